Background: an optimization exercise with open tools, aiming at a short achievable clock period and few clock cycles. Do not read the settings as production practice.
Function was checked by simulation only, so behaviour that the tests miss may differ from the original.
Runs are listed by start time; runs that overlapped did not see each other's results, and the first one shown may already differ from the original design.
Not every run is shown, and edits may drop behaviour that the tests do not exercise.
Power figures rest on the tool's default switching activity, not on a simulated workload.

**flow/config.mk**
```make
export PLATFORM = sky130hd
export DESIGN_NAME = rv_core
export DESIGN_NICKNAME = rv_core
export VERILOG_FILES = /design/flow/design.v
export SDC_FILE = /design/flow/constraint.sdc
export NUM_CORES = 4
export LEC_CHECK = 0
export CAP_MARGIN = 20
export CORE_MARGIN = 2
export CORE_UTILIZATION = 45
export PLACE_DENSITY = 0.6
export SLEW_MARGIN = 20
```
**flow/constraint.sdc**
```tcl
create_clock -name core_clock -period 8.0 [get_ports {i_core_clk}]
set_input_delay 1.6000 -clock core_clock [delete_from_list [all_inputs] [get_ports {i_core_clk}]]
set_output_delay 1.6000 -clock core_clock [all_outputs]
set_load 0.01 [all_outputs]
```
**flow/design.v**
```verilog
module rv_dff #(
    parameter   BW_DATA     = 32,
    parameter   INIT_VAL    = 0
)(  
    input                       i_dff_clk,
    input                       i_dff_rstn,
    input                       i_dff_en,
    input       [BW_DATA-1:0]   i_dff_d,
    output reg  [BW_DATA-1:0]   o_dff_q
);
    always @(posedge i_dff_clk) begin
        if (!i_dff_rstn) begin
            o_dff_q <= INIT_VAL;
        end else if (i_dff_en) begin
            o_dff_q <= i_dff_d;
        end
    end
endmodule
module rv_adder #(  
    parameter   BW_DATA = 32
)(  
    input   [BW_DATA-1:0]   i_adder_data1,
    input   [BW_DATA-1:0]   i_adder_data2,
    output  [BW_DATA-1:0]   o_adder_data
);
    assign o_adder_data = i_adder_data1 + i_adder_data2;
endmodule
module rv_alu ( 
    input       [32-1:0]     i_alu_a,
    input       [32-1:0]     i_alu_b,
    input       [3:0]           i_alu_ctrl,
    output reg  [32-1:0]     o_alu_res
);
    always @(*) begin
        case (i_alu_ctrl)
            4'd4   : o_alu_res = i_alu_a & i_alu_b;
            4'd3    : o_alu_res = i_alu_a | i_alu_b;
            4'd0   : o_alu_res = i_alu_a + i_alu_b;
            4'd1   : o_alu_res = i_alu_a - i_alu_b;
            4'd2   : o_alu_res = i_alu_a ^ i_alu_b;
            4'd9  : o_alu_res = i_alu_a < i_alu_b ? 32'd1 : 32'd0;
            4'd5   : o_alu_res = i_alu_a << i_alu_b[4:0];
            4'd7   : o_alu_res = $signed(i_alu_a) >>> $signed(i_alu_b[4:0]);
            4'd6   : o_alu_res = i_alu_a >>> (i_alu_b[4:0]);
            4'd8   : o_alu_res = $signed(i_alu_a) < $signed(i_alu_b) ? 32'd1 : 32'd0;
            default             : o_alu_res = 32'bx;
        endcase
    end
endmodule
module rv_immext (  
    input       [31:7]      i_immext_instr_31to7,
    input       [2:0]       i_immext_ctrl,
    output reg  [32-1:0] o_immext_ext_imm
);
    always @(*) begin 
        case (i_immext_ctrl)
            3'd4  : o_immext_ext_imm = {{20{i_immext_instr_31to7[31]}}, i_immext_instr_31to7[31:20]};
            3'd1  : o_immext_ext_imm = {{20{i_immext_instr_31to7[31]}}, i_immext_instr_31to7[31:25], i_immext_instr_31to7[11:7]};
            3'd2  : o_immext_ext_imm = {{20{i_immext_instr_31to7[31]}}, i_immext_instr_31to7[7], i_immext_instr_31to7[30:25], i_immext_instr_31to7[11:8], 1'b0};
            3'd3  : o_immext_ext_imm = {{12{i_immext_instr_31to7[31]}}, i_immext_instr_31to7[19:12], i_immext_instr_31to7[20], i_immext_instr_31to7[30:21], 1'b0};
            default         : o_immext_ext_imm = {i_immext_instr_31to7[31:12], 12'b0};   
        endcase
    end
endmodule
module rv_regfile ( 
    input                   i_rf_clk,
    input                   i_rf_rstn,
    input   [4:0]           i_rf_ra1,
    input   [4:0]           i_rf_ra2,
    input   [32-1:0]     i_rf_wd,
    input   [4:0]           i_rf_wa,
    input                   i_rf_we,
    output  [32-1:0]     o_rf_rd1,
    output  [32-1:0]     o_rf_rd2
);
    reg [32-1:0] reg_arr [0:31];
    integer i;
    always @(posedge i_rf_clk) begin
        if (!i_rf_rstn) begin
            for (i=0; i<32; i=i+1) begin
                reg_arr[i] <= 32'd0;
            end
        end else if (i_rf_we) begin
            if (i_rf_wa != 5'd0) begin
                reg_arr[i_rf_wa] <= i_rf_wd;
            end
        end
    end
    assign o_rf_rd1 = reg_arr[i_rf_ra1];
    assign o_rf_rd2 = reg_arr[i_rf_ra2];
endmodule
module rv_if_stage (    
    input                       i_if_clk,
    input                       i_if_rstn,
    input                       i_if_flush,      
    input                       i_if_stall,      
    input       [32-1:0]     i_if_imem_rd,
    output      [32-1:0]     o_if_imem_ra,
    input       [32-1:0]     i_if_target_addr,
    output reg  [32-1:0]     o_if_id_pc,
    output reg  [31:0]          o_if_id_instr
);
    wire    [31:0]          instr_if;
    wire    [32-1:0]     pc_if;
    wire    [32-1:0]     pc_next;
    wire    [32-1:0]     pc_plus_4_if;
    assign  o_if_imem_ra    = pc_if;
    assign  instr_if        = i_if_imem_rd;
    assign  pc_next         = i_if_flush ? i_if_target_addr : pc_plus_4_if;
    rv_dff #(
        .BW_DATA                (32                      ),
        .INIT_VAL               (0                   )
    ) u_pc(
        .i_dff_clk              (i_if_clk                   ),
        .i_dff_rstn             (i_if_rstn                  ),
        .i_dff_en               (!i_if_stall                ),
        .i_dff_d                (pc_next                    ),
        .o_dff_q                (pc_if                      )
    );
    rv_adder #(
        .BW_DATA                (32                      )
    ) u_rv_adder_pc_plus_4_id(
        .i_adder_data1          (pc_if                      ),
        .i_adder_data2          (32'd4                      ),
        .o_adder_data           (pc_plus_4_if               )
    );
    always @(posedge i_if_clk) begin
        if (!i_if_rstn) begin
            o_if_id_instr   <= 'd0;
            o_if_id_pc      <= 'd0;
        end else begin
            if (i_if_flush) begin
                o_if_id_instr   <= 'd0;
                o_if_id_pc      <= 'd0;
            end else if (!i_if_stall) begin
                o_if_id_instr   <= instr_if;
                o_if_id_pc      <= pc_if;
            end
        end
    end
endmodule
module rv_ctrl(
    input       [6:0]   i_ctrl_opcode,
    input       [2:0]   i_ctrl_func3,
    input               i_ctrl_func7_5,
    output reg  [2:0]   o_ctrl_immext_ctrl,
    output              o_ctrl_is_branch,
    output              o_ctrl_is_jump,
    output              o_ctrl_is_load,
    output reg  [3:0]   o_ctrl_alu_ctrl,
    output              o_ctrl_alu_a_sel,
    output              o_ctrl_alu_b_sel,
    output              o_ctrl_dmem_we,
    output reg  [2:0]   o_ctrl_dmem_bytectrl,
    output              o_ctrl_rf_we,
    output reg  [1:0]   o_ctrl_rf_wd_pre_sel
);
    reg     illegal_instr;
    always @(*) begin
        case (i_ctrl_opcode)
            7'b0100011,
            7'b1100011,
            7'b0110111,
            7'b0010111,
            7'b1101111,
            7'b0000011,
            7'b1100111,
            7'b0110011,
            7'b0010011,
            7'b1110011     : illegal_instr = 1'b0;
            default             : illegal_instr = 1'b1;
        endcase
    end
    assign o_ctrl_is_branch = (i_ctrl_opcode == 7'b1100011);
    assign o_ctrl_is_jump   = (i_ctrl_opcode == 7'b1101111) || (i_ctrl_opcode == 7'b1100111);
    assign o_ctrl_is_load   = (i_ctrl_opcode == 7'b0000011);
    assign o_ctrl_alu_a_sel = (i_ctrl_opcode == 7'b0010111) || (i_ctrl_opcode == 7'b1101111) || (i_ctrl_opcode == 7'b1100011);    
    assign o_ctrl_alu_b_sel = (i_ctrl_opcode == 7'b0110011);                                                                                  
    assign o_ctrl_dmem_we   = !illegal_instr ? (i_ctrl_opcode[6:4] == 3'b010)   : 1'b0;      
    assign o_ctrl_rf_we     = !illegal_instr ? (i_ctrl_opcode[5:2] != 4'b1000)  : 1'b0;      
    always @(*) begin
        case (i_ctrl_opcode)
            7'b1100111,
            7'b1101111       : o_ctrl_rf_wd_pre_sel = 2'd2;       
            7'b0110111   : o_ctrl_rf_wd_pre_sel = 2'd1;         
            default             : o_ctrl_rf_wd_pre_sel = 2'd0;         
        endcase
    end
    always @(*) begin
        case (i_ctrl_opcode)
            7'b0110111,
            7'b0010111 : o_ctrl_immext_ctrl = 3'd0;   
            7'b0100011       : o_ctrl_immext_ctrl = 3'd1;   
            7'b1100011       : o_ctrl_immext_ctrl = 3'd2;   
            7'b1101111       : o_ctrl_immext_ctrl = 3'd3;   
            default             : o_ctrl_immext_ctrl = 3'd4;   
        endcase
    end
    always @(*) begin
        case (i_ctrl_func3)
            3'h0    : o_ctrl_dmem_bytectrl = 3'd1;
            3'h1    : o_ctrl_dmem_bytectrl = 3'd3;
            3'h2    : o_ctrl_dmem_bytectrl = 3'd0;
            3'h4    : o_ctrl_dmem_bytectrl = 3'd2;
            default : o_ctrl_dmem_bytectrl = 3'd4;
        endcase
    end
    always @(*) begin
        case (i_ctrl_opcode)
            7'b0110011,
            7'b0010011 : begin
                case (i_ctrl_func3)
                     3'h0       : o_ctrl_alu_ctrl = i_ctrl_opcode[5]&&i_ctrl_func7_5 ? 4'd1 : 4'd0;
                     3'h1       : o_ctrl_alu_ctrl = 4'd5;
                     3'h2       : o_ctrl_alu_ctrl = 4'd8;
                     3'h3       : o_ctrl_alu_ctrl = 4'd9;
                     3'h4       : o_ctrl_alu_ctrl = 4'd2;
                     3'h5       : o_ctrl_alu_ctrl = i_ctrl_func7_5 ? 4'd7 : 4'd6;
                     3'h6       : o_ctrl_alu_ctrl = 4'd3;
                     3'h7       : o_ctrl_alu_ctrl = 4'd4;
                endcase
            end
            default : o_ctrl_alu_ctrl = 4'd0;
        endcase
    end
    reg [8*128-1:0] DEBUG_INSTR_ID;
    always @(*) begin
        case (i_ctrl_opcode)
            7'b0110011   : begin
                case (i_ctrl_func3)
                    3'h0    : DEBUG_INSTR_ID = i_ctrl_func7_5 ? "SUB" : "ADD";
                    3'h4    : DEBUG_INSTR_ID = i_ctrl_func7_5 ? "UNDEFINED" : "XOR";
                    3'h6    : DEBUG_INSTR_ID = i_ctrl_func7_5 ? "UNDEFINED" : "OR";
                    3'h7    : DEBUG_INSTR_ID = i_ctrl_func7_5 ? "UNDEFINED" : "AND";
                    3'h1    : DEBUG_INSTR_ID = i_ctrl_func7_5 ? "UNDEFINED" : "SLL";
                    3'h5    : DEBUG_INSTR_ID = i_ctrl_func7_5 ? "SRA" : "SRL";
                    3'h2    : DEBUG_INSTR_ID = i_ctrl_func7_5 ? "UNDEFINED" : "SLT";
                    3'h3    : DEBUG_INSTR_ID = i_ctrl_func7_5 ? "UNDEFINED" : "SLTU";
                endcase
            end
            7'b0010011 : begin
                case (i_ctrl_func3)
                    3'h0    : DEBUG_INSTR_ID = "ADDI";
                    3'h4    : DEBUG_INSTR_ID = "XORI";
                    3'h6    : DEBUG_INSTR_ID = "ORI";
                    3'h7    : DEBUG_INSTR_ID = "ANDI";
                    3'h1    : DEBUG_INSTR_ID = i_ctrl_func7_5 ? "UNDEFINED" : "SLLI";
                    3'h5    : DEBUG_INSTR_ID = i_ctrl_func7_5 ? "SRAI" : "SRLI";
                    3'h2    : DEBUG_INSTR_ID = i_ctrl_func7_5 ? "UNDEFINED" : "SLTI";
                    default : DEBUG_INSTR_ID = i_ctrl_func7_5 ? "UNDEFINED" : "SLTIU";
                endcase
            end
            7'b0000011 : begin
                case (i_ctrl_func3)
                    3'h0    : DEBUG_INSTR_ID = "LB";
                    3'h1    : DEBUG_INSTR_ID = "LH";
                    3'h2    : DEBUG_INSTR_ID = "LW";
                    3'h4    : DEBUG_INSTR_ID = "LBU";
                    3'h5    : DEBUG_INSTR_ID = "LHU";
                    default : DEBUG_INSTR_ID = "UNDEFINED";
                endcase
            end
            7'b1100111 : DEBUG_INSTR_ID = i_ctrl_func3==3'h0 ? "JALR" : "UNDEFINED";
            7'b0100011 : begin
                case (i_ctrl_func3)
                    3'h0    : DEBUG_INSTR_ID = "SB";
                    3'h1    : DEBUG_INSTR_ID = "SH";
                    3'h2    : DEBUG_INSTR_ID = "SW";
                    default : DEBUG_INSTR_ID = "UNDEFINED";
                endcase
            end
            7'b1100011 : begin
                case (i_ctrl_func3)
                    3'h0    : DEBUG_INSTR_ID = "BEQ";
                    3'h1    : DEBUG_INSTR_ID = "BNE";
                    3'h4    : DEBUG_INSTR_ID = "BLT";
                    3'h5    : DEBUG_INSTR_ID = "BGE";
                    3'h6    : DEBUG_INSTR_ID = "BLTU";
                    3'h7    : DEBUG_INSTR_ID = "BGEU";
                    default : DEBUG_INSTR_ID = "UNDEFINED";
                endcase
            end
            7'b1101111       : DEBUG_INSTR_ID = "JAL";
            7'b0110111   : DEBUG_INSTR_ID = "LUI";
            7'b0010111 : DEBUG_INSTR_ID = "AUIPC";
            7'b1110011     : DEBUG_INSTR_ID = i_ctrl_func3==3'h0 ? "E" : "UNDEFINED";
            default             : DEBUG_INSTR_ID = "UNDEFINED";
        endcase
    end
endmodule 
module rv_id_stage (    
    input                       i_id_clk,
    input                       i_id_rstn,
    input                       i_id_flush,      
    input                       i_id_stall,      
    input       [32-1:0]     i_id_pc,
    input       [31:0]          i_id_instr,
    input       [32-1:0]     i_id_rf_rd1,
    input       [32-1:0]     i_id_rf_rd2,
    output      [4:0]           o_id_rf_ra1,
    output      [4:0]           o_id_rf_ra2,
    output reg  [32-1:0]     o_id_ex_pc,
    output reg  [2:0]           o_id_ex_func3,
    output reg  [32-1:0]     o_id_ex_ext_imm,
    output reg                  o_id_ex_is_branch,
    output reg                  o_id_ex_is_jump,
    output reg                  o_id_ex_is_load,
    output reg  [3:0]           o_id_ex_alu_ctrl,
    output reg                  o_id_ex_alu_a_sel,
    output reg                  o_id_ex_alu_b_sel,
    output reg                  o_id_ex_dmem_we,
    output reg  [2:0]           o_id_ex_dmem_bytectrl,
    output reg                  o_id_ex_rf_we,
    output reg  [4:0]           o_id_ex_rf_wa,
    output reg  [32-1:0]     o_id_ex_rf_rd1,
    output reg  [32-1:0]     o_id_ex_rf_rd2,
    output reg  [1:0]           o_id_ex_rf_wd_pre_sel,
    input       [32-1:0]     i_id_rf_rd_fwd_wb,
    input                       i_id_rf_rd1_sel,
    input                       i_id_rf_rd2_sel,
    input       [32-1:0]     i_id_ex_rf_rd1_hold,     
    input       [32-1:0]     i_id_ex_rf_rd2_hold,
    output reg  [4:0]           o_id_ex_rf_ra1,          
    output reg  [4:0]           o_id_ex_rf_ra2           
);
    wire                is_branch_id;
    wire                is_jump_id;
    wire                is_load_id;
    wire [2:0]          immext_ctrl;
    wire [32-1:0]    ext_imm_id;
    wire [3:0]          alu_ctrl_id;
    wire                alu_a_sel_id;
    wire                alu_b_sel_id;
    wire                dmem_we_id;
    wire [2:0]          dmem_bytectrl_id;
    wire                rf_we_id;
    wire [4:0]          rf_wa_id;
    wire [1:0]          rf_wd_pre_sel_id;
    wire [32-1:0]    rf_rd_muxed_id [1:2];
    assign rf_wa_id             = i_id_instr[11:7];
    assign o_id_rf_ra1          = i_id_instr[19:15];
    assign o_id_rf_ra2          = i_id_instr[24:20];
    assign rf_rd_muxed_id[1]    = i_id_rf_rd1_sel ? i_id_rf_rd_fwd_wb : i_id_rf_rd1;
    assign rf_rd_muxed_id[2]    = i_id_rf_rd2_sel ? i_id_rf_rd_fwd_wb : i_id_rf_rd2;
    rv_ctrl 
    u_rv_ctrl(
        .i_ctrl_opcode              (i_id_instr[6:0]                        ),
        .i_ctrl_func3               (i_id_instr[14:12]                      ),
        .i_ctrl_func7_5             (i_id_instr[30]                         ),
        .o_ctrl_immext_ctrl         (immext_ctrl                            ),
        .o_ctrl_is_branch           (is_branch_id                           ),
        .o_ctrl_is_jump             (is_jump_id                             ),
        .o_ctrl_is_load             (is_load_id                             ),
        .o_ctrl_alu_ctrl            (alu_ctrl_id                            ),
        .o_ctrl_alu_a_sel           (alu_a_sel_id                           ),
        .o_ctrl_alu_b_sel           (alu_b_sel_id                           ),
        .o_ctrl_dmem_we             (dmem_we_id                             ),
        .o_ctrl_dmem_bytectrl       (dmem_bytectrl_id                       ),
        .o_ctrl_rf_we               (rf_we_id                               ),
        .o_ctrl_rf_wd_pre_sel       (rf_wd_pre_sel_id                       )
    );
    rv_immext 
    u_rv_immext(
        .i_immext_instr_31to7       (i_id_instr[31:7]                       ),
        .i_immext_ctrl              (immext_ctrl                            ),
        .o_immext_ext_imm           (ext_imm_id                             )
    );
    always @(posedge i_id_clk) begin
        if (!i_id_rstn) begin
            o_id_ex_pc              <= 'd0; 
            o_id_ex_func3           <= 'd0;
            o_id_ex_ext_imm         <= 'd0;
            o_id_ex_is_branch       <= 'd0;
            o_id_ex_is_jump         <= 'd0;
            o_id_ex_is_load         <= 'd0;
            o_id_ex_alu_ctrl        <= 'd0;
            o_id_ex_alu_a_sel       <= 'd0;
            o_id_ex_alu_b_sel       <= 'd0;
            o_id_ex_dmem_we         <= 'd0;
            o_id_ex_dmem_bytectrl   <= 'd0;
            o_id_ex_rf_we           <= 'd0;
            o_id_ex_rf_wa           <= 'd0;
            o_id_ex_rf_rd1          <= 'd0;
            o_id_ex_rf_rd2          <= 'd0;
            o_id_ex_rf_wd_pre_sel   <= 'd0;
            o_id_ex_rf_ra1          <= 'd0;
            o_id_ex_rf_ra2          <= 'd0;
        end else begin
            if (i_id_flush) begin
                o_id_ex_pc              <= 'd0;
                o_id_ex_func3           <= 'd0;
                o_id_ex_ext_imm         <= 'd0;
                o_id_ex_is_branch       <= 'd0;
                o_id_ex_is_jump         <= 'd0;
                o_id_ex_is_load         <= 'd0;
                o_id_ex_alu_ctrl        <= 'd0;
                o_id_ex_alu_a_sel       <= 'd0;
                o_id_ex_alu_b_sel       <= 'd0;
                o_id_ex_dmem_we         <= 'd0;
                o_id_ex_dmem_bytectrl   <= 'd0;
                o_id_ex_rf_we           <= 'd0;
                o_id_ex_rf_wa           <= 'd0;
                o_id_ex_rf_rd1          <= 'd0;
                o_id_ex_rf_rd2          <= 'd0;
                o_id_ex_rf_wd_pre_sel   <= 'd0;
                o_id_ex_rf_ra1          <= 'd0;
                o_id_ex_rf_ra2          <= 'd0;
            end else if (i_id_stall) begin
                o_id_ex_rf_rd1          <= i_id_ex_rf_rd1_hold;
                o_id_ex_rf_rd2          <= i_id_ex_rf_rd2_hold;
            end else begin
                o_id_ex_pc              <= i_id_pc;
                o_id_ex_func3           <= i_id_instr[14:12];
                o_id_ex_ext_imm         <= ext_imm_id;
                o_id_ex_is_branch       <= is_branch_id;
                o_id_ex_is_jump         <= is_jump_id;
                o_id_ex_is_load         <= is_load_id;
                o_id_ex_alu_ctrl        <= alu_ctrl_id;
                o_id_ex_alu_a_sel       <= alu_a_sel_id;
                o_id_ex_alu_b_sel       <= alu_b_sel_id;
                o_id_ex_dmem_we         <= dmem_we_id;
                o_id_ex_dmem_bytectrl   <= dmem_bytectrl_id;
                o_id_ex_rf_wa           <= rf_wa_id;
                o_id_ex_rf_we           <= rf_we_id;
                o_id_ex_rf_rd1          <= rf_rd_muxed_id[1];
                o_id_ex_rf_rd2          <= rf_rd_muxed_id[2];
                o_id_ex_rf_wd_pre_sel   <= rf_wd_pre_sel_id;
                o_id_ex_rf_ra1          <= o_id_rf_ra1;
                o_id_ex_rf_ra2          <= o_id_rf_ra2;
            end
        end
    end
endmodule
module rv_branch_comp ( 
    input   [32-1:0]     i_brcomp_a,
    input   [32-1:0]     i_brcomp_b,
    input   [2:0]           i_brcomp_func3_ex,
    input                   i_brcomp_is_branch_ex,
    input                   i_brcomp_is_jump_ex,
    output                  o_brcomp_flush_ifid 
);
    reg     take_branch;
    wire    brcomp_eq   = i_brcomp_a == i_brcomp_b;
    wire    brcomp_lt   = $signed(i_brcomp_a) < $signed(i_brcomp_b);
    wire    brcomp_ltu  = i_brcomp_a < i_brcomp_b;
    assign  o_brcomp_flush_ifid = take_branch&&i_brcomp_is_branch_ex || i_brcomp_is_jump_ex;
    always @(*) begin
        case (i_brcomp_func3_ex)
            3'h0  : take_branch = brcomp_eq;
            3'h1  : take_branch = !brcomp_eq;
            3'h4  : take_branch = brcomp_lt;
            3'h5  : take_branch = !brcomp_lt;
            3'h6 : take_branch = brcomp_ltu;
            default     : take_branch = !brcomp_ltu;  
        endcase
    end
endmodule
module rv_ex_stage (    
    input                       i_ex_clk,
    input                       i_ex_rstn,
    input                       i_ex_stall,      
    output                      o_ex_flush_ifid,
    input       [32-1:0]     i_ex_pc,
    input       [2:0]           i_ex_func3,
    input       [32-1:0]     i_ex_ext_imm,
    input                       i_ex_is_branch,
    input                       i_ex_is_jump,
    input                       i_ex_is_load,
    input       [3:0]           i_ex_alu_ctrl,
    input                       i_ex_alu_a_sel,
    input                       i_ex_alu_b_sel,
    input                       i_ex_dmem_we,
    input       [2:0]           i_ex_dmem_bytectrl,
    input       [32-1:0]     i_ex_rf_rd1,
    input       [32-1:0]     i_ex_rf_rd2,
    input       [4:0]           i_ex_rf_wa,
    input                       i_ex_rf_we,
    input       [1:0]           i_ex_rf_wd_pre_sel,
    output reg  [32-1:0]     o_ex_if_target_addr,
    output reg                  o_ex_mem_is_load,
    output reg  [32-1:0]     o_ex_mem_alu_res,
    output reg  [32-1:0]     o_ex_mem_ext_imm,
    output reg  [32-1:0]     o_ex_mem_pc_plus_4,
    output reg                  o_ex_mem_dmem_we,
    output reg  [32-1:0]     o_ex_mem_dmem_wd,
    output reg  [2:0]           o_ex_mem_dmem_bytectrl,
    output reg                  o_ex_mem_rf_we,
    output reg  [4:0]           o_ex_mem_rf_wa,
    output reg  [1:0]           o_ex_mem_rf_wd_pre_sel,
    input       [32-1:0]     i_ex_rf_rd_fwd_mem,
    input       [32-1:0]     i_ex_rf_rd_fwd_wb,
    input       [1:0]           i_ex_rf_rd1_sel,
    input       [1:0]           i_ex_rf_rd2_sel,
    output      [32-1:0]     o_ex_rf_rd1_fwd,         
    output      [32-1:0]     o_ex_rf_rd2_fwd          
);
    wire    [32-1:0]     pc_plus_4_ex;
    wire                    flush_ifid_ex;
    assign o_ex_flush_ifid      = flush_ifid_ex && !i_ex_stall;
    reg     [32-1:0]     rf_rd_muxed_ex [1:2];
    reg     [32-1:0]     alu_a;
    reg     [32-1:0]     alu_b;
    wire    [32-1:0]     alu_res_ex;
    assign o_ex_if_target_addr  = alu_res_ex;
    always @(*) begin
        case (i_ex_rf_rd1_sel)
            2'b01   : rf_rd_muxed_ex[1] = i_ex_rf_rd_fwd_mem;
            2'b10   : rf_rd_muxed_ex[1] = i_ex_rf_rd_fwd_wb;
            default : rf_rd_muxed_ex[1] = i_ex_rf_rd1;
        endcase
    end
    always @(*) begin
        case (i_ex_rf_rd2_sel)
            2'b01   : rf_rd_muxed_ex[2] = i_ex_rf_rd_fwd_mem;
            2'b10   : rf_rd_muxed_ex[2] = i_ex_rf_rd_fwd_wb;
            default : rf_rd_muxed_ex[2] = i_ex_rf_rd2;
        endcase
    end
    assign o_ex_rf_rd1_fwd = rf_rd_muxed_ex[1];
    assign o_ex_rf_rd2_fwd = rf_rd_muxed_ex[2];
    assign alu_a = i_ex_alu_a_sel ? i_ex_pc             : rf_rd_muxed_ex[1];
    assign alu_b = i_ex_alu_b_sel ? rf_rd_muxed_ex[2]   : i_ex_ext_imm;
    rv_alu 
    u_rv_alu(
        .i_alu_a                (alu_a                  ),
        .i_alu_b                (alu_b                  ),
        .i_alu_ctrl             (i_ex_alu_ctrl          ),
        .o_alu_res              (alu_res_ex             )
    );
    rv_branch_comp
    u_rv_branch_comp(
        .i_brcomp_a             (rf_rd_muxed_ex[1]      ),
        .i_brcomp_b             (rf_rd_muxed_ex[2]      ),
        .i_brcomp_func3_ex      (i_ex_func3             ),
        .i_brcomp_is_branch_ex  (i_ex_is_branch         ),
        .i_brcomp_is_jump_ex    (i_ex_is_jump           ),
        .o_brcomp_flush_ifid    (flush_ifid_ex          )
    );
    rv_adder #(
        .BW_DATA                (32                  )
    ) u_rv_adder_pc_plus_4_ex(
        .i_adder_data1          (i_ex_pc                ),
        .i_adder_data2          (32'd4                  ),
        .o_adder_data           (pc_plus_4_ex           )
    );
    always @(posedge i_ex_clk) begin
        if (!i_ex_rstn) begin
            o_ex_mem_dmem_we        <= 'd0;
            o_ex_mem_rf_we          <= 'd0;
            o_ex_mem_is_load        <= 'd0;
            o_ex_mem_alu_res        <= 'd0;
            o_ex_mem_pc_plus_4      <= 'd0;
            o_ex_mem_ext_imm        <= 'd0;
            o_ex_mem_dmem_wd        <= 'd0;
            o_ex_mem_dmem_bytectrl  <= 'd0;
            o_ex_mem_rf_wa          <= 'd0;
            o_ex_mem_rf_wd_pre_sel  <= 'd0;
        end else begin
            o_ex_mem_dmem_we        <= i_ex_dmem_we && !i_ex_stall;
            o_ex_mem_rf_we          <= i_ex_rf_we   && !i_ex_stall;
            o_ex_mem_is_load        <= i_ex_is_load && !i_ex_stall;
            o_ex_mem_alu_res        <= alu_res_ex;
            o_ex_mem_pc_plus_4      <= pc_plus_4_ex;
            o_ex_mem_ext_imm        <= i_ex_ext_imm;
            o_ex_mem_dmem_wd        <= rf_rd_muxed_ex[2];
            o_ex_mem_dmem_bytectrl  <= i_ex_dmem_bytectrl;
            o_ex_mem_rf_wa          <= i_ex_rf_wa;
            o_ex_mem_rf_wd_pre_sel  <= i_ex_rf_wd_pre_sel;
        end
    end
endmodule
module rv_mem_stage (   
    input                       i_mem_clk,
    input                       i_mem_rstn,
    input                       i_mem_is_load,
    input       [32-1:0]     i_mem_alu_res,
    input       [32-1:0]     i_mem_ext_imm,
    input       [32-1:0]     i_mem_pc_plus_4,
    input                       i_mem_dmem_we,
    input       [32-1:0]     i_mem_dmem_wd,
    input       [2:0]           i_mem_dmem_bytectrl,
    input                       i_mem_rf_we,
    input       [4:0]           i_mem_rf_wa,
    input       [1:0]           i_mem_rf_wd_pre_sel,
    output reg                  o_mem_wb_is_load,
    output reg  [32-1:0]     o_mem_wb_dmem_rd,
    output reg                  o_mem_wb_rf_we,
    output reg  [4:0]           o_mem_wb_rf_wa,
    output reg  [32-1:0]     o_mem_wb_rf_wd_pre,
    input       [32-1:0]     i_mem_dmem_rd,
    output      [32-1:0]     o_mem_dmem_a,
    output                      o_mem_dmem_we,
    output      [32-1:0]     o_mem_dmem_wd,
    output      [2:0]           o_mem_dmem_bytectrl,
    output reg  [32-1:0]     o_mem_rf_rd_fwd          
);
    assign o_mem_dmem_a         = i_mem_alu_res;
    assign o_mem_dmem_we        = i_mem_dmem_we;
    assign o_mem_dmem_wd        = i_mem_dmem_wd;
    assign o_mem_dmem_bytectrl  = i_mem_dmem_bytectrl;
    always @(*) begin
        case (i_mem_rf_wd_pre_sel)
            2'd1      : o_mem_rf_rd_fwd = i_mem_ext_imm;
            2'd2    : o_mem_rf_rd_fwd = i_mem_pc_plus_4;
            default                 : o_mem_rf_rd_fwd = i_mem_alu_res;
        endcase
    end
    always @(posedge i_mem_clk) begin
        if (!i_mem_rstn) begin
            o_mem_wb_rf_we      <= 'd0;
            o_mem_wb_is_load    <= 'd0;
            o_mem_wb_dmem_rd    <= 'd0;
            o_mem_wb_rf_wa      <= 'd0;
            o_mem_wb_rf_wd_pre  <= 'd0;
        end else begin
            o_mem_wb_rf_we      <= i_mem_rf_we;
            o_mem_wb_is_load    <= i_mem_is_load;
            o_mem_wb_dmem_rd    <= i_mem_dmem_rd;
            o_mem_wb_rf_wa      <= i_mem_rf_wa;
            o_mem_wb_rf_wd_pre  <= o_mem_rf_rd_fwd;
        end
    end
endmodule
module rv_wb_stage (    
    input                   i_wb_is_load,
    input   [32-1:0]     i_wb_dmem_rd,
    input                   i_wb_rf_we,
    input   [4:0]           i_wb_rf_wa,
    input   [32-1:0]     i_wb_rf_wd_pre,
    output                  o_wb_rf_we,
    output  [4:0]           o_wb_rf_wa,
    output  [32-1:0]     o_wb_rf_wd,
    output  [32-1:0]     o_wb_rf_rd_fwd   
);
    assign o_wb_rf_we       = i_wb_rf_we;
    assign o_wb_rf_wa       = i_wb_rf_wa;
    assign o_wb_rf_wd       = i_wb_is_load ? i_wb_dmem_rd : i_wb_rf_wd_pre;
    assign o_wb_rf_rd_fwd   = o_wb_rf_wd;
endmodule
module rv_hazard_unit(
    input               i_haz_is_load_mem,
    input               i_haz_is_load_wb,
    input       [4:0]   i_haz_rf_ra1_id,
    input       [4:0]   i_haz_rf_ra2_id,
    input       [4:0]   i_haz_rf_ra1_ex,
    input       [4:0]   i_haz_rf_ra2_ex,
    input       [4:0]   i_haz_rf_wa_mem,
    input       [4:0]   i_haz_rf_wa_wb,
    input               i_haz_rf_we_mem,
    input               i_haz_rf_we_wb,
    output reg  [1:0]   o_haz_rf_rd1_sel_ex,     
    output reg  [1:0]   o_haz_rf_rd2_sel_ex,     
    output              o_haz_rf_rd1_sel_id,     
    output              o_haz_rf_rd2_sel_id,     
    output              o_haz_stall_ifid         
);
    wire    [1:0]   raw_hazard [1:2];            
    assign o_haz_stall_ifid = i_haz_is_load_mem && (raw_hazard[1][0] || raw_hazard[2][0]);
    assign raw_hazard[1][0] = (i_haz_rf_ra1_ex == i_haz_rf_wa_mem)  &&  i_haz_rf_we_mem && (i_haz_rf_wa_mem != 5'b0);
    assign raw_hazard[1][1] = (i_haz_rf_ra1_ex == i_haz_rf_wa_wb)   &&  i_haz_rf_we_wb  && (i_haz_rf_wa_wb != 5'b0);
    assign raw_hazard[2][0] = (i_haz_rf_ra2_ex == i_haz_rf_wa_mem)  &&  i_haz_rf_we_mem && (i_haz_rf_wa_mem != 5'b0);
    assign raw_hazard[2][1] = (i_haz_rf_ra2_ex == i_haz_rf_wa_wb)   &&  i_haz_rf_we_wb  && (i_haz_rf_wa_wb != 5'b0);
    assign o_haz_rf_rd1_sel_id = (i_haz_rf_ra1_id==i_haz_rf_wa_wb) && i_haz_rf_we_wb && (i_haz_rf_wa_wb != 5'b0);
    assign o_haz_rf_rd2_sel_id = (i_haz_rf_ra2_id==i_haz_rf_wa_wb) && i_haz_rf_we_wb && (i_haz_rf_wa_wb != 5'b0);
    always @(*) begin
        case (raw_hazard[1])
            2'b00 : o_haz_rf_rd1_sel_ex = 2'd0;
            2'b01 : o_haz_rf_rd1_sel_ex = 2'd1;
            2'b10 : o_haz_rf_rd1_sel_ex = 2'd2;
            2'b11 : o_haz_rf_rd1_sel_ex = 2'd1;
        endcase
    end
    always @(*) begin
        case (raw_hazard[2])
            2'b00 : o_haz_rf_rd2_sel_ex = 2'd0;
            2'b01 : o_haz_rf_rd2_sel_ex = 2'd1;
            2'b10 : o_haz_rf_rd2_sel_ex = 2'd2;
            2'b11 : o_haz_rf_rd2_sel_ex = 2'd1;
        endcase
    end
endmodule
module rv_core (
    input                   i_core_clk,
    input                   i_core_rstn,
    input   [31:0]          i_core_imem_rd,
    output  [32-1:0]     o_core_imem_ra,
    input   [32-1:0]     i_core_dmem_rd,
    output  [32-1:0]     o_core_dmem_a,
    output  [32-1:0]     o_core_dmem_wd,
    output                  o_core_dmem_we,
    output  [2:0]           o_core_dmem_bytectrl
);
    wire                    flush_ifid;
    wire                    stall_ifid;
    wire    [32-1:0]     target_addr;
    wire    [32-1:0]     rf_rd_fwd_mem;
    wire    [32-1:0]     rf_rd_fwd_wb;
    wire                    rf_rd1_sel_id;
    wire                    rf_rd2_sel_id;
    wire    [1:0]           rf_rd1_sel_ex;
    wire    [1:0]           rf_rd2_sel_ex;
    wire                    rf_we_core;
    wire    [4:0]           rf_wa_core;
    wire    [32-1:0]     rf_wd_core;
    wire    [4:0]           rf_ra1_core;
    wire    [4:0]           rf_ra2_core;
    wire    [32-1:0]     rf_rd1_core;
    wire    [32-1:0]     rf_rd2_core;
    wire    [32-1:0]     pc_id;
    wire    [31:0]          instr_id;
    wire    [32-1:0]     pc_ex;
    wire    [2:0]           func3_ex;
    wire    [32-1:0]     ext_imm_ex;
    wire                    is_branch_ex;
    wire                    is_jump_ex;
    wire                    is_load_ex;
    wire    [3:0]           alu_ctrl_ex;
    wire                    alu_a_sel_ex;
    wire                    alu_b_sel_ex;
    wire                    dmem_we_ex;
    wire    [32-1:0]     dmem_wd_ex;
    wire    [2:0]           dmem_bytectrl_ex;
    wire                    rf_we_ex;
    wire    [4:0]           rf_wa_ex;
    wire    [32-1:0]     rf_rd1_ex;
    wire    [32-1:0]     rf_rd2_ex;
    wire    [1:0]           rf_wd_pre_sel_ex;
    wire    [32-1:0]     rf_rd1_fwd_ex;
    wire    [32-1:0]     rf_rd2_fwd_ex;
    wire    [4:0]           rf_ra1_ex;
    wire    [4:0]           rf_ra2_ex;
    wire                    is_load_mem;
    wire    [32-1:0]     alu_res_mem;
    wire    [32-1:0]     pc_plus_4_mem;
    wire    [32-1:0]     ext_imm_mem;
    wire                    dmem_we_mem;
    wire    [32-1:0]     dmem_wd_mem;
    wire    [2:0]           dmem_bytectrl_mem;
    wire    [1:0]           rf_wd_pre_sel_mem;
    wire                    rf_we_mem;
    wire    [4:0]           rf_wa_mem;
    wire                    is_load_wb;
    wire    [32-1:0]     dmem_rd_wb;
    wire                    rf_we_wb;
    wire    [4:0]           rf_wa_wb;
    wire    [32-1:0]     rf_wd_pre_wb;
    rv_regfile
    u_rv_regfle(
        .i_rf_clk               (i_core_clk             ),
        .i_rf_rstn              (i_core_rstn            ),
        .i_rf_ra1               (rf_ra1_core            ),
        .i_rf_ra2               (rf_ra2_core            ),
        .i_rf_wd                (rf_wd_core             ),
        .i_rf_wa                (rf_wa_core             ),
        .i_rf_we                (rf_we_core             ),
        .o_rf_rd1               (rf_rd1_core            ),
        .o_rf_rd2               (rf_rd2_core            )
    );
    rv_if_stage 
    u_rv_if_stage(
        .i_if_clk               (i_core_clk             ),
        .i_if_rstn              (i_core_rstn            ),
        .i_if_flush             (flush_ifid             ),   
        .i_if_stall             (stall_ifid             ),   
        .i_if_imem_rd           (i_core_imem_rd         ),
        .o_if_imem_ra           (o_core_imem_ra         ),
        .i_if_target_addr       (target_addr            ),
        .o_if_id_pc             (pc_id                  ),
        .o_if_id_instr          (instr_id               )
    );
    rv_id_stage 
    u_rv_id_stage(
        .i_id_clk               (i_core_clk             ),
        .i_id_rstn              (i_core_rstn            ),
        .i_id_flush             (flush_ifid             ),   
        .i_id_stall             (stall_ifid             ),   
        .i_id_rf_rd1            (rf_rd1_core            ),
        .i_id_rf_rd2            (rf_rd2_core            ),
        .o_id_rf_ra1            (rf_ra1_core            ),
        .o_id_rf_ra2            (rf_ra2_core            ),
        .i_id_pc                (pc_id                  ),
        .i_id_instr             (instr_id               ),
        .o_id_ex_pc             (pc_ex                  ),
        .o_id_ex_func3          (func3_ex               ),
        .o_id_ex_ext_imm        (ext_imm_ex             ),
        .o_id_ex_is_branch      (is_branch_ex           ),
        .o_id_ex_is_jump        (is_jump_ex             ),
        .o_id_ex_is_load        (is_load_ex             ),
        .o_id_ex_alu_ctrl       (alu_ctrl_ex            ),
        .o_id_ex_alu_a_sel      (alu_a_sel_ex           ),
        .o_id_ex_alu_b_sel      (alu_b_sel_ex           ),
        .o_id_ex_dmem_we        (dmem_we_ex             ),
        .o_id_ex_dmem_bytectrl  (dmem_bytectrl_ex       ),
        .o_id_ex_rf_we          (rf_we_ex               ),
        .o_id_ex_rf_wa          (rf_wa_ex               ),
        .o_id_ex_rf_rd1         (rf_rd1_ex              ),
        .o_id_ex_rf_rd2         (rf_rd2_ex              ),
        .o_id_ex_rf_wd_pre_sel  (rf_wd_pre_sel_ex       ),
        .i_id_rf_rd_fwd_wb      (rf_rd_fwd_wb           ),   
        .i_id_rf_rd1_sel        (rf_rd1_sel_id          ),   
        .i_id_rf_rd2_sel        (rf_rd2_sel_id          ),   
        .i_id_ex_rf_rd1_hold    (rf_rd1_fwd_ex          ),   
        .i_id_ex_rf_rd2_hold    (rf_rd2_fwd_ex          ),   
        .o_id_ex_rf_ra1         (rf_ra1_ex              ),   
        .o_id_ex_rf_ra2         (rf_ra2_ex              )    
    );
    rv_ex_stage 
    u_rv_ex_stage(
        .i_ex_clk               (i_core_clk             ),
        .i_ex_rstn              (i_core_rstn            ),
        .i_ex_stall             (stall_ifid             ),   
        .o_ex_flush_ifid        (flush_ifid             ),
        .i_ex_pc                (pc_ex                  ),
        .i_ex_func3             (func3_ex               ),
        .i_ex_ext_imm           (ext_imm_ex             ),
        .i_ex_is_branch         (is_branch_ex           ),
        .i_ex_is_jump           (is_jump_ex             ),
        .i_ex_is_load           (is_load_ex             ),
        .i_ex_alu_ctrl          (alu_ctrl_ex            ),
        .i_ex_alu_a_sel         (alu_a_sel_ex           ),
        .i_ex_alu_b_sel         (alu_b_sel_ex           ),
        .i_ex_dmem_we           (dmem_we_ex             ),
        .i_ex_dmem_bytectrl     (dmem_bytectrl_ex       ),
        .i_ex_rf_we             (rf_we_ex               ),
        .i_ex_rf_wa             (rf_wa_ex               ),
        .i_ex_rf_rd1            (rf_rd1_ex              ),
        .i_ex_rf_rd2            (rf_rd2_ex              ),
        .i_ex_rf_wd_pre_sel     (rf_wd_pre_sel_ex       ),
        .o_ex_if_target_addr    (target_addr            ),
        .o_ex_mem_is_load       (is_load_mem            ),
        .o_ex_mem_alu_res       (alu_res_mem            ),
        .o_ex_mem_ext_imm       (ext_imm_mem            ),
        .o_ex_mem_pc_plus_4     (pc_plus_4_mem          ),
        .o_ex_mem_dmem_we       (dmem_we_mem            ),
        .o_ex_mem_dmem_wd       (dmem_wd_mem            ),
        .o_ex_mem_dmem_bytectrl (dmem_bytectrl_mem      ),
        .o_ex_mem_rf_wa         (rf_wa_mem              ),
        .o_ex_mem_rf_we         (rf_we_mem              ),
        .o_ex_mem_rf_wd_pre_sel (rf_wd_pre_sel_mem      ),
        .i_ex_rf_rd_fwd_mem     (rf_rd_fwd_mem          ),   
        .i_ex_rf_rd_fwd_wb      (rf_rd_fwd_wb           ),   
        .i_ex_rf_rd1_sel        (rf_rd1_sel_ex          ),   
        .i_ex_rf_rd2_sel        (rf_rd2_sel_ex          ),   
        .o_ex_rf_rd1_fwd        (rf_rd1_fwd_ex          ),   
        .o_ex_rf_rd2_fwd        (rf_rd2_fwd_ex          )    
    );
    rv_mem_stage 
    u_rv_mem_stage(
        .i_mem_clk              (i_core_clk             ),
        .i_mem_rstn             (i_core_rstn            ),
        .i_mem_dmem_rd          (i_core_dmem_rd         ),
        .o_mem_dmem_a           (o_core_dmem_a          ),
        .o_mem_dmem_we          (o_core_dmem_we         ),
        .o_mem_dmem_wd          (o_core_dmem_wd         ),
        .o_mem_dmem_bytectrl    (o_core_dmem_bytectrl   ),
        .i_mem_is_load          (is_load_mem            ),
        .i_mem_alu_res          (alu_res_mem            ),
        .i_mem_pc_plus_4        (pc_plus_4_mem          ),
        .i_mem_ext_imm          (ext_imm_mem            ),
        .i_mem_dmem_we          (dmem_we_mem            ),
        .i_mem_dmem_wd          (dmem_wd_mem            ),
        .i_mem_dmem_bytectrl    (dmem_bytectrl_mem      ),
        .i_mem_rf_we            (rf_we_mem              ),
        .i_mem_rf_wa            (rf_wa_mem              ),
        .i_mem_rf_wd_pre_sel    (rf_wd_pre_sel_mem      ),
        .o_mem_wb_is_load       (is_load_wb             ),
        .o_mem_wb_dmem_rd       (dmem_rd_wb             ),
        .o_mem_wb_rf_we         (rf_we_wb               ),
        .o_mem_wb_rf_wa         (rf_wa_wb               ),
        .o_mem_wb_rf_wd_pre     (rf_wd_pre_wb           ),
        .o_mem_rf_rd_fwd        (rf_rd_fwd_mem          )    
    );
    rv_wb_stage 
    u_rv_wb_stage(
        .o_wb_rf_wa             (rf_wa_core             ),
        .o_wb_rf_we             (rf_we_core             ),
        .o_wb_rf_wd             (rf_wd_core             ),
        .i_wb_is_load           (is_load_wb             ),
        .i_wb_dmem_rd           (dmem_rd_wb             ),
        .i_wb_rf_wa             (rf_wa_wb               ),
        .i_wb_rf_we             (rf_we_wb               ),
        .i_wb_rf_wd_pre         (rf_wd_pre_wb           ),
        .o_wb_rf_rd_fwd         (rf_rd_fwd_wb           )    
    );
    rv_hazard_unit 
    u_rv_hazard_unit(
        .i_haz_is_load_mem      (is_load_mem            ),
        .i_haz_is_load_wb       (is_load_wb             ),
        .i_haz_rf_ra1_id        (rf_ra1_core            ),
        .i_haz_rf_ra2_id        (rf_ra2_core            ),
        .i_haz_rf_ra1_ex        (rf_ra1_ex              ),
        .i_haz_rf_ra2_ex        (rf_ra2_ex              ),
        .i_haz_rf_we_mem        (rf_we_mem              ),
        .i_haz_rf_wa_mem        (rf_wa_mem              ),
        .i_haz_rf_we_wb         (rf_we_wb               ),
        .i_haz_rf_wa_wb         (rf_wa_wb               ),
        .o_haz_rf_rd1_sel_ex    (rf_rd1_sel_ex          ),   
        .o_haz_rf_rd2_sel_ex    (rf_rd2_sel_ex          ),   
        .o_haz_rf_rd1_sel_id    (rf_rd1_sel_id          ),   
        .o_haz_rf_rd2_sel_id    (rf_rd2_sel_id          ),   
        .o_haz_stall_ifid       (stall_ifid             )    
    );
endmodule
```
**flow/run.sh**
```bash
#!/bin/bash
# synth_recipe.tcl (not shown) runs the flow's synth.tcl, then flattens the netlist and writes it again
# the make line also repeats each setting of config.mk as NAME=value (left out here)
make -C /OpenROAD-flow-scripts/flow DESIGN_CONFIG=/design/flow/config.mk WORK_HOME=/design/flow/orfs CLKGATE_MAP_FILE= SYNTH_SCRIPT=/design/flow/synth_recipe.tcl finish
```
==> results of run 1 <==
==> cell usage in the layout, fill, tap and decap left out, drive strengths merged, types with 120 or more instances in the layout <==
cell type | synthesis | layout
dfxtp | 480 | 480
and2 | 126 | 126
buf | 147 | 254
clkdlybuf4s50 | 0 | 164
o21ai | 261 | 261
nor2 | 1537 | 1537
mux4 | 640 | 640
mux2i | 181 | 181
a21oi | 462 | 462
ha | 141 | 141
nand2 | 524 | 524
clkbuf | 515 | 209
edfxtp | 1024 | 1024
inv | 112 | 120
==> stage by stage <==
step / total power [mW] / setup WS [ns] / area, um2
finish: 19.33 / 0.5194 / 92250
global route: 19.79 / 0.1297 / 92240
CTS: 19.29 / 0.8095 / 92180
detailed placement: 11.89 / 0.8630 / 86970
global placement: 11.87 / 0.8101 / 86950
floorplan: 10.64 / 2.255 / 82090
==> worst reg2reg max path, cell delays in order, from the launching register on <==
cell	delay [ns]
dfxtp_1	0.57
nor2_1	0.23
a211o_1	0.42
nor2_4	0.85
nor2_1	0.14
a211oi_1	0.29
a21oi_1	0.15
a21oi_1	0.74
inv_1	0.17
ha_1	0.27
or4_1	0.54
o211ai_1	0.37
o211ai_1	0.27
a311oi_1	0.53
o21bai_1	0.18
a2111oi_0	0.62
nor2_1	0.13
xor2_1	0.17
nor2_1	0.06
o32ai_1	0.52
a21oi_1	0.12
==> where the power goes <==
part / switching (mW) / internal (mW)
logic: 1.85 / 1.14
registers: 0.246 / 8.58
clock network: 3.30 / 4.21
total: 5.40 / 13.9
==> per-layer routing <==
metal / wire length [um] / GRT usage [%] / vias up / share of wire [%]
met5: 78 / 0 / - / 0.024
li1: - / - / 26540 / -
met2: 148300 / 52.99 / 4489 / 45
met3: 36430 / 6.697 / 763 / 11
met4: 17730 / 16.96 / 12 / 5.4
met1: 125900 / 48.02 / 32760 / 38
==> final timing paths <==
check	start	endpoint	slack (ns)	cells past startpoint
hold / removal	u_rv_id_stage.o_id_ex_rf_wa[3]	u_rv_id_stage.o_id_ex_rf_wa[3]	0.45	2
setup reg to reg	u_rv_mem_stage.o_mem_wb_rf_wa[0]	u_rv_if_stage.u_pc.o_dff_q[28]	0.52	20
hold reg to reg	u_rv_id_stage.o_id_ex_rf_wa[3]	u_rv_id_stage.o_id_ex_rf_wa[3]	0.45	2
setup / recovery	u_rv_mem_stage.o_mem_wb_rf_wa[0]	u_rv_if_stage.u_pc.o_dff_q[28]	0.52	20
==> cell families (layout without fill, tap and decap cells) <==
family / after synthesis / count (layout) / synth area share, %
mux: 901 / 901 / 21.00
buf+inv: 775 / 827 / 3.710
other cells: 1 / 38 / 0.004575
fa+ha+maj: 143 / 143 / 2.201
xor+xnor: 84 / 84 / 0.8975
flops: 1504 / 1504 / 49.23
compound gates: 1211 / 1211 / 9.620
simple gates: 2598 / 2598 / 13.33
==> layout make-up <==
type	count	area, um2	area share (%)
repair buffers	419	3827	4.149
diodes	6	15.01	0.01627
well taps	2370	2965	3.214
flip-flops and latches	1504	40400	43.79
inverters	113	429.2	0.4652
multi-input cells	4969	39410	42.72
clock inverters	87	832.0	0.9019
clock buffers	208	4380	4.748
==> impl_metrics.csv, run 1 <==
group,metric,value,unit
floorplanning,die-width,430.8,um
status,run_status,"finished clean",
cts,post_cts_hold_buffer_count,0,
timing,worst_relative_slew_slack,19.92,%
timing,tightestPinTransition,1.178,ns
timing,max_clock_freq,133.7,MHz
cts,numCtsBuffers,164,
grt,globalRouteOverflowTotal,0,
grt,maximum_number_of_pins_on_one_net_before_global_route_repair,109,
synth,synth_top_flop_cell,"edfxtp_1",
setup_path,cp.required,8.67,ns
floorplanning,io_pins,166,
setup_path,path_buf_inv,1,
layout,drive_gt1_share,19.64,%
worst_hold_path,worstHoldPathType,"register to register",
cts,cts_buffer_depth,3,
synth,cell_area_synth,81970,um2
setup_path,cp_max_fo,45,
layout,largest_register,"u_rv_regfle.reg_arr",
drt,drt-wirelength-per-cell,33.95,um
layout,layout.cells.non_filler,9676,
synth,synthMostInstantiatedCell,"nor2_1",
grt,grt_pass1_vias,61580,
layout,largest_register_ff_count,1024,
setup_path,cp-end-kind,"register",
floorplanning,start_util,45.31,%
drt,drtIter0Drc,10190,
synth,syn_avg_cell_area,11.36,um2
cts,post-cts-setup-buffer-count,0,
timing,setup_viol,0,
timing,hold_viol,0,
drt,routed_wl,328.5,mm
setup_path,critical_path.startpoint_type,"register",
timing,setup_repair_after_global_routing_missed_its_margin,"false",
cts,worst_skew_pair.late_latency,0.84,ns
grt,initial_antenna_violation_count,13,
drt,detail_route.first_pass.iterations,6,
place,io_buffers,165,
floorplanning,die_h,430.8,um
drt,dr_total_vias,64560,
grt,globalRouteTotalUtil,34.84,%
synth,synth_enable_flop_cells,1024,
cts,cts.sink_count,1504,
pwr,ir_worst_vdd,0.1739,mV
setup_path,crit_path_top_delay_cell,"nor2_4",
synth,yosys.area.top_type_share,37.51,%
timing,finalHoldWorstSlack,0.4490,ns
drt,drtAntennaViolNets,0,
floorplanning,row_count,156,
setup_path,timing.setup.critical_path_class,"register to register",
pwr,power.density_cell_area,209.6,nW/um2
synth,netlist_instances,7217,
layout,final.fill_count,15790,
setup_path,critical-path-top-cell-by-count,"nor2_1",
setup_path,cp_top_family,"compound AO/OA/AOI/OAI gates",
job,cap_viol_max_count,0,
timing,finClkSkew,0.06528,ns
timing,finalMaxSlewViolations,0,
cts,tritoncts,"done",
layout,fin_util,50.99,%
timing,period_minus_slack,7.481,ns
layout,areaGrowthSynthToFinish,12.54,%
place,gp_congestion,1.034,
drt,post-route-drc-count,0,
drt,detail_route.vias_per_cell,6.672,
synth,ys_warn_count,19,
cts,clk_pin_slew,0.06,ns
timing,setup-tns-final,0,ns
pwr,leakage,31.57,nW
place,placed_cells_incl_taps,9373,
synth,post_synth_main_area_contributors,"edfxtp_1 (38%), mux4_2 (18%), dfxtp_1 (12%)",
setup_path,cp_cell_sequence,"nor2_1 > a211o_1 > nor2_4 > nor2_1 > a211oi_1 > a21oi_1 > a21oi_1 > inv_1 > ha_1 > or4_1 > o211ai_1 > o211ai_1 > a311oi_1 > o21bai_1 > a2111oi_0 > nor2_1 > xor2_1 > nor2_1 > o32ai_1 > a21oi_1",
synth,flip_flop_and_latch_count_after_synthesis,1504,
cts,cts.root.buffer_cell,"clkbuf_16",
layout,layout.nets,7380,
cts,cts.htree.levels,4,
timing,final.period_utilization,93.51,%
synth,seq_area_frac_synth,49.23,%
synth,yosysTopAreaCell,"edfxtp_1",
cts,post_cts_gate_resize_count,0,
synth,async_flop_share,0,%
setup_path,delay_of_the_slowest_cell_on_the_worst_path,0.84,ns
floorplanning,core_area,180900,um2
place,hpwl,216.4,mm
grt,grt_pass1_wl,461.3,mm
synth,synth_cell_types,103,
synth,synth_commonest_cells,"nor2_1 (1536), edfxtp_1 (1024), mux4_2 (640)",
floorplanning,die-area,185600,um2
setup_path,worst-endpoint-arrival,8.15,ns
Testbench counts, summed over its fixed seeds: cycles 56,341.
==> inputs of run 2 (changes only) <==
==> flow/design.v (replaced) <==
module rv_adder #(
    parameter   W = 32
)(
    input   [W-1:0] a,
    input   [W-1:0] b,
    input           ci,
    output  [W-1:0] s
);
    localparam L = 5;            
    wire [W-1:0] g [0:L];
    wire [W-1:0] p [0:L];
    wire [W-1:0] x = a ^ b;
    assign g[0] = (a & b) | {{(W-1){1'b0}}, x[0] & ci};
    assign p[0] = x;
    genvar l, i;
    generate
        for (l = 0; l < L; l = l + 1) begin : g_lvl
            for (i = 0; i < W; i = i + 1) begin : g_bit
                if (i >= (1 << l)) begin : g_op
                    assign g[l+1][i] = g[l][i] | (p[l][i] & g[l][i-(1<<l)]);
                    assign p[l+1][i] = p[l][i] & p[l][i-(1<<l)];
                end else begin : g_pass
                    assign g[l+1][i] = g[l][i];
                    assign p[l+1][i] = p[l][i];
                end
            end
        end
    endgenerate
    assign s = x ^ {g[L][W-2:0], ci};
endmodule
module rv_branch_comp (
    input   [31:0]  a,
    input   [31:0]  b,
    output          eq,
    output          lt,
    output          ltu
);
    wire [30:0] g0 = a[30:0] & ~b[30:0];
    wire [30:0] p0 = ~(a[30:0] ^ b[30:0]);
    wire [31:0] gl0 = {1'b0, g0[30:1], g0[0] | p0[0]};
    wire [31:0] pl0 = {1'b1, p0};
    wire [15:0] gl1, pl1;
    wire [7:0]  gl2, pl2;
    wire [3:0]  gl3, pl3;
    wire [1:0]  gl4, pl4;
    genvar i;
    generate
        for (i = 0; i < 16; i = i + 1) begin : g_l1
            assign gl1[i] = gl0[2*i+1] | (pl0[2*i+1] & gl0[2*i]);
            assign pl1[i] = pl0[2*i+1] & pl0[2*i];
        end
        for (i = 0; i < 8; i = i + 1) begin : g_l2
            assign gl2[i] = gl1[2*i+1] | (pl1[2*i+1] & gl1[2*i]);
            assign pl2[i] = pl1[2*i+1] & pl1[2*i];
        end
        for (i = 0; i < 4; i = i + 1) begin : g_l3
            assign gl3[i] = gl2[2*i+1] | (pl2[2*i+1] & gl2[2*i]);
            assign pl3[i] = pl2[2*i+1] & pl2[2*i];
        end
        for (i = 0; i < 2; i = i + 1) begin : g_l4
            assign gl4[i] = gl3[2*i+1] | (pl3[2*i+1] & gl3[2*i]);
            assign pl4[i] = pl3[2*i+1] & pl3[2*i];
        end
    endgenerate
    wire ge30 = gl4[1] | (pl4[1] & gl4[0]);
    wire p31  = ~(a[31] ^ b[31]);
    wire geu  = (a[31] & ~b[31]) | (p31 & ge30);
    wire ges  = (~a[31] & b[31]) | (p31 & ge30);
    assign ltu = ~geu;
    assign lt  = ~ges;
    assign eq  = &(~(a ^ b));
endmodule
module rv_core (
    input               i_core_clk,
    input               i_core_rstn,
    input       [31:0]  i_core_imem_rd,
    output      [31:0]  o_core_imem_ra,
    input       [31:0]  i_core_dmem_rd,
    output      [31:0]  o_core_dmem_a,
    output      [31:0]  o_core_dmem_wd,
    output              o_core_dmem_we,
    output      [2:0]   o_core_dmem_bytectrl
);
    wire clk  = i_core_clk;
    wire rstn = i_core_rstn;
    reg  [31:0] pc_f;
    reg         valid_d;
    reg  [31:0] ins_d;
    reg  [31:0] pc_d;
    reg  [31:0] off_d;       
    reg  [31:0] imm_d;       
    reg  [31:1] s1_d, s2_d;  
    reg         d_lui, d_auipc, d_jal, d_jalr, d_br, d_load, d_store, d_opimm, d_op;
    reg  [2:0]  bc_d;
    reg         wen_e, ld_e, st_e, jmp_e, br_e;
    reg  [4:0]  rd_e;
    reg  [2:0]  bc_e;
    reg  [31:0] rv1_e, rv2_e, imm_e, pre_e, tgt_e;
    reg         a_m_e, a_w_e, a_r_e;
    reg         b_i_e, b_m_e, b_w_e, b_r_e;
    reg         s_m_e, s_w_e, s_r_e;
    reg  [8:0]  c_eq_e, c_ne_e, c_lt_e, c_ge_e, c_ltu_e, c_geu_e;
    reg         op_add_e, op_sub_e, op_slt_e, op_sltu_e, op_xor_e, op_or_e, op_and_e;
    reg         op_sll_e, op_srl_e, op_sra_e, op_pre_e;
    reg         wen_m, ld_m, st_m;
    reg  [4:0]  rd_m;
    reg  [2:0]  bc_m;
    reg  [31:0] res_m, wd_m;
    reg         wen_w;
    reg  [4:0]  rd_w;
    reg  [31:0] res_w;
    reg  [31:0] rf [1:31];
    assign o_core_imem_ra = pc_f;
    wire [31:0] ins_f = i_core_imem_rd;
    wire [4:0]  opf   = ins_f[6:2];
    wire f_lui   = (opf == 5'b01101);
    wire f_auipc = (opf == 5'b00101);
    wire f_jal   = (opf == 5'b11011);
    wire f_jalr  = (opf == 5'b11001);
    wire f_br    = (opf == 5'b11000);
    wire f_load  = (opf == 5'b00000);
    wire f_store = (opf == 5'b01000);
    wire f_opimm = (opf == 5'b00100);
    wire f_op    = (opf == 5'b01100);
    wire [31:0] immI_f = {{20{ins_f[31]}}, ins_f[31:20]};
    wire [31:0] immS_f = {{20{ins_f[31]}}, ins_f[31:25], ins_f[11:7]};
    wire [31:0] immB_f = {{20{ins_f[31]}}, ins_f[7], ins_f[30:25], ins_f[11:8], 1'b0};
    wire [31:0] immJ_f = {{12{ins_f[31]}}, ins_f[19:12], ins_f[20], ins_f[30:21], 1'b0};
    wire [31:0] immU_f = {ins_f[31:12], 12'b0};
    wire [31:0] off_f  = !ins_f[6] ? immU_f : ins_f[3] ? immJ_f : immB_f;
    wire [31:0] imm_f  = f_store ? immS_f : immI_f;
    reg  [2:0]  bc_f;
    always @(*) begin
        case (ins_f[14:12])
            3'd0:    bc_f = 3'd1;    
            3'd1:    bc_f = 3'd3;    
            3'd2:    bc_f = 3'd0;    
            3'd4:    bc_f = 3'd2;    
            default: bc_f = 3'd4;    
        endcase
    end
    wire [31:1] s1_f, s2_f;
    genvar gi;
    generate
        for (gi = 1; gi < 32; gi = gi + 1) begin : g_sel
            assign s1_f[gi] = (ins_f[19:15] == gi);
            assign s2_f[gi] = (ins_f[24:20] == gi);
        end
    endgenerate
    wire [4:0]  rs1_d = ins_d[19:15];
    wire [4:0]  rs2_d = ins_d[24:20];
    wire [4:0]  rd_d  = ins_d[11:7];
    wire [2:0]  f3_d  = ins_d[14:12];
    wire        f7_d  = ins_d[30];
    wire [31:0] tgt_d;
    rv_adder u_tgt (.a(pc_d), .b(off_d), .ci(1'b0), .s(tgt_d));
    wire [31:0] pcp4_d = pc_d + 32'd4;
    reg  [31:0] rr1_d, rr2_d;
    integer k;
    always @(*) begin
        rr1_d = 32'd0;
        rr2_d = 32'd0;
        for (k = 1; k < 32; k = k + 1) begin
            rr1_d = rr1_d | ({32{s1_d[k]}} & rf[k]);
            rr2_d = rr2_d | ({32{s2_d[k]}} & rf[k]);
        end
    end
    wire byp1_d = wen_w && (rd_w == rs1_d);
    wire byp2_d = wen_w && (rd_w == rs2_d);
    wire [31:0] rv1_d = byp1_d ? res_w : rr1_d;
    wire [31:0] rv2_d = byp2_d ? res_w : rr2_d;
    wire stall = valid_d && ld_e && wen_e && (rs1_d == rd_e || rs2_d == rd_e);
    wire redirect;           
    wire off4_d     = (off_d == 32'd4);
    wire redirect_d = valid_d && d_jal && !off4_d && !stall;
    wire wr_d = d_lui || d_auipc || d_jal || d_jalr || d_load || d_opimm || d_op;
    wire a_m_d = wen_e && (rd_e == rs1_d);
    wire a_w_d = wen_m && (rd_m == rs1_d) && !a_m_d;
    wire a_r_d = !a_m_d && !a_w_d;
    wire b_m_d = wen_e && (rd_e == rs2_d);
    wire b_w_d = wen_m && (rd_m == rs2_d) && !b_m_d;
    wire b_r_d = !b_m_d && !b_w_d;
    wire b_i_d = !(d_op || d_br);
    wire [2:0] as_d = {a_w_d, a_m_d, a_r_d};
    wire [2:0] bs_d = {b_w_d, b_m_d, b_r_d};
    wire [8:0] pair_d;
    generate
        for (gi = 0; gi < 9; gi = gi + 1) begin : g_pair
            assign pair_d[gi] = d_br && as_d[gi / 3] && bs_d[gi % 3];
        end
    endgenerate
    wire alu_d = d_op || d_opimm;
    wire sub_d = d_op && f7_d;
    wire [31:0] pre_d = d_lui ? off_d : d_auipc ? tgt_d : pcp4_d;
    wire go_e = valid_d && !stall && !redirect;
    wire [31:0] opa = ({32{a_m_e}} & res_m) | ({32{a_w_e}} & res_w) | ({32{a_r_e}} & rv1_e);
    wire [31:0] opb = ({32{b_i_e}} & imm_e) | ({32{b_m_e}} & res_m) | ({32{b_w_e}} & res_w) | ({32{b_r_e}} & rv2_e);
    wire [31:0] ops = ({32{s_m_e}} & res_m) | ({32{s_w_e}} & res_w) | ({32{s_r_e}} & rv2_e);
    wire [31:0] sum, dif;
    rv_adder u_add (.a(opa), .b(opb),  .ci(1'b0), .s(sum));
    rv_adder u_sub (.a(opa), .b(~opb), .ci(1'b1), .s(dif));
    wire        eq_ab, lt, ltu;
    rv_branch_comp u_cmp (.a(opa), .b(opb), .eq(eq_ab), .lt(lt), .ltu(ltu));
    wire [31:0] shl  = opa << opb[4:0];
    wire [31:0] shr  = opa >> opb[4:0];
    wire [31:0] sar  = $signed(opa) >>> opb[4:0];
    wire [31:0] res_e = ({32{op_add_e}} & sum)
                      | ({32{op_sub_e}} & dif)
                      | ({32{op_slt_e}} & {31'd0, lt})
                      | ({32{op_sltu_e}} & {31'd0, ltu})
                      | ({32{op_xor_e}} & (opa ^ opb))
                      | ({32{op_or_e}}  & (opa | opb))
                      | ({32{op_and_e}} & (opa & opb))
                      | ({32{op_sll_e}} & shl)
                      | ({32{op_srl_e}} & shr)
                      | ({32{op_sra_e}} & sar)
                      | ({32{op_pre_e}} & pre_e);
    wire [31:0] srcs [0:2];
    assign srcs[0] = rv1_e;
    assign srcs[1] = res_m;
    assign srcs[2] = res_w;
    wire [31:0] srct [0:2];
    assign srct[0] = rv2_e;
    assign srct[1] = res_m;
    assign srct[2] = res_w;
    wire [8:0] p_eq, p_lt, p_ltu;
    generate
        for (gi = 0; gi < 9; gi = gi + 1) begin : g_bc
            if (gi == 4 || gi == 8) begin : g_same
                assign p_eq[gi]  = 1'b1;
                assign p_lt[gi]  = 1'b0;
                assign p_ltu[gi] = 1'b0;
            end else begin : g_cmp
                rv_branch_comp u_c (.a(srcs[gi / 3]), .b(srct[gi % 3]),
                                    .eq(p_eq[gi]), .lt(p_lt[gi]), .ltu(p_ltu[gi]));
            end
        end
    endgenerate
    wire taken = br_e && |((c_eq_e & p_eq) | (c_ne_e & ~p_eq) |
                           (c_lt_e & p_lt) | (c_ge_e & ~p_lt) |
                           (c_ltu_e & p_ltu) | (c_geu_e & ~p_ltu));
    wire [31:0] jt_r, jt_m, jt_w;
    rv_adder u_jr (.a(rv1_e), .b(imm_e), .ci(1'b0), .s(jt_r));
    rv_adder u_jm (.a(res_m), .b(imm_e), .ci(1'b0), .s(jt_m));
    rv_adder u_jw (.a(res_w), .b(imm_e), .ci(1'b0), .s(jt_w));
    wire [31:0] jt = ({32{a_r_e}} & jt_r) | ({32{a_m_e}} & jt_m) | ({32{a_w_e}} & jt_w);
    assign redirect = taken || jmp_e;
    wire [31:0] redir_e = jmp_e ? {jt[31:1], 1'b0} : tgt_e;
    wire [31:0] pc_seq = stall ? pc_f : pc_f + 32'd4;
    always @(posedge clk) begin
        if (!rstn)
            pc_f <= 32'd0;
        else
            pc_f <= redirect ? redir_e : redirect_d ? tgt_d : pc_seq;
    end
    always @(posedge clk) begin
        if (!rstn)
            valid_d <= 1'b0;
        else if (redirect || redirect_d)
            valid_d <= 1'b0;
        else if (!stall)
            valid_d <= 1'b1;
    end
    always @(posedge clk) begin
        if (!stall) begin
            ins_d   <= ins_f;
            pc_d    <= pc_f;
            off_d   <= off_f;
            imm_d   <= imm_f;
            s1_d    <= s1_f;
            s2_d    <= s2_f;
            d_lui   <= f_lui;
            d_auipc <= f_auipc;
            d_jal   <= f_jal;
            d_jalr  <= f_jalr;
            d_br    <= f_br;
            d_load  <= f_load;
            d_store <= f_store;
            d_opimm <= f_opimm;
            d_op    <= f_op;
            bc_d    <= bc_f;
        end
    end
    always @(posedge clk) begin
        if (!rstn) begin
            wen_e  <= 1'b0;
            ld_e   <= 1'b0;
            st_e   <= 1'b0;
            jmp_e  <= 1'b0;
            br_e   <= 1'b0;
        end else begin
            wen_e  <= go_e && wr_d && (rd_d != 5'd0);
            ld_e   <= go_e && d_load;
            st_e   <= go_e && d_store;
            jmp_e  <= go_e && d_jalr;
            br_e   <= go_e && d_br;
        end
    end
    always @(posedge clk) begin
        rd_e      <= rd_d;
        bc_e      <= bc_d;
        rv1_e     <= rv1_d;
        rv2_e     <= rv2_d;
        imm_e     <= imm_d;
        pre_e     <= pre_d;
        tgt_e     <= tgt_d;
        a_m_e     <= a_m_d;
        a_w_e     <= a_w_d;
        a_r_e     <= a_r_d;
        b_i_e     <= b_i_d;
        b_m_e     <= !b_i_d && b_m_d;
        b_w_e     <= !b_i_d && b_w_d;
        b_r_e     <= !b_i_d && b_r_d;
        s_m_e     <= b_m_d;
        s_w_e     <= b_w_d;
        s_r_e     <= b_r_d;
        c_eq_e    <= pair_d & {9{f3_d == 3'd0}};
        c_ne_e    <= pair_d & {9{f3_d == 3'd1}};
        c_lt_e    <= pair_d & {9{f3_d == 3'd4}};
        c_ge_e    <= pair_d & {9{f3_d == 3'd5}};
        c_ltu_e   <= pair_d & {9{f3_d == 3'd6}};
        c_geu_e   <= pair_d & {9{f3_d == 3'd7}};
        op_add_e  <= d_load || d_store || (alu_d && f3_d == 3'd0 && !sub_d);
        op_sub_e  <= alu_d && f3_d == 3'd0 && sub_d;
        op_sll_e  <= alu_d && f3_d == 3'd1;
        op_slt_e  <= alu_d && f3_d == 3'd2;
        op_sltu_e <= alu_d && f3_d == 3'd3;
        op_xor_e  <= alu_d && f3_d == 3'd4;
        op_srl_e  <= alu_d && f3_d == 3'd5 && !f7_d;
        op_sra_e  <= alu_d && f3_d == 3'd5 && f7_d;
        op_or_e   <= alu_d && f3_d == 3'd6;
        op_and_e  <= alu_d && f3_d == 3'd7;
        op_pre_e  <= d_lui || d_auipc || d_jal || d_jalr;
    end
    always @(posedge clk) begin
        if (!rstn) begin
            wen_m <= 1'b0;
            ld_m  <= 1'b0;
            st_m  <= 1'b0;
        end else begin
            wen_m <= wen_e;
            ld_m  <= ld_e;
            st_m  <= st_e;
        end
    end
    always @(posedge clk) begin
        rd_m  <= rd_e;
        bc_m  <= bc_e;
        res_m <= res_e;
        wd_m  <= ops;
    end
    assign o_core_dmem_a        = res_m;
    assign o_core_dmem_wd       = wd_m;
    assign o_core_dmem_we       = st_m;
    assign o_core_dmem_bytectrl = bc_m;
    always @(posedge clk) begin
        if (!rstn)
            wen_w <= 1'b0;
        else
            wen_w <= wen_m;
    end
    always @(posedge clk) begin
        rd_w  <= rd_m;
        res_w <= ld_m ? i_core_dmem_rd : res_m;
    end
    integer i;
    always @(posedge clk) begin
        if (!rstn) begin
            for (i = 1; i < 32; i = i + 1)
                rf[i] <= 32'd0;
        end else if (wen_w) begin
            rf[rd_w] <= res_w;
        end
    end
endmodule
--- a/flow/config.mk
+++ b/flow/config.mk
@@ -5,8 +5,10 @@
 export SDC_FILE = /design/flow/constraint.sdc
 export NUM_CORES = 4
 export LEC_CHECK = 0
+export ABC_CLOCK_PERIOD_IN_PS = 2500
 export CAP_MARGIN = 20
 export CORE_MARGIN = 2
-export CORE_UTILIZATION = 45
-export PLACE_DENSITY = 0.6
+export CORE_UTILIZATION = 50
+export PLACE_DENSITY = 0.62
+export SETUP_SLACK_MARGIN = 5
 export SLEW_MARGIN = 20
==> impl_metrics.csv, run 2 <==
group,metric,value,unit
timing,setup-tns-final,0,ns
floorplanning,die-area,176600,um2
setup_path,critical-path-top-cell-by-count,"a31oi_1",
drt,detail_route.vias_per_cell,7.813,
drt,drtIter0Drc,18440,
synth,synth_enable_flop_cells,1158,
worst_hold_path,hold-path-cell-count,0,
synth,synth_cell_types,87,
synth,synth_commonest_cells,"nor3_1 (1179), edfxtp_1 (1158), clkbuf_1 (690)",
timing,finClkSkew,0.04894,ns
synth,yosysTopAreaCell,"edfxtp_1",
grt,globalRouteTotalUtil,51.79,%
timing,hold_viol,0,
synth,yosys.area.top_type_share,40.15,%
floorplanning,row_count,152,
layout,drive_gt1_share,20.88,%
timing,max_clock_freq,236.8,MHz
setup_path,ff2ff_setup_slack,3.78,ns
timing,setup_viol,0,
drt,detail_route.first_pass.iterations,21,
setup_path,cp_max_fo,6,
layout,final_common_cell,"edfxtp_1",
timing,worst_relative_slew_slack,7.216,%
worst_hold_path,min-delay-start,"ins_d[25]",
setup_path,cp_cell_sequence,"buf_6 > buf_6 > ha_1 > a211o_1 > or4_1 > o211ai_1 > a211o_1 > a31oi_1 > a31oi_1 > xnor2_1 > or3_1 > a31oi_1",
floorplanning,start_util,50.38,%
layout,most-common-layout-cells,"edfxtp_1 (1158), nor3_1 (1127), buf_4 (547)",
synth,syn_avg_cell_area,9.986,um2
setup_path,crit-reg2reg-launch,"res_m[9]",
place,place_worst_setup_slack,2.362,ns
synth,synthMostInstantiatedCell,"nor3_1",
cts,tritoncts,"done",
layout,areaGrowthSynthToFinish,22.87,%
cts,cts.htree.levels,4,
layout,layout.cells.non_filler,11510,
place,dpl-instance-area,91390,um2
synth,synth_top_flop_cell,"edfxtp_1",
drt,dr_total_vias,89900,
place,placed_cells_incl_taps,10670,
layout,fin_util,61.90,%
timing,tightestPinTransition,1.392,ns
setup_path,worst_reg_to_reg_cells,12,
status,run_status,"finished clean",
synth,async_flop_share,0,%
floorplanning,core_area,171900,um2
timing,finalMaxSlewViolations,0,
place,io_buffers,163,
grt,initial_antenna_violation_count,35,
timing,period_minus_slack,4.223,ns
grt,globalRouteOverflowTotal,0,
synth,netlist_instances,8674,
timing,setup_repair_after_global_routing_missed_its_margin,"true",
drt,drt-wirelength-per-cell,41.20,um
timing,final.period_utilization,52.79,%
worst_hold_path,holdPathEnd,"imm_e[5]",
floorplanning,die_h,420.2,um
grt,grt_pass1_vias,83300,
setup_path,crit_path_top_delay_cell,"o211ai_1",
worst_hold_path,worstHoldPathType,"register to register",
drt,routed_wl,474.1,mm
setup_path,cp.required,8.77,ns
layout,largest_register,"rf",
synth,cell_area_synth,86620,um2
synth,flip_flop_and_latch_count_after_synthesis,1526,
cts,cts.root.buffer_cell,"clkbuf_16",
setup_path,critical_path.startpoint_type,"register",
setup_path,timing.setup.critical_path_class,"register to register",
synth,post_synth_main_area_contributors,"edfxtp_1 (40%), dfxtp_1 (8.5%), nor3_1 (6.8%)",
pwr,ir_worst_vdd,0.2716,mV
cts,numCtsBuffers,167,
layout,final.fill_count,14190,
drt,drtAntennaViolNets,0,
setup_path,cp_top_family,"compound AO/OA/AOI/OAI gates",
setup_path,r2r_end,"pc_f[31]",
pwr,leakage,39.04,nW
cts,post_cts_hold_buffer_count,0,
floorplanning,die-width,420.2,um
cts,worst_skew_pair.late_latency,0.89,ns
floorplanning,io_pins,166,
grt,grt_pass1_wl,641.0,mm
synth,ys_warn_count,2,
layout,final_design_area_no_fill,106400,um2
grt,maximum_number_of_pins_on_one_net_before_global_route_repair,146,
cts,clk_pin_slew,0.07,ns
job,cap_viol_max_count,0,
pwr,power.density_cell_area,222.5,nW/um2
setup_path,delay_of_the_slowest_cell_on_the_worst_path,0.58,ns
setup_path,cp-end-kind,"register",
timing,setup_ws,3.777,ns
place,hpwl,279.2,mm
cts,cts_buffer_depth,3,
layout,layout.nets,9553,
place,gp_congestion,1.095,
layout,largest_register_ff_count,992,
setup_path,path_buf_inv,2,
synth,seq_area_frac_synth,48.65,%
cts,cts.sink_count,1526,
setup_path,worst-endpoint-arrival,4.99,ns
drt,post-route-drc-count,0,
-- run 2: cell types whose count changed in the layout (fill, tap and decap cells not counted), sizes merged, moves of 252 or more --
cell,previous run,this run
nor2,1537,433
nor3,105,1179
mux4,640,0
buf,254,831
a22oi,41,453
ha,141,449
a221oi,17,301
a22o,14,266
-- run 2: power breakdown --
| part | total (mW) | switching (mW) | leakage, nW | internal, mW |
|---|---|---|---|---|
| clock | 8.29 | 3.58 | 2.81 | 4.71 |
| combinational | 5.95 | 3.83 | 20.9 | 2.12 |
| sequential | 9.43 | 0.543 | 15.3 | 8.89 |
| total | 23.7 | 7.95 | 39.0 | 15.7 |
-- run 2: final cells by class --
cell class / instances / area (um2) / area share, %
antenna: 23 / 57.56 / 0.05408
clock inverter: 91 / 1117 / 1.050
inverter: 329 / 1366 / 1.284
clock buffer: 220 / 4669 / 4.388
timing repair inverter: 9 / 75.07 / 0.07054
multi-input combinational: 6077 / 44770 / 42.07
tap: 2310 / 2890 / 2.716
sequential: 1526 / 42550 / 39.98
timing repair buffer: 921 / 8929 / 8.390
-- run 2: cells by family after synthesis --
kind of cell	count (synthesis)	synth area share (%)
compound gates	2542	21.19
mux	121	1.417
flops	1526	48.65
simple gates	2777	15.66
fa+ha+maj	457	6.659
xor+xnor	171	1.729
buf+inv	1080	4.695
-- run 2: what timing repair did --
action,CTS,global route
resized for setup,1293,354
cloned,33,7
setup buffers,350,110
endpoints found under the hold margin,0,0
endpoints found under the setup margin,1864,385
pin swaps,263,177
-- run 2: per-layer routing --
metal / part of all wire (%) / up-vias / track usage (%)
li1: - / 34650 / -
met1: 31 / 42390 / 57.98
met2: 40 / 9415 / 72.81
met3: 16 / 3399 / 22.80
met4: 13 / 44 / 49.21
met5: 0.19 / - / 2.473
-- run 2: how the worst max path moves through the flow --
stage	startpoint	end	slack, ns	cells past startpoint
after floorplan	rv2_e[16]	pc_f[7]	4.05	13
after global placement	res_m[25]	pc_f[7]	2.44	12
after detailed placement	res_m[25]	pc_f[7]	2.36	12
after CTS	res_w[12]	pc_f[7]	3.72	15
after global routing	res_m[18]	pc_f[19]	3.74	16
final	res_m[9]	pc_f[31]	3.78	12
-- run 2: stage by stage --
stage | hold slack [ns] | power, mW
final | 0.3137 | 23.68
after global routing | 0.3217 | 24.10
after CTS | 0.3243 | 22.89
after detailed placement | 0.3128 | 14.09
after global placement | 0.3100 | 14.03
after floorplan | 0.3096 | 12.14
Testbench counts for the RTL of run 2, summed over its fixed seeds: cycles 55,618.
==> inputs of run 3 (changes only) <==
--- a/flow/design.v
+++ b/flow/design.v
@@ -1,21 +1,20 @@
 module rv_adder #(
-    parameter   W = 32
+    parameter   CI = 0
 )(
-    input   [W-1:0] a,
-    input   [W-1:0] b,
-    input           ci,
-    output  [W-1:0] s
+    input   [31:0]  a,
+    input   [31:0]  b,
+    output  [31:0]  s
 );
-    localparam L = 5;            
-    wire [W-1:0] g [0:L];
-    wire [W-1:0] p [0:L];
-    wire [W-1:0] x = a ^ b;
-    assign g[0] = (a & b) | {{(W-1){1'b0}}, x[0] & ci};
+    wire [31:0] g [0:5];
+    wire [31:0] p [0:5];
+    wire [31:0] x = a ^ b;
+    wire        c0 = CI;
+    assign g[0] = (a & b) | {31'd0, x[0] & c0};
     assign p[0] = x;
     genvar l, i;
     generate
-        for (l = 0; l < L; l = l + 1) begin : g_lvl
-            for (i = 0; i < W; i = i + 1) begin : g_bit
+        for (l = 0; l < 5; l = l + 1) begin : g_lvl
+            for (i = 0; i < 32; i = i + 1) begin : g_bit
                 if (i >= (1 << l)) begin : g_op
                     assign g[l+1][i] = g[l][i] | (p[l][i] & g[l][i-(1<<l)]);
                     assign p[l+1][i] = p[l][i] & p[l][i-(1<<l)];
@@ -26,7 +25,30 @@
             end
         end
     endgenerate
-    assign s = x ^ {g[L][W-2:0], ci};
+    assign s = x ^ {g[5][30:0], c0};
+endmodule
+module rv_alu (
+    input   [8:0]   sel,
+    input           lt,
+    input           ltu,
+    input   [31:0]  x,
+    input   [31:0]  o,
+    input   [31:0]  n,
+    input   [31:0]  shl,
+    input   [31:0]  shr,
+    input   [31:0]  sar,
+    input   [31:0]  pre,
+    output  [31:0]  res
+);
+    assign res = ({32{sel[0]}} & {31'd0, lt})
+               | ({32{sel[1]}} & {31'd0, ltu})
+               | ({32{sel[2]}} & x)
+               | ({32{sel[3]}} & o)
+               | ({32{sel[4]}} & n)
+               | ({32{sel[5]}} & shl)
+               | ({32{sel[6]}} & shr)
+               | ({32{sel[7]}} & sar)
+               | ({32{sel[8]}} & pre);
 endmodule
 module rv_branch_comp (
     input   [31:0]  a,
@@ -70,6 +92,51 @@
     assign lt  = ~ges;
     assign eq  = &(~(a ^ b));
 endmodule
+module rv_fwd5 (
+    input   [4:0]   s,
+    input   [31:0]  d0,
+    input   [31:0]  d1,
+    input   [31:0]  d2,
+    input   [31:0]  d3,
+    input   [31:0]  d4,
+    output  [31:0]  q
+);
+    assign q = ({32{s[0]}} & d0) | ({32{s[1]}} & d1) | ({32{s[2]}} & d2) |
+               ({32{s[3]}} & d3) | ({32{s[4]}} & d4);
+endmodule
+module rv_fwd6 (
+    input   [5:0]   s,
+    input   [31:0]  d0,
+    input   [31:0]  d1,
+    input   [31:0]  d2,
+    input   [31:0]  d3,
+    input   [31:0]  d4,
+    input   [31:0]  d5,
+    output  [31:0]  q
+);
+    assign q = ({32{s[0]}} & d0) | ({32{s[1]}} & d1) | ({32{s[2]}} & d2) |
+               ({32{s[3]}} & d3) | ({32{s[4]}} & d4) | ({32{s[5]}} & d5);
+endmodule
+module rv_wb_stage (
+    input           u_add,
+    input           u_sub,
+    input   [31:0]  sum,
+    input   [31:0]  dif,
+    input   [31:0]  rest,
+    output  [31:0]  res
+);
+    assign res = ({32{u_add}} & sum) | ({32{u_sub}} & dif) | rest;
+endmodule
+module rv_hazard_unit (
+    input           eq,
+    input           lt,
+    input           ltu,
+    input   [5:0]   c,       
+    output          t
+);
+    assign t = (c[0] & eq) | (c[1] & ~eq) | (c[2] & lt) | (c[3] & ~lt) |
+               (c[4] & ltu) | (c[5] & ~ltu);
+endmodule
 module rv_core (
     input               i_core_clk,
     input               i_core_rstn,
@@ -83,6 +150,7 @@
 );
     wire clk  = i_core_clk;
     wire rstn = i_core_rstn;
+    genvar gi;
     reg  [31:0] pc_f;
     reg         valid_d;
     reg  [31:0] ins_d;
@@ -95,17 +163,24 @@
     reg         wen_e, ld_e, st_e, jmp_e, br_e;
     reg  [4:0]  rd_e;
     reg  [2:0]  bc_e;
-    reg  [31:0] rv1_e, rv2_e, imm_e, pre_e, tgt_e;
-    reg         a_m_e, a_w_e, a_r_e;
-    reg         b_i_e, b_m_e, b_w_e, b_r_e;
-    reg         s_m_e, s_w_e, s_r_e;
-    reg  [8:0]  c_eq_e, c_ne_e, c_lt_e, c_ge_e, c_ltu_e, c_geu_e;
+    reg  [31:0] rv1_e, rv2_e, imm_e, pre_e, tgt_e, pcp4_e;
+    reg         pred_e;
+    reg  [4:0]  fa_e;        
+    reg  [5:0]  fb_e;        
+    reg  [4:0]  fs_e;        
+    reg         a_r_e, a_m_e, a_w_e;
+    reg         b_r_e, b_m_e, b_w_e;
+    reg  [5:0]  c_e [0:8];
+    reg         tc_e;
     reg         op_add_e, op_sub_e, op_slt_e, op_sltu_e, op_xor_e, op_or_e, op_and_e;
     reg         op_sll_e, op_srl_e, op_sra_e, op_pre_e;
-    reg         wen_m, ld_m, st_m;
+    reg         wen_m, ld_m, st_m, jmp_m, tc_m, pred_m;
+    reg  [8:0]  cnd_m;
     reg  [4:0]  rd_m;
     reg  [2:0]  bc_m;
-    reg  [31:0] res_m, wd_m;
+    reg         u_add_m, u_sub_m;
+    reg  [31:0] sum_m, dif_m, rest_m, wd_m;
+    reg  [31:0] ja_m, imm_m, tgt_m, pcp4_m;
     reg         wen_w;
     reg  [4:0]  rd_w;
     reg  [31:0] res_w;
@@ -140,7 +215,6 @@
         endcase
     end
     wire [31:1] s1_f, s2_f;
-    genvar gi;
     generate
         for (gi = 1; gi < 32; gi = gi + 1) begin : g_sel
             assign s1_f[gi] = (ins_f[19:15] == gi);
@@ -153,7 +227,7 @@
     wire [2:0]  f3_d  = ins_d[14:12];
     wire        f7_d  = ins_d[30];
     wire [31:0] tgt_d;
-    rv_adder u_tgt (.a(pc_d), .b(off_d), .ci(1'b0), .s(tgt_d));
+    rv_adder #(.CI(0)) u_tgt (.a(pc_d), .b(off_d), .s(tgt_d));
     wire [31:0] pcp4_d = pc_d + 32'd4;
     reg  [31:0] rr1_d, rr2_d;
     integer k;
@@ -170,9 +244,10 @@
     wire [31:0] rv1_d = byp1_d ? res_w : rr1_d;
     wire [31:0] rv2_d = byp2_d ? res_w : rr2_d;
     wire stall = valid_d && ld_e && wen_e && (rs1_d == rd_e || rs2_d == rd_e);
-    wire redirect;           
+    wire redir;              
     wire off4_d     = (off_d == 32'd4);
-    wire redirect_d = valid_d && d_jal && !off4_d && !stall;
+    wire pred_d     = d_br && off_d[31];
+    wire redirect_d = valid_d && !stall && ((d_jal && !off4_d) || pred_d);
     wire wr_d = d_lui || d_auipc || d_jal || d_jalr || d_load || d_opimm || d_op;
     wire a_m_d = wen_e && (rd_e == rs1_d);
     wire a_w_d = wen_m && (rd_m == rs1_d) && !a_m_d;
@@ -181,40 +256,55 @@
     wire b_w_d = wen_m && (rd_m == rs2_d) && !b_m_d;
     wire b_r_d = !b_m_d && !b_w_d;
     wire b_i_d = !(d_op || d_br);
+    wire m_add = op_add_e;
+    wire m_sub = op_sub_e;
+    wire m_oth = !op_add_e && !op_sub_e;
+    wire [4:0] fa_d = {a_m_d && m_oth, a_m_d && m_sub, a_m_d && m_add, a_w_d, a_r_d};
+    wire [4:0] fs_d = {b_m_d && m_oth, b_m_d && m_sub, b_m_d && m_add, b_w_d, b_r_d};
+    wire [5:0] fb_d = b_i_d ? 6'b000001 : {fs_d, 1'b0};
     wire [2:0] as_d = {a_w_d, a_m_d, a_r_d};
     wire [2:0] bs_d = {b_w_d, b_m_d, b_r_d};
-    wire [8:0] pair_d;
-    generate
-        for (gi = 0; gi < 9; gi = gi + 1) begin : g_pair
-            assign pair_d[gi] = d_br && as_d[gi / 3] && bs_d[gi % 3];
-        end
-    endgenerate
+    wire [5:0] cf_d;
+    assign cf_d[0] = f3_d == (pred_d ? 3'd1 : 3'd0);
+    assign cf_d[1] = f3_d == (pred_d ? 3'd0 : 3'd1);
+    assign cf_d[2] = f3_d == (pred_d ? 3'd5 : 3'd4);
+    assign cf_d[3] = f3_d == (pred_d ? 3'd4 : 3'd5);
+    assign cf_d[4] = f3_d == (pred_d ? 3'd7 : 3'd6);
+    assign cf_d[5] = f3_d == (pred_d ? 3'd6 : 3'd7);
+    wire tc_d = d_br && ((a_m_d && b_m_d) || (a_w_d && b_w_d)) &&
+                ((f3_d == 3'd0 || f3_d == 3'd5 || f3_d == 3'd7) != pred_d);
     wire alu_d = d_op || d_opimm;
     wire sub_d = d_op && f7_d;
     wire [31:0] pre_d = d_lui ? off_d : d_auipc ? tgt_d : pcp4_d;
-    wire go_e = valid_d && !stall && !redirect;
-    wire [31:0] opa = ({32{a_m_e}} & res_m) | ({32{a_w_e}} & res_w) | ({32{a_r_e}} & rv1_e);
-    wire [31:0] opb = ({32{b_i_e}} & imm_e) | ({32{b_m_e}} & res_m) | ({32{b_w_e}} & res_w) | ({32{b_r_e}} & rv2_e);
-    wire [31:0] ops = ({32{s_m_e}} & res_m) | ({32{s_w_e}} & res_w) | ({32{s_r_e}} & rv2_e);
+    wire go_e = valid_d && !stall && !redir;
+    wire [31:0] res_m;
+    rv_wb_stage u_resm (.u_add(u_add_m), .u_sub(u_sub_m), .sum(sum_m), .dif(dif_m),
+                        .rest(rest_m), .res(res_m));
+    wire [31:0] opa, opb, opa_a, opb_a, opa_s, opb_s, ops;
+    rv_fwd5 u_fa  (.s(fa_e), .d0(rv1_e), .d1(res_w), .d2(sum_m), .d3(dif_m), .d4(rest_m), .q(opa));
+    rv_fwd5 u_faa (.s(fa_e), .d0(rv1_e), .d1(res_w), .d2(sum_m), .d3(dif_m), .d4(rest_m), .q(opa_a));
+    rv_fwd5 u_fas (.s(fa_e), .d0(rv1_e), .d1(res_w), .d2(sum_m), .d3(dif_m), .d4(rest_m), .q(opa_s));
+    rv_fwd6 u_fb  (.s(fb_e), .d0(imm_e), .d1(rv2_e), .d2(res_w), .d3(sum_m), .d4(dif_m), .d5(rest_m), .q(opb));
+    rv_fwd6 u_fba (.s(fb_e), .d0(imm_e), .d1(rv2_e), .d2(res_w), .d3(sum_m), .d4(dif_m), .d5(rest_m), .q(opb_a));
+    rv_fwd6 u_fbs (.s(fb_e), .d0(imm_e), .d1(rv2_e), .d2(res_w), .d3(sum_m), .d4(dif_m), .d5(rest_m), .q(opb_s));
+    rv_fwd5 u_fs  (.s(fs_e), .d0(rv2_e), .d1(res_w), .d2(sum_m), .d3(dif_m), .d4(rest_m), .q(ops));
     wire [31:0] sum, dif;
-    rv_adder u_add (.a(opa), .b(opb),  .ci(1'b0), .s(sum));
-    rv_adder u_sub (.a(opa), .b(~opb), .ci(1'b1), .s(dif));
+    rv_adder #(.CI(0)) u_add (.a(opa_a), .b(opb_a),  .s(sum));
+    rv_adder #(.CI(1)) u_sub (.a(opa_s), .b(~opb_s), .s(dif));
     wire        eq_ab, lt, ltu;
     rv_branch_comp u_cmp (.a(opa), .b(opb), .eq(eq_ab), .lt(lt), .ltu(ltu));
     wire [31:0] shl  = opa << opb[4:0];
     wire [31:0] shr  = opa >> opb[4:0];
     wire [31:0] sar  = $signed(opa) >>> opb[4:0];
-    wire [31:0] res_e = ({32{op_add_e}} & sum)
-                      | ({32{op_sub_e}} & dif)
-                      | ({32{op_slt_e}} & {31'd0, lt})
-                      | ({32{op_sltu_e}} & {31'd0, ltu})
-                      | ({32{op_xor_e}} & (opa ^ opb))
-                      | ({32{op_or_e}}  & (opa | opb))
-                      | ({32{op_and_e}} & (opa & opb))
-                      | ({32{op_sll_e}} & shl)
-                      | ({32{op_srl_e}} & shr)
-                      | ({32{op_sra_e}} & sar)
-                      | ({32{op_pre_e}} & pre_e);
+    wire [31:0] rest_e;
+    rv_alu u_res (
+        .sel ({op_pre_e, op_sra_e, op_srl_e, op_sll_e, op_and_e, op_or_e, op_xor_e,
+               op_sltu_e, op_slt_e}),
+        .lt (lt), .ltu (ltu),
+        .x (opa ^ opb), .o (opa | opb), .n (opa & opb),
+        .shl (shl), .shr (shr), .sar (sar), .pre (pre_e),
+        .res (rest_e)
+    );
     wire [31:0] srcs [0:2];
     assign srcs[0] = rv1_e;
     assign srcs[1] = res_m;
@@ -223,40 +313,34 @@
     assign srct[0] = rv2_e;
     assign srct[1] = res_m;
     assign srct[2] = res_w;
-    wire [8:0] p_eq, p_lt, p_ltu;
+    wire [8:0] pt;
     generate
         for (gi = 0; gi < 9; gi = gi + 1) begin : g_bc
             if (gi == 4 || gi == 8) begin : g_same
-                assign p_eq[gi]  = 1'b1;
-                assign p_lt[gi]  = 1'b0;
-                assign p_ltu[gi] = 1'b0;
+                assign pt[gi] = 1'b0;
             end else begin : g_cmp
+                wire p_eq, p_lt, p_ltu;
                 rv_branch_comp u_c (.a(srcs[gi / 3]), .b(srct[gi % 3]),
-                                    .eq(p_eq[gi]), .lt(p_lt[gi]), .ltu(p_ltu[gi]));
+                                    .eq(p_eq), .lt(p_lt), .ltu(p_ltu));
+                rv_hazard_unit u_t (.eq(p_eq), .lt(p_lt), .ltu(p_ltu), .c(c_e[gi]), .t(pt[gi]));
             end
         end
     endgenerate
-    wire taken = br_e && |((c_eq_e & p_eq) | (c_ne_e & ~p_eq) |
-                           (c_lt_e & p_lt) | (c_ge_e & ~p_lt) |
-                           (c_ltu_e & p_ltu) | (c_geu_e & ~p_ltu));
-    wire [31:0] jt_r, jt_m, jt_w;
-    rv_adder u_jr (.a(rv1_e), .b(imm_e), .ci(1'b0), .s(jt_r));
-    rv_adder u_jm (.a(res_m), .b(imm_e), .ci(1'b0), .s(jt_m));
-    rv_adder u_jw (.a(res_w), .b(imm_e), .ci(1'b0), .s(jt_w));
-    wire [31:0] jt = ({32{a_r_e}} & jt_r) | ({32{a_m_e}} & jt_m) | ({32{a_w_e}} & jt_w);
-    assign redirect = taken || jmp_e;
-    wire [31:0] redir_e = jmp_e ? {jt[31:1], 1'b0} : tgt_e;
+    assign redir = |cnd_m || tc_m || jmp_m;
+    wire [31:0] jt_m;
+    rv_adder #(.CI(0)) u_jt (.a(ja_m), .b(imm_m), .s(jt_m));
+    wire [31:0] rtgt_m = jmp_m ? {jt_m[31:1], 1'b0} : pred_m ? pcp4_m : tgt_m;
     wire [31:0] pc_seq = stall ? pc_f : pc_f + 32'd4;
     always @(posedge clk) begin
         if (!rstn)
             pc_f <= 32'd0;
         else
-            pc_f <= redirect ? redir_e : redirect_d ? tgt_d : pc_seq;
+            pc_f <= redir ? rtgt_m : redirect_d ? tgt_d : pc_seq;
     end
     always @(posedge clk) begin
         if (!rstn)
             valid_d <= 1'b0;
-        else if (redirect || redirect_d)
+        else if (redir || redirect_d)
             valid_d <= 1'b0;
         else if (!stall)
             valid_d <= 1'b1;
@@ -296,6 +380,7 @@
             br_e   <= go_e && d_br;
         end
     end
+    integer j;
     always @(posedge clk) begin
         rd_e      <= rd_d;
         bc_e      <= bc_d;
@@ -304,22 +389,14 @@
         imm_e     <= imm_d;
         pre_e     <= pre_d;
         tgt_e     <= tgt_d;
-        a_m_e     <= a_m_d;
-        a_w_e     <= a_w_d;
-        a_r_e     <= a_r_d;
-        b_i_e     <= b_i_d;
-        b_m_e     <= !b_i_d && b_m_d;
-        b_w_e     <= !b_i_d && b_w_d;
-        b_r_e     <= !b_i_d && b_r_d;
-        s_m_e     <= b_m_d;
-        s_w_e     <= b_w_d;
-        s_r_e     <= b_r_d;
-        c_eq_e    <= pair_d & {9{f3_d == 3'd0}};
-        c_ne_e    <= pair_d & {9{f3_d == 3'd1}};
-        c_lt_e    <= pair_d & {9{f3_d == 3'd4}};
-        c_ge_e    <= pair_d & {9{f3_d == 3'd5}};
-        c_ltu_e   <= pair_d & {9{f3_d == 3'd6}};
-        c_geu_e   <= pair_d & {9{f3_d == 3'd7}};
+        pcp4_e    <= pcp4_d;
+        pred_e    <= pred_d;
+        fa_e      <= fa_d;
+        fb_e      <= fb_d;
+        fs_e      <= fs_d;
+        for (j = 0; j < 9; j = j + 1)
+            c_e[j] <= (d_br && as_d[j / 3] && bs_d[j % 3]) ? cf_d : 6'd0;
+        tc_e      <= tc_d;
         op_add_e  <= d_load || d_store || (alu_d && f3_d == 3'd0 && !sub_d);
         op_sub_e  <= alu_d && f3_d == 3'd0 && sub_d;
         op_sll_e  <= alu_d && f3_d == 3'd1;
@@ -337,19 +414,34 @@
             wen_m <= 1'b0;
             ld_m  <= 1'b0;
             st_m  <= 1'b0;
+            jmp_m <= 1'b0;
+            tc_m  <= 1'b0;
+            cnd_m <= 9'd0;
         end else begin
-            wen_m <= wen_e;
-            ld_m  <= ld_e;
-            st_m  <= st_e;
+            wen_m <= wen_e && !redir;
+            ld_m  <= ld_e && !redir;
+            st_m  <= st_e && !redir;
+            jmp_m <= jmp_e && !redir;
+            tc_m  <= tc_e && br_e && !redir;
+            cnd_m <= pt & {9{br_e && !redir}};
         end
     end
     always @(posedge clk) begin
-        rd_m  <= rd_e;
-        bc_m  <= bc_e;
-        res_m <= res_e;
-        wd_m  <= ops;
+        rd_m    <= rd_e;
+        bc_m    <= bc_e;
+        u_add_m <= op_add_e;
+        u_sub_m <= op_sub_e;
+        sum_m   <= sum;
+        dif_m   <= dif;
+        rest_m  <= rest_e;
+        wd_m    <= ops;
+        ja_m    <= opa;
+        imm_m   <= imm_e;
+        tgt_m   <= tgt_e;
+        pcp4_m  <= pcp4_e;
+        pred_m  <= pred_e;
     end
-    assign o_core_dmem_a        = res_m;
+    assign o_core_dmem_a        = sum_m;
     assign o_core_dmem_wd       = wd_m;
     assign o_core_dmem_we       = st_m;
     assign o_core_dmem_bytectrl = bc_m;
==> flow/config.mk (replaced) <==
export PLATFORM = sky130hd
export DESIGN_NAME = rv_core
export DESIGN_NICKNAME = rv_core
export VERILOG_FILES = /design/flow/design.v
export SDC_FILE = /design/flow/constraint.sdc
export NUM_CORES = 4
export LEC_CHECK = 0
export CAP_MARGIN = 20
export CORE_MARGIN = 2
export CORE_UTILIZATION = 40
export PLACE_DENSITY = 0.55
export SETUP_SLACK_MARGIN = 5
export SLEW_MARGIN = 20
export SYNTH_HIERARCHICAL = 1
==> impl_metrics.csv, run 3 <==
group,metric,value,unit
job,cap_viol_max_count,0,
layout,most-common-layout-cells,"edfxtp_1 (1158), and2_1 (1022), a22oi_1 (860)",
timing,final.period_utilization,49.26,%
layout,largest_register,"rf",
layout,footprint_of_the_multi_input_gates,49500,um2
layout,layout.cells.non_filler,13080,
setup_path,critPathLaunch,"fa_e[0]",
timing,setup_viol,0,
place,gp_congestion,0.9699,
drt,detail_route.vias_per_cell,7.073,
layout,fin_util,48.08,%
floorplanning,core_area,242800,um2
floorplanning,row_count,181,
cts,tritoncts,"done",
setup_path,worst-endpoint-arrival,4.64,ns
grt,grt_pass1_vias,85390,
timing,hold_viol,0,
setup_path,crit-reg2reg-launch,"fa_e[0]",
layout,largest_registers,"rf x992, c_e x42",
drt,drtIter0Drc,19530,
place,placed_cells_incl_taps,12300,
synth,syn_avg_cell_area,10.44,um2
drt,detailroute.wirelength.met2,194.5,mm
timing,period_minus_slack,3.941,ns
drt,routed_wl,508.4,mm
grt,maximum_number_of_pins_on_one_net_before_global_route_repair,140,
status,run_status,"finished clean",
timing,finalMaxSlewViolations,0,
pwr,p_seq_share,42.3,%
cts,cts.htree.levels,4,
cts,numCtsBuffers,193,
floorplanning,die-width,497.8,um
worst_hold_path,worstHoldPathType,"register to register",
pwr,p_int,17.53,mW
layout,area.sequential,46860,um2
layout,drive_gt1_share,18.69,%
cts,clk_pin_slew,0.06,ns
timing,finalHoldWorstSlack,0.3192,ns
setup_path,timing.setup.critical_path_class,"register to register",
cts,post_cts_hold_buffer_count,0,
drt,detail_route.first_pass.iterations,15,
drt,detailroute.wirelength.met3,88.70,mm
grt,globalRouteTotalUtil,38.84,%
timing,worst_relative_slew_slack,13.92,%
pwr,ir_worst_vdd,0.2352,mV
floorplanning,io_pins,166,
synth,ys_warn_count,11,
pwr,combPwrFrac,22.4,%
drt,dr_total_vias,92530,
pwr,switchingPower,8.384,mW
synth,netlist_instances,9342,
drt,drtAntennaViolNets,0,
cts,worst_skew_pair.late_latency,0.90,ns
layout,final_common_cell,"edfxtp_1",
layout,final.fill_count,22140,
drt,wirelength_met1,186.3,mm
drt,post-route-drc-count,0,
layout,areaGrowthSynthToFinish,19.68,%
timing,setup-tns-final,0,ns
timing,tightestPinTransition,1.291,ns
setup_path,critical_path.startpoint_type,"register",
floorplanning,die-area,247800,um2
floorplanning,start_util,40.17,%
pwr,netSwitchingFraction,32.35,%
cts,cts.root.buffer_cell,"clkbuf_16",
timing,setup_repair_after_global_routing_missed_its_margin,"true",
layout,largest_register_ff_count,992,
pwr,leakage,44.44,nW
drt,routed.top_layer,"met5",
setup_path,cp-end-kind,"register",
grt,globalRouteOverflowTotal,0,
floorplanning,die_h,497.8,um
pwr,power.density_cell_area,222.0,nW/um2
timing,max_clock_freq,253.8,MHz
place,hpwl,291.3,mm
drt,drt-wirelength-per-cell,38.86,um
grt,initial_antenna_violation_count,60,
grt,grt_pass1_wl,681.4,mm
cts,cts_buffer_depth,3,
setup_path,cp_max_fo,25,
synth,cell_area_synth,97530,um2
setup_path,cp.required,8.69,ns
worst_hold_path,min-delay-start,"pcp4_e[21]",
place,io_buffers,163,
layout,layout.nets,10210,
cts,cts.sink_count,1744,
pwr,power_frac_clock,35.3,%
timing,finClkSkew,0.07045,ns
-- run 3: worst max-delay path, cell delays in order, from the launching register on --
cell,delay (ns)
dfxtp_4,0.43
bufbuf_16,0.35
a222oi_1,0.42
nand2_2,0.24
mux4_2,0.59
buf_4,0.17
mux2i_4,0.16
nor2_1,0.05
a31oi_1,0.21
a21oi_1,0.12
a222oi_1,0.84
nand3_1,0.18
-- run 3: stage by stage --
step	worst slack [ns]	instance area, um2	power [mW]
after CTS	4.314	114000	25.20
after global placement	3.214	102800	15.46
final	4.059	116700	25.92
after detailed placement	3.165	102900	15.51
after global routing	4.033	116700	26.51
after floorplan	4.690	98020	13.42
-- run 3: path summary, 6_finish.rpt --
check	slack, ns	endpoint	depth (start not counted)
max reg2reg	4.06	rest_m[25]	11
max	4.06	rest_m[25]	11
min reg2reg	0.32	pcp4_m[21]	0
min	0.32	pcp4_m[21]	0
-- run 3: what timing repair did --
item                                    in CTS  in global routing
endpoints found under the setup margin    1664                296
endpoints found under the hold margin        0                  0
pin swaps                                  184                193
gates cloned                                 7                 13
gates resized for setup                   1072                314
setup buffers                              268                101
-- run 3: cell type report --
| class | count | share of cell area, % |
|---|---|---|
| diodes | 34 | 0.07289 |
| well taps | 3202 | 3.432 |
| clock buffers | 259 | 4.580 |
| inverters | 465 | 1.526 |
| clock inverters | 99 | 0.8682 |
| flip-flops and latches | 1744 | 40.15 |
| repair buffers | 832 | 6.967 |
| multi-input cells | 6446 | 42.41 |
-- run 3: power by group through the flow --
stage          Combinational (mW)  Sequential (mW)  Clock [mW]
5_1_grt                      6.03             11.0        9.49
4_1_cts                      5.15             10.9        9.15
6_report                     5.80             11.0        9.15
2_1_floorplan                2.59             10.8           0
3_5_place_dp                 4.36             11.2           0
3_3_place_gp                 4.32             11.1           0
-- run 3: routing by layer --
layer	GRT usage, %	up-vias
met1	50.74	44750
met3	18.53	2204
li1	-	36390
met5	0.7332	-
met4	21.52	45
met2	51.99	9147
Testbench counts for the RTL of run 3, summed over its fixed seeds: cycles 57,700.
==> inputs of run 4 (changes only) <==
--- a/flow/design.v
+++ b/flow/design.v
@@ -168,6 +168,9 @@
     reg  [4:0]  fa_e;        
     reg  [5:0]  fb_e;        
     reg  [4:0]  fs_e;        
+    reg  [4:0]  fa_a_e, fa_s_e, fa_h_e;
+    reg  [5:0]  fb_a_e, fb_s_e, fb_h_e;
+    reg         u_add_c, u_sub_c;    
     reg         a_r_e, a_m_e, a_w_e;
     reg         b_r_e, b_m_e, b_w_e;
     reg  [5:0]  c_e [0:8];
@@ -180,6 +183,7 @@
     reg  [2:0]  bc_m;
     reg         u_add_m, u_sub_m;
     reg  [31:0] sum_m, dif_m, rest_m, wd_m;
+    reg  [31:0] ma_m;        
     reg  [31:0] ja_m, imm_m, tgt_m, pcp4_m;
     reg         wen_w;
     reg  [4:0]  rd_w;
@@ -275,27 +279,34 @@
                 ((f3_d == 3'd0 || f3_d == 3'd5 || f3_d == 3'd7) != pred_d);
     wire alu_d = d_op || d_opimm;
     wire sub_d = d_op && f7_d;
+    wire add_d  = d_load || d_store || (alu_d && f3_d == 3'd0 && !sub_d);
+    wire subo_d = alu_d && f3_d == 3'd0 && sub_d;
+    wire sh_d   = alu_d && (f3_d == 3'd1 || f3_d == 3'd5);
     wire [31:0] pre_d = d_lui ? off_d : d_auipc ? tgt_d : pcp4_d;
     wire go_e = valid_d && !stall && !redir;
-    wire [31:0] res_m;
+    wire [31:0] res_m, res_mc;
     rv_wb_stage u_resm (.u_add(u_add_m), .u_sub(u_sub_m), .sum(sum_m), .dif(dif_m),
                         .rest(rest_m), .res(res_m));
-    wire [31:0] opa, opb, opa_a, opb_a, opa_s, opb_s, ops;
+    rv_wb_stage u_resc (.u_add(u_add_c), .u_sub(u_sub_c), .sum(sum_m), .dif(dif_m),
+                        .rest(rest_m), .res(res_mc));
+    wire [31:0] opa, opb, opa_a, opb_a, opa_s, opb_s, opa_h, opb_h, ops;
     rv_fwd5 u_fa  (.s(fa_e), .d0(rv1_e), .d1(res_w), .d2(sum_m), .d3(dif_m), .d4(rest_m), .q(opa));
-    rv_fwd5 u_faa (.s(fa_e), .d0(rv1_e), .d1(res_w), .d2(sum_m), .d3(dif_m), .d4(rest_m), .q(opa_a));
-    rv_fwd5 u_fas (.s(fa_e), .d0(rv1_e), .d1(res_w), .d2(sum_m), .d3(dif_m), .d4(rest_m), .q(opa_s));
+    rv_fwd5 u_fah (.s(fa_h_e), .d0(rv1_e), .d1(res_w), .d2(sum_m), .d3(dif_m), .d4(rest_m), .q(opa_h));
+    rv_fwd6 u_fbh (.s(fb_h_e), .d0(imm_e), .d1(rv2_e), .d2(res_w), .d3(sum_m), .d4(dif_m), .d5(rest_m), .q(opb_h));
+    rv_fwd5 u_faa (.s(fa_a_e), .d0(rv1_e), .d1(res_w), .d2(sum_m), .d3(dif_m), .d4(rest_m), .q(opa_a));
+    rv_fwd5 u_fas (.s(fa_s_e), .d0(rv1_e), .d1(res_w), .d2(sum_m), .d3(dif_m), .d4(rest_m), .q(opa_s));
     rv_fwd6 u_fb  (.s(fb_e), .d0(imm_e), .d1(rv2_e), .d2(res_w), .d3(sum_m), .d4(dif_m), .d5(rest_m), .q(opb));
-    rv_fwd6 u_fba (.s(fb_e), .d0(imm_e), .d1(rv2_e), .d2(res_w), .d3(sum_m), .d4(dif_m), .d5(rest_m), .q(opb_a));
-    rv_fwd6 u_fbs (.s(fb_e), .d0(imm_e), .d1(rv2_e), .d2(res_w), .d3(sum_m), .d4(dif_m), .d5(rest_m), .q(opb_s));
+    rv_fwd6 u_fba (.s(fb_a_e), .d0(imm_e), .d1(rv2_e), .d2(res_w), .d3(sum_m), .d4(dif_m), .d5(rest_m), .q(opb_a));
+    rv_fwd6 u_fbs (.s(fb_s_e), .d0(imm_e), .d1(rv2_e), .d2(res_w), .d3(sum_m), .d4(dif_m), .d5(rest_m), .q(opb_s));
     rv_fwd5 u_fs  (.s(fs_e), .d0(rv2_e), .d1(res_w), .d2(sum_m), .d3(dif_m), .d4(rest_m), .q(ops));
     wire [31:0] sum, dif;
     rv_adder #(.CI(0)) u_add (.a(opa_a), .b(opb_a),  .s(sum));
     rv_adder #(.CI(1)) u_sub (.a(opa_s), .b(~opb_s), .s(dif));
     wire        eq_ab, lt, ltu;
     rv_branch_comp u_cmp (.a(opa), .b(opb), .eq(eq_ab), .lt(lt), .ltu(ltu));
-    wire [31:0] shl  = opa << opb[4:0];
-    wire [31:0] shr  = opa >> opb[4:0];
-    wire [31:0] sar  = $signed(opa) >>> opb[4:0];
+    wire [31:0] shl  = opa_h << opb_h[4:0];
+    wire [31:0] shr  = opa_h >> opb_h[4:0];
+    wire [31:0] sar  = $signed(opa_h) >>> opb_h[4:0];
     wire [31:0] rest_e;
     rv_alu u_res (
         .sel ({op_pre_e, op_sra_e, op_srl_e, op_sll_e, op_and_e, op_or_e, op_xor_e,
@@ -307,11 +318,11 @@
     );
     wire [31:0] srcs [0:2];
     assign srcs[0] = rv1_e;
-    assign srcs[1] = res_m;
+    assign srcs[1] = res_mc;
     assign srcs[2] = res_w;
     wire [31:0] srct [0:2];
     assign srct[0] = rv2_e;
-    assign srct[1] = res_m;
+    assign srct[1] = res_mc;
     assign srct[2] = res_w;
     wire [8:0] pt;
     generate
@@ -393,12 +404,18 @@
         pred_e    <= pred_d;
         fa_e      <= fa_d;
         fb_e      <= fb_d;
+        fa_a_e    <= add_d ? fa_d : 5'd0;
+        fb_a_e    <= add_d ? fb_d : 6'd0;
+        fa_s_e    <= subo_d ? fa_d : 5'd0;
+        fb_s_e    <= subo_d ? fb_d : 6'd0;
+        fa_h_e    <= sh_d ? fa_d : 5'd0;
+        fb_h_e    <= sh_d ? fb_d : 6'd0;
         fs_e      <= fs_d;
         for (j = 0; j < 9; j = j + 1)
             c_e[j] <= (d_br && as_d[j / 3] && bs_d[j % 3]) ? cf_d : 6'd0;
         tc_e      <= tc_d;
-        op_add_e  <= d_load || d_store || (alu_d && f3_d == 3'd0 && !sub_d);
-        op_sub_e  <= alu_d && f3_d == 3'd0 && sub_d;
+        op_add_e  <= add_d;
+        op_sub_e  <= subo_d;
         op_sll_e  <= alu_d && f3_d == 3'd1;
         op_slt_e  <= alu_d && f3_d == 3'd2;
         op_sltu_e <= alu_d && f3_d == 3'd3;
@@ -431,7 +448,10 @@
         bc_m    <= bc_e;
         u_add_m <= op_add_e;
         u_sub_m <= op_sub_e;
+        u_add_c <= op_add_e && d_br;
+        u_sub_c <= op_sub_e && d_br;
         sum_m   <= sum;
+        ma_m    <= sum & {32{ld_e || st_e}};
         dif_m   <= dif;
         rest_m  <= rest_e;
         wd_m    <= ops;
@@ -441,7 +461,7 @@
         pcp4_m  <= pcp4_e;
         pred_m  <= pred_e;
     end
-    assign o_core_dmem_a        = sum_m;
+    assign o_core_dmem_a        = ma_m;
     assign o_core_dmem_wd       = wd_m;
     assign o_core_dmem_we       = st_m;
     assign o_core_dmem_bytectrl = bc_m;
--- a/flow/config.mk
+++ b/flow/config.mk
@@ -7,7 +7,10 @@
 export LEC_CHECK = 0
 export CAP_MARGIN = 20
 export CORE_MARGIN = 2
-export CORE_UTILIZATION = 40
+export CORE_UTILIZATION = 45
+export CTS_CLUSTER_DIAMETER = 150
+export CTS_CLUSTER_SIZE = 50
+export MIN_ROUTING_LAYER = met2
 export PLACE_DENSITY = 0.55
 export SETUP_SLACK_MARGIN = 5
 export SLEW_MARGIN = 20
==> impl_metrics.csv, run 4 <==
group,metric,value,unit
floorplanning,die_h,476.4,um
place,io_buffers,163,
cts,cts.htree.levels,2,
grt,globalRouteOverflowTotal,489,
synth,cell_area_synth,100400,um2
grt,maximum_number_of_pins_on_one_net_before_global_route_repair,167,
place,gp_congestion,1.160,
cts,numCtsBuffers,47,
status,lastStage,"global routing (5_1_grt)",
grt,grt_pass1_vias,136700,
cts,cts_buffer_depth,3,
grt,grt_pass1_wl,840.1,mm
place,place_worst_setup_slack,2.988,ns
cts,cts.sink_count,1811,
floorplanning,io_pins,166,
cts,cts.root.buffer_cell,"clkbuf_16",
floorplanning,row_count,173,
status,run_status,"aborted with a tool error",
floorplanning,start_util,45.21,%
synth,ys_warn_count,11,
synth,syn_avg_cell_area,10.48,um2
synth,netlist_instances,9586,
cts,post_cts_hold_buffer_count,0,
floorplanning,die-width,476.4,um
place,placed_cells_incl_taps,12360,
status,stop_error,"[ERROR GRT-0116] Global routing finished with congestion. Check the congestion regions in the DRC Viewer.",
place,hpwl,335.2,mm
grt,globalRouteTotalUtil,77.68,%
[run 4: repair_timing]
item | CTS
pin swaps | 291
setup buffers | 296
setup endpoints to repair | 2044
resized for setup | 1155
gates cloned | 15
endpoints found under the hold margin | 0
[run 4: per-stage QoR]
| step | hold WS (ns) | power (mW) | utilization (%) | instance area, um2 |
|---|---|---|---|---|
| floorplan | 0.3096 | 12.31 | - | 100900 |
| global placement | 0.3097 | 13.79 | 47.66 | 105800 |
| detailed placement | 0.3121 | 13.82 | 47.67 | 105900 |
| CTS | 0.3353 | 18.18 | 51.25 | 113800 |
[run 4: worst max-delay path by stage]
stage,from,slack [ns],to,depth (start not counted)
2_1_floorplan,i_core_rstn,4.81,rf[13][0],4
3_3_place_gp,i_core_rstn,2.89,rf[25][21],6
3_5_place_dp,i_core_rstn,2.99,rf[9][18],6
4_1_cts,fa_h_e[0],4.32,rest_m[19],11
[run 4: routing by layer]
| metal | GRT usage (%) | overflow |
|---|---|---|
| met1 | - | - |
| met2 | 80.38 | 11 |
| met3 | 88.83 | 391 |
| met5 | 72.31 | 67 |
| met4 | 54.46 | 20 |
[run 4: power groups by stage]
stage | registers (mW) | logic [mW] | clock network, mW
floorplan | 10.8 | 1.51 | 0
global placement | 11.0 | 2.82 | 0
detailed placement | 11.0 | 2.83 | 0
CTS | 10.8 | 3.12 | 4.31
Testbench counts for the RTL of run 4, summed over its fixed seeds: cycles 57,700.
==> inputs of run 5 (changes only) <==
--- a/flow/design.v
+++ b/flow/design.v
@@ -28,15 +28,22 @@
     assign s = x ^ {g[5][30:0], c0};
 endmodule
 module rv_alu (
-    input   [8:0]   sel,
+    input   [2:0]   sel,     
+    input   [31:0]  shl,
+    input   [31:0]  shr,
+    input   [31:0]  sar,
+    input   [31:0]  lo,      
+    output  [31:0]  res
+);
+    assign res = ({32{sel[0]}} & shl) | ({32{sel[1]}} & shr) | ({32{sel[2]}} & sar) | lo;
+endmodule
+module rv_alu_lo (
+    input   [5:0]   sel,     
     input           lt,
     input           ltu,
     input   [31:0]  x,
     input   [31:0]  o,
     input   [31:0]  n,
-    input   [31:0]  shl,
-    input   [31:0]  shr,
-    input   [31:0]  sar,
     input   [31:0]  pre,
     output  [31:0]  res
 );
@@ -45,10 +52,7 @@
                | ({32{sel[2]}} & x)
                | ({32{sel[3]}} & o)
                | ({32{sel[4]}} & n)
-               | ({32{sel[5]}} & shl)
-               | ({32{sel[6]}} & shr)
-               | ({32{sel[7]}} & sar)
-               | ({32{sel[8]}} & pre);
+               | ({32{sel[5]}} & pre);
 endmodule
 module rv_branch_comp (
     input   [31:0]  a,
@@ -127,6 +131,19 @@
 );
     assign res = ({32{u_add}} & sum) | ({32{u_sub}} & dif) | rest;
 endmodule
+module rv_fwd6n (
+    input   [5:0]   s,
+    input   [31:0]  d0,
+    input   [31:0]  d1,
+    input   [31:0]  d2,
+    input   [31:0]  d3,
+    input   [31:0]  d4,
+    input   [31:0]  d5,
+    output  [31:0]  q
+);
+    assign q = ~(({32{s[0]}} & d0) | ({32{s[1]}} & d1) | ({32{s[2]}} & d2) |
+                 ({32{s[3]}} & d3) | ({32{s[4]}} & d4) | ({32{s[5]}} & d5));
+endmodule
 module rv_hazard_unit (
     input           eq,
     input           lt,
@@ -168,8 +185,8 @@
     reg  [4:0]  fa_e;        
     reg  [5:0]  fb_e;        
     reg  [4:0]  fs_e;        
-    reg  [4:0]  fa_a_e, fa_s_e, fa_h_e;
-    reg  [5:0]  fb_a_e, fb_s_e, fb_h_e;
+    reg  [4:0]  fa_a_e, fa_s_e, fa_l_e, fa_r_e, fa_q_e;
+    reg  [5:0]  fb_a_e, fb_s_e, fb_l_e, fb_r_e, fb_q_e;
     reg         u_add_c, u_sub_c;    
     reg         a_r_e, a_m_e, a_w_e;
     reg         b_r_e, b_m_e, b_w_e;
@@ -281,7 +298,9 @@
     wire sub_d = d_op && f7_d;
     wire add_d  = d_load || d_store || (alu_d && f3_d == 3'd0 && !sub_d);
     wire subo_d = alu_d && f3_d == 3'd0 && sub_d;
-    wire sh_d   = alu_d && (f3_d == 3'd1 || f3_d == 3'd5);
+    wire sll_d  = alu_d && f3_d == 3'd1;
+    wire srl_d  = alu_d && f3_d == 3'd5 && !f7_d;
+    wire sra_d  = alu_d && f3_d == 3'd5 && f7_d;
     wire [31:0] pre_d = d_lui ? off_d : d_auipc ? tgt_d : pcp4_d;
     wire go_e = valid_d && !stall && !redir;
     wire [31:0] res_m, res_mc;
@@ -289,31 +308,38 @@
                         .rest(rest_m), .res(res_m));
     rv_wb_stage u_resc (.u_add(u_add_c), .u_sub(u_sub_c), .sum(sum_m), .dif(dif_m),
                         .rest(rest_m), .res(res_mc));
-    wire [31:0] opa, opb, opa_a, opb_a, opa_s, opb_s, opa_h, opb_h, ops;
+    wire [31:0] opa, opb, opa_a, opb_a, opa_s, opb_s, opa_l, opb_l, opa_r, opb_r, opa_q, opb_q, ops;
     rv_fwd5 u_fa  (.s(fa_e), .d0(rv1_e), .d1(res_w), .d2(sum_m), .d3(dif_m), .d4(rest_m), .q(opa));
-    rv_fwd5 u_fah (.s(fa_h_e), .d0(rv1_e), .d1(res_w), .d2(sum_m), .d3(dif_m), .d4(rest_m), .q(opa_h));
-    rv_fwd6 u_fbh (.s(fb_h_e), .d0(imm_e), .d1(rv2_e), .d2(res_w), .d3(sum_m), .d4(dif_m), .d5(rest_m), .q(opb_h));
+    rv_fwd5 u_fal (.s(fa_l_e), .d0(rv1_e), .d1(res_w), .d2(sum_m), .d3(dif_m), .d4(rest_m), .q(opa_l));
+    rv_fwd6 u_fbl (.s(fb_l_e), .d0(imm_e), .d1(rv2_e), .d2(res_w), .d3(sum_m), .d4(dif_m), .d5(rest_m), .q(opb_l));
+    rv_fwd5 u_far (.s(fa_r_e), .d0(rv1_e), .d1(res_w), .d2(sum_m), .d3(dif_m), .d4(rest_m), .q(opa_r));
+    rv_fwd6 u_fbr (.s(fb_r_e), .d0(imm_e), .d1(rv2_e), .d2(res_w), .d3(sum_m), .d4(dif_m), .d5(rest_m), .q(opb_r));
+    rv_fwd5 u_faq (.s(fa_q_e), .d0(rv1_e), .d1(res_w), .d2(sum_m), .d3(dif_m), .d4(rest_m), .q(opa_q));
+    rv_fwd6 u_fbq (.s(fb_q_e), .d0(imm_e), .d1(rv2_e), .d2(res_w), .d3(sum_m), .d4(dif_m), .d5(rest_m), .q(opb_q));
     rv_fwd5 u_faa (.s(fa_a_e), .d0(rv1_e), .d1(res_w), .d2(sum_m), .d3(dif_m), .d4(rest_m), .q(opa_a));
     rv_fwd5 u_fas (.s(fa_s_e), .d0(rv1_e), .d1(res_w), .d2(sum_m), .d3(dif_m), .d4(rest_m), .q(opa_s));
     rv_fwd6 u_fb  (.s(fb_e), .d0(imm_e), .d1(rv2_e), .d2(res_w), .d3(sum_m), .d4(dif_m), .d5(rest_m), .q(opb));
     rv_fwd6 u_fba (.s(fb_a_e), .d0(imm_e), .d1(rv2_e), .d2(res_w), .d3(sum_m), .d4(dif_m), .d5(rest_m), .q(opb_a));
-    rv_fwd6 u_fbs (.s(fb_s_e), .d0(imm_e), .d1(rv2_e), .d2(res_w), .d3(sum_m), .d4(dif_m), .d5(rest_m), .q(opb_s));
+    rv_fwd6n u_fbs (.s(fb_s_e), .d0(imm_e), .d1(rv2_e), .d2(res_w), .d3(sum_m), .d4(dif_m), .d5(rest_m), .q(opb_s));
     rv_fwd5 u_fs  (.s(fs_e), .d0(rv2_e), .d1(res_w), .d2(sum_m), .d3(dif_m), .d4(rest_m), .q(ops));
     wire [31:0] sum, dif;
     rv_adder #(.CI(0)) u_add (.a(opa_a), .b(opb_a),  .s(sum));
-    rv_adder #(.CI(1)) u_sub (.a(opa_s), .b(~opb_s), .s(dif));
+    rv_adder #(.CI(1)) u_sub (.a(opa_s), .b(opb_s), .s(dif));    
     wire        eq_ab, lt, ltu;
     rv_branch_comp u_cmp (.a(opa), .b(opb), .eq(eq_ab), .lt(lt), .ltu(ltu));
-    wire [31:0] shl  = opa_h << opb_h[4:0];
-    wire [31:0] shr  = opa_h >> opb_h[4:0];
-    wire [31:0] sar  = $signed(opa_h) >>> opb_h[4:0];
-    wire [31:0] rest_e;
-    rv_alu u_res (
-        .sel ({op_pre_e, op_sra_e, op_srl_e, op_sll_e, op_and_e, op_or_e, op_xor_e,
-               op_sltu_e, op_slt_e}),
+    wire [31:0] shl  = opa_l << opb_l[4:0];
+    wire [31:0] shr  = opa_r >> opb_r[4:0];
+    wire [31:0] sar  = $signed(opa_q) >>> opb_q[4:0];
+    wire [31:0] lo_e, rest_e;
+    rv_alu_lo u_lo (
+        .sel ({op_pre_e, op_and_e, op_or_e, op_xor_e, op_sltu_e, op_slt_e}),
         .lt (lt), .ltu (ltu),
-        .x (opa ^ opb), .o (opa | opb), .n (opa & opb),
-        .shl (shl), .shr (shr), .sar (sar), .pre (pre_e),
+        .x (opa ^ opb), .o (opa | opb), .n (opa & opb), .pre (pre_e),
+        .res (lo_e)
+    );
+    rv_alu u_res (
+        .sel ({op_sra_e, op_srl_e, op_sll_e}),
+        .shl (shl), .shr (shr), .sar (sar), .lo (lo_e),
         .res (rest_e)
     );
     wire [31:0] srcs [0:2];
@@ -408,8 +434,12 @@
         fb_a_e    <= add_d ? fb_d : 6'd0;
         fa_s_e    <= subo_d ? fa_d : 5'd0;
         fb_s_e    <= subo_d ? fb_d : 6'd0;
-        fa_h_e    <= sh_d ? fa_d : 5'd0;
-        fb_h_e    <= sh_d ? fb_d : 6'd0;
+        fa_l_e    <= sll_d ? fa_d : 5'd0;
+        fb_l_e    <= sll_d ? fb_d : 6'd0;
+        fa_r_e    <= srl_d ? fa_d : 5'd0;
+        fb_r_e    <= srl_d ? fb_d : 6'd0;
+        fa_q_e    <= sra_d ? fa_d : 5'd0;
+        fb_q_e    <= sra_d ? fb_d : 6'd0;
         fs_e      <= fs_d;
         for (j = 0; j < 9; j = j + 1)
             c_e[j] <= (d_br && as_d[j / 3] && bs_d[j % 3]) ? cf_d : 6'd0;
==> impl_metrics.csv, run 5 <==
group,metric,value,unit
synth,ys_warn_count,11,
place,placed_cells_incl_taps,12860,
cts,cts_buffer_depth,3,
floorplanning,die-width,485.1,um
status,stop_error,"[ERROR GRT-0116] Global routing finished with congestion. Check the congestion regions in the DRC Viewer.",
cts,post_cts_hold_buffer_count,0,
floorplanning,io_pins,166,
status,run_status,"aborted with a tool error",
grt,globalRouteOverflowTotal,1780,
grt,grt_pass1_vias,149300,
synth,cell_area_synth,104200,um2
status,lastStage,"global routing (5_1_grt)",
cts,numCtsBuffers,51,
synth,syn_avg_cell_area,10.38,um2
floorplanning,row_count,176,
place,gp_congestion,1.160,
cts,cts.root.buffer_cell,"clkbuf_16",
place,hpwl,360.2,mm
floorplanning,start_util,45.27,%
place,io_buffers,163,
grt,grt_pass1_wl,995.2,mm
floorplanning,die_h,485.1,um
grt,maximum_number_of_pins_on_one_net_before_global_route_repair,94,
cts,cts.htree.levels,2,
grt,globalRouteTotalUtil,87.62,%
synth,netlist_instances,10040,
run 5: worst min path at each step:
stage	from	end	slack (ns)	cells past startpoint
3_3_place_gp	tgt_e[1]	tgt_m[1]	0.31	0
2_1_floorplan	bc_e[0]	bc_m[0]	0.31	0
3_5_place_dp	pcp4_e[9]	pcp4_m[9]	0.31	0
4_1_cts	pred_e	pred_m	0.34	0
run 5: stage by stage:
stage,util [%],cell area [um2],worst slack (ns),hold WS [ns]
CTS,51.11,117600,4.468,0.3411
detailed placement,47.69,109800,3.239,0.3121
global placement,47.69,109700,3.268,0.3096
floorplan,-,104700,3.692,0.3096
run 5: what timing repair did:
| action | in CTS |
|---|---|
| pin swaps | 241 |
| cloned | 16 |
| setup buffers | 279 |
| resized for setup | 1243 |
| endpoints found under the setup margin | 1996 |
run 5: layer usage:
| metal | GRT overflow | global-route usage [%] |
|---|---|---|
| met5 | 200 | 81.61 |
| met4 | 284 | 73.49 |
| met3 | 1036 | 94.36 |
| met2 | 260 | 89.56 |
| met1 | - | - |
run 5: power by group through the flow:
stage / clock (mW) / combinational, mW / sequential [mW]
3_3_place_gp: 0 / 3.09 / 11.0
2_1_floorplan: 0 / 1.47 / 10.9
4_1_cts: 4.58 / 3.52 / 10.8
3_5_place_dp: 0 / 3.11 / 11.0
Testbench counts for the RTL of run 5, summed over its fixed seeds: cycles 57,700.

-- static timing again, ports no longer ideal --
The results above use ideal ports. As a check the final layouts listed here were re-extracted and re-timed, cells and wires unchanged.
Step 1, drivers: a clkbuf_16 drives i_core_clk and a buf_2 each remaining input, both assumed.
Step 2 times the ports against the registers' clock, not the clock port: input delays grow and output delays shrink by t, the midpoint of the rising clock arrivals with the driver on.
Three values: ideal, step 1, step 2; two values: the first two.
run	shift t [ns]	setup WS [ns]	hold slack, ns	latest minus earliest clock arrival (ns)	worst register clock-pin slew, ns
run 1	0.903	0.519 / 0.519 / 0.519	0.449 / 0.449 / 0.449	0.071 / 0.071	0.07 / 0.07
run 2	0.974	3.777 / 3.777 / 3.777	0.314 / 0.314 / 0.314	0.057 / 0.057	0.07 / 0.07
run 3	0.968	4.059 / 4.059 / 4.059	0.319 / 0.319 / 0.319	0.074 / 0.074	0.07 / 0.07
After both steps every run listed still meets setup and hold.
